Context: an optimization exercise on an open-source flow, tuned for small area. The choices shown serve that exercise and are no tape-out recipe.
RTL that was checked went through simulation tests only; none was proved equivalent to the original.
The runs stand in the order in which they began. Some may have run side by side, so a run need not build on the results above it, and the first need not be the original design.
The series may have gaps, and a smaller design here may also do less where the tests do not look.
Function not checked in run 3: the RTL went through the layout flow alone.
In runs 9 to 14 the design's own scripts or RTL, not TritonCTS, make the clock network.
The flow treats the clock pin as an ideal source. Dropping or thinning the clock tree relies on that and would not hold on a real chip.
No activity file was given, so power comes from the tool's default toggle rates.

--- flow/design.v ---
module pewpew (
	input clk,
	input rst,
	input RX,
	output TST1,
	output TST2,
	output TST3,
	output TST4,
	output TST5,
	output LED1,
	output LED2,
	output LED3,
	output LED4,
	output LED5
);
	parameter integer BAUD_RATE = 9600;
	parameter integer CLOCK_FREQ_HZ = 12000000;
	localparam integer PERIOD = CLOCK_FREQ_HZ / BAUD_RATE;
	wire [7:0] uart_rx_byte;
	wire uart_rx_latch;
	uart_rx #(
		.HALF_PERIOD(PERIOD / 2)
	) uart_rx1 (
		.clk(clk),
		.rst(rst),
		.RX(RX),
		.debug_led(LED5),
		.read_byte(uart_rx_byte),
		.latch(uart_rx_latch)
	);
	localparam integer N_BITS = 20;
	reg reset;   
	assign LED1 = ~reset;
	assign LED2 = ~RX;
	assign LED3 = 1'b0;
	assign LED4 = 1'b0;
	reg [N_BITS-1:0] repeat_period;   
	wire [N_BITS-1:0] pulse_length = 120;
	wire [N_BITS-1:0] warm_up_time = 1680;
	reg [N_BITS-1:0] delay;   
	wire [N_BITS-1:0] pre_exposure = 120;
	reg [N_BITS-1:0] exposure_time;  
	wire cmd_enable_match;
	cmd #(
		.KEY("E")
	) cmd_enable (
		.clk(clk),
		.rst(rst),
		.in_byte(uart_rx_byte),
		.latch(uart_rx_latch),
		.match(cmd_enable_match)
	);
	wire cmd_disable_match;
	cmd #(
		.KEY("D")
	) cmd_disable (
		.clk(clk),
		.rst(rst),
		.in_byte(uart_rx_byte),
		.latch(uart_rx_latch),
		.match(cmd_disable_match)
	);
	wire cmd_reset_match;
	cmd #(
		.KEY("R")
	) cmd_reset (
		.clk(clk),
		.rst(rst),
		.in_byte(uart_rx_byte),
		.latch(uart_rx_latch),
		.match(cmd_reset_match)
	);
	wire cmd_val_repeat_period_match;
	wire [N_BITS-1:0] cmd_val_repeat_period_value;
	cmd_val #(
		.KEY("p"),
		.VAL_BITS(N_BITS)
	) cmd_val_repeat_period (
		.clk(clk),
		.rst(rst),
		.in_byte(uart_rx_byte),
		.latch(uart_rx_latch),
		.match(cmd_val_repeat_period_match),
		.value(cmd_val_repeat_period_value)
	);
	wire cmd_val_delay_match;
	wire [N_BITS-1:0] cmd_val_delay_value;
	cmd_val #(
		.KEY("d"),
		.VAL_BITS(N_BITS)
	) cmd_val_delay (
		.clk(clk),
		.rst(rst),
		.in_byte(uart_rx_byte),
		.latch(uart_rx_latch),
		.match(cmd_val_delay_match),
		.value(cmd_val_delay_value)
	);
	wire cmd_val_exposure_match;
	wire [N_BITS-1:0] cmd_val_exposure_value;
	cmd_val #(
		.KEY("e"),
		.VAL_BITS(N_BITS)
	) cmd_val_exposure (
		.clk(clk),
		.rst(rst),
		.in_byte(uart_rx_byte),
		.latch(uart_rx_latch),
		.match(cmd_val_exposure_match),
		.value(cmd_val_exposure_value)
	);
	always @(posedge clk) begin
		if (rst) begin
			reset <= 1;
			repeat_period <= 800000;
			delay <= 1200;
			exposure_time <= 360;
		end else begin
		if (cmd_enable_match) begin
			reset <= 0;
		end else if (cmd_disable_match) begin
			reset <= 1;
		end else if (cmd_reset_match) begin
			reset <= ~reset;
		end
		if (cmd_val_repeat_period_match) repeat_period <= cmd_val_repeat_period_value;
		if (cmd_val_delay_match) delay <= cmd_val_delay_value;
		if (cmd_val_exposure_match) exposure_time <= cmd_val_exposure_value;
		end
	end
	pulser #(
		.N_BITS(N_BITS)
	) pulser_1 (
		.clk(clk),
		.reset(reset),
		.repeat_period(repeat_period),
		.pulse_length(pulse_length),
		.warm_up_time(warm_up_time),
		.delay(delay),
		.pre_exposure(pre_exposure),
		.exposure_time(exposure_time),
		.warm_up_a(TST1),
		.warm_up_b(TST2),
		.trigger_a(TST3),
		.trigger_b(TST4),
		.camera(TST5)
	);
endmodule
module pulser #(
	parameter N_BITS = 20
) (
	input clk,
	input reset,
	input [N_BITS-1:0] repeat_period,
	input [N_BITS-1:0] pulse_length,
	input [N_BITS-1:0] warm_up_time,
	input [N_BITS-1:0] delay,
	input [N_BITS-1:0] pre_exposure,
	input [N_BITS-1:0] exposure_time,
	output warm_up_a,
	output warm_up_b,
	output trigger_a,
	output trigger_b,
	output camera
);
	reg [N_BITS-1:0] count;
	always @(posedge clk) begin
		if (reset) begin
			count <= 0;
		end else if (count >= repeat_period) begin
			count <= 0;
		end else begin
			count <= count + 1;
		end
	end
	assign warm_up_a = ~reset & (count > 0) & (count <= pulse_length);
	assign warm_up_b = ~reset & (
		(count > delay) &
		(count <= (delay + pulse_length)));
	assign trigger_a = ~reset & (
		(count > warm_up_time) &
		(count <= (warm_up_time + pulse_length)));
	assign trigger_b = ~reset & (
		(count > (warm_up_time + delay)) &
		(count <= (warm_up_time + delay + pulse_length)));
	assign camera = ~reset & (
		(
			(count > (warm_up_time - pre_exposure)) &
			(count <= (warm_up_time - pre_exposure + exposure_time))) |
		(
			(count > (warm_up_time - pre_exposure + delay)) &
			(count <= (warm_up_time - pre_exposure + delay + exposure_time))));
endmodule
module uart_rx #(
	parameter integer HALF_PERIOD = 5
) (
	input  clk,
	input  rst,
	input  RX,
	output debug_led,
	output reg [7:0] read_byte,
	output reg latch
);
	reg [7:0] buffer;
	reg [$clog2(3*HALF_PERIOD):0] cycle_cnt;
	reg [3:0] bit_cnt;
	reg recv;
	always @(posedge clk) begin
		if (rst) begin
			read_byte <= 8'hFF;
			latch <= 0;
			cycle_cnt <= 0;
			bit_cnt <= 0;
			recv <= 0;
		end else if (!recv) begin
			latch <= 0;
			if (!RX) begin
				cycle_cnt <= HALF_PERIOD;
				bit_cnt <= 0;
				recv <= 1;
			end
		end else begin
			if (cycle_cnt == 2*HALF_PERIOD) begin
				cycle_cnt <= 0;
				bit_cnt <= bit_cnt + 1;
				if (bit_cnt == 1) begin
					latch <= 0;
				end
				if (bit_cnt > 8) begin
					read_byte <= buffer;
					latch <= 1;
					recv <= 0;
				end else begin
					buffer <= {RX, buffer[7:1]};
				end
			end else begin
				cycle_cnt <= cycle_cnt + 1;
			end
		end
	end
	assign debug_led = latch;
endmodule
module cmd #(
	parameter KEY = "a"
) (
	input clk,
	input rst,
	input [7:0] in_byte,
	input latch,
	output reg match
);
	parameter STATE_WAIT = 0;   
	parameter STATE_IGNORE = 1;   
	parameter STATE_PACKET = 2;   
	reg [2:0] state;
	always @(posedge clk) begin
		if (rst) begin
			state <= STATE_WAIT;
			match <= 0;
		end else
		case (state)
			STATE_WAIT: begin
				match <= 0;
				if (latch) begin
					if (in_byte == KEY) begin
						state <= STATE_PACKET;
						match <= 1;
					end else if ((in_byte == 10) | (in_byte == 13)) begin
						state <= STATE_WAIT;
					end else begin
						state <= STATE_IGNORE;
					end
				end else begin
					state <= STATE_WAIT;
				end
			end
			STATE_IGNORE: begin
				match <= 0;
				if (latch & ((in_byte == 10) | (in_byte == 13))) begin
					state <= STATE_WAIT;
				end else begin
					state <= STATE_IGNORE;
				end
			end
			STATE_PACKET: begin
				match <= 0;
				if (latch & ((in_byte == 10) | (in_byte == 13))) begin
					state <= STATE_WAIT;
				end else begin
					state <= STATE_PACKET;
				end
			end
		endcase
	end
endmodule
module cmd_val #(
	parameter KEY = "a",
	parameter VAL_BITS = 8
) (
	input clk,
	input rst,
	input [7:0] in_byte,
	input latch,
	output reg match,
	output reg [VAL_BITS-1:0] value
);
	parameter STATE_WAIT = 0;   
	parameter STATE_IGNORE = 1;   
	parameter STATE_PACKET = 2;   
	reg [2:0] state;
	always @(posedge clk) begin
		if (rst) begin
			state <= STATE_WAIT;
			match <= 0;
		end else
		case (state)
			STATE_WAIT: begin
				match <= 0;
				if (latch) begin
					if (in_byte == KEY) begin
						state <= STATE_PACKET;
						value <= 0;
					end else if ((in_byte == 10) | (in_byte == 13)) begin
						state <= STATE_WAIT;
					end else begin
						state <= STATE_IGNORE;
					end
				end else begin
					state <= STATE_WAIT;
				end
			end
			STATE_IGNORE: begin
				match <= 0;
				if (latch & ((in_byte == 10) | (in_byte == 13))) begin
					state <= STATE_WAIT;
				end else begin
					state <= STATE_IGNORE;
				end
			end
			STATE_PACKET: begin
				if (latch) begin
					case (in_byte)
						10, 13: begin
							state <= STATE_WAIT;
							match <= 1;
						end
						"0","1","2","3","4",   
						"5","6","7","8","9": begin
							state <= STATE_PACKET;
							value <= (
								(value << 3) + (value << 1) +
								(in_byte - 48)
							);
						end
						default: state <= STATE_PACKET;
					endcase
				end else begin
					state <= STATE_PACKET;
				end
			end
		endcase
	end
endmodule
--- flow/run.sh ---
#!/bin/bash
# synth_recipe.tcl (not shown) runs the flow's synth.tcl, then flattens the netlist and writes it again
# the make line also repeats each setting of config.mk as NAME=value (left out here)
make -C /OpenROAD-flow-scripts/flow DESIGN_CONFIG=/design/flow/config.mk WORK_HOME=/design/flow/orfs CLKGATE_MAP_FILE= SYNTH_SCRIPT=/design/flow/synth_recipe.tcl finish
--- flow/config.mk ---
export PLATFORM = sky130hd
export DESIGN_NAME = pewpew
export DESIGN_NICKNAME = pewpew
export VERILOG_FILES = /design/flow/design.v
export SDC_FILE = /design/flow/constraint.sdc
export NUM_CORES = 4
export LEC_CHECK = 0
export CAP_MARGIN = 20
export CORE_MARGIN = 2
export CORE_UTILIZATION = 40
export SLEW_MARGIN = 20
--- flow/constraint.sdc ---
create_clock -name core_clock -period 10.0 [get_ports {clk}]
set_input_delay 2.0000 -clock core_clock [delete_from_list [all_inputs] [get_ports {clk}]]
set_output_delay 2.0000 -clock core_clock [all_outputs]
set_load 0.01 [all_outputs]
==> flow_metrics.tcl, run 1 <==
set metrics [dict create \
    status "no timing/DRC/antenna violations" \
    arrival_ns 5.94 \
    dpl_cell_area_mm2 0.0176 \
    clk_latency_ns 0.46 \
    cp_slowest_cell "clkdlybuf4s50_1" \
    hold_class "reg2reg" \
    synthCells 1878 \
    slowest_delay_ns 0.63 \
    drt-total-wl_mm 41.2 \
    seq_area_frac_synth 0.268 \
    ctsResizeCount 0 \
    die_x_um 210 \
    crit_chain "inv_1 -> ha_1 -> nand3b_1 -> xnor2_1 -> ha_1 -> o21a_1 -> o21ai_0 -> a221oi_1 -> a2bb2oi_1 -> a31oi_1 -> o21ai_0 -> a21oi_1 -> xor2_1 -> ha_1 -> nand4_1 -> nor4_1 -> a2bb2oi_1 -> o41ai_1 -> clkdlybuf4s50_1" \
    max_clock_freq_ghz 0.126 \
    antenna_found_initial 0 \
    drtIter0Drc 786 \
    drive_gt1_frac 0.0335 \
    instances_no_fill 2420 \
    hold_depth 1 \
    rsz0062_at_grt "no" \
    max_cap_violations 0 \
    std_cell_rows 75 \
    die_area_mm2 0.0440 \
    use_met3 0.0251 \
    nNetsFinal 2181 \
    busiest_layer "met2" \
    cts_tree "done" \
    place_hpwl_mm 31.7 \
    clk_pin_slew_ns 0.07 \
    cts-root-buf "clkbuf_16" \
    syn2layout_area_growth_pct 7.31 \
    drv_slew 0 \
    crit_fanout 8 \
    reg2reg_from "uart_rx1.read_byte[4]" \
    use_met2 0.335 \
    ys_seq_elements 193 \
    core_mm2 0.0419 \
    fp.dieH_um 210 \
    track_usage 0.194 \
    worst_slew_pin_slew_ns 0.996 \
    synth_cell_types 68 \
    holdCritStartpoint "cmd_enable.match" \
    min_period_ns 7.94 \
    crit_top_cell "ha_1" \
    finalSetupTns_ns 0 \
    critPathRequiredTime_ns 8.00 \
    start_kind "flop" \
    grt_pass1_vias 13300 \
    io_buffer_count 10 \
    ys.flop_type "dfxtp_1" \
    async_flop_share 0 \
    htree_levels 4 \
    grt_max_degree 69 \
    via_per_inst 5.48 \
    clock_sinks 193 \
    place_congestion 0.881 \
    drc 0 \
    io_pins 13 \
    end_kind "output port" \
    ys_warn_count 9 \
    numCtsBuffers 17 \
    post_cts_buffers 0 \
    slew_headroom 0.331 \
    layout_common_cells "258 x ha_1, 179 x nor2_1, 140 x inv_1" \
    hold-path-endpoint "reset" \
    postCtsHoldBufs 0 \
    postRouteAntennaNets 0 \
    fin_worst_skew_ns 0.0154 \
    hold_violations 0 \
    start_util 0.405 \
    first_pass_iters 5 \
    wl_per_cell_um 17.0 \
    met1_usage 0.260 \
    setup_viol 0 \
    overflow 0 \
    finalInstanceArea_mm2 0.0182 \
    syn_area_per_cell_um2 9.02 \
    critical_path_class "reg2out" \
    syn_area_mm2 0.0169 \
    clockBufferDepth 2 \
    place_inst 2388 \
    synth_edf_count 68 \
    num_vias 13300 \
    ff2ff_setup_slack_ns 5.43 \
    grt_pass1_wl_mm 69.2 \
    fin_crit_sh 0.794 \
    antenna_cells 0 \
    layout_commonest_cell "ha_1" \
    r2r-end "cmd_val_delay.value[18]" \
    reg2reg_depth 11 \
]
-- area by class of cell --
class / count / area, um^2
Clock inverter: 15 / 145
Sequential cell: 193 / 4540
Inverter: 147 / 552
Timing Repair Buffer: 21 / 178
Clock buffer: 17 / 425
Multi-Input combinational cell: 1488 / 11700
Fill cell: 4053 / 23700
Tap cell: 539 / 674
-- synthesized netlist by cell type (11+ instances only) --
master / n / area (um^2)
nand2_1: 93 / 349
nand4_1: 50 / 313
fa_1: 52 / 1040
mux2i_1: 57 / 571
a311oi_1: 16 / 140
clkbuf_1: 34 / 128
xnor2_1: 106 / 928
xor2_1: 49 / 429
o21a_1: 11 / 82.6
nor3_1: 27 / 135
nor2b_1: 18 / 113
a31oi_1: 12 / 75.1
nor4_1: 13 / 81.3
nand2b_1: 18 / 113
nor2_1: 179 / 672
a21o_1: 74 / 556
a21oi_1: 120 / 601
o21ai_0: 73 / 365
o211ai_1: 22 / 165
ha_1: 258 / 3230
dfxtp_1: 125 / 2500
edfxtp_1: 68 / 2040
inv_1: 140 / 526
and3_1: 27 / 169
nand3_1: 33 / 165
a211oi_1: 22 / 165
and2_1: 53 / 332
-- cell families (layout without fill, tap and decap cells) --
kind of cell,count (synthesis),after routing,share of synthesized area
compound gates,405,405,0.155
xor+xnor,155,155,0.0802
fa+ha+maj,310,310,0.252
buf+inv,198,200,0.0451
flops,193,193,0.268
mux,57,57,0.0337
other cells,1,2,0.000221
simple gates,559,559,0.166
-- sequential cells by signal (all words and copies together) (netlist names), 2 cells and up --
register                     count
repeat_period                   20
cmd_enable.state                 2
uart_rx1.cycle_cnt              12
cmd_val_exposure.value          20
cmd_disable.state                2
uart_rx1.bit_cnt                 4
cmd_val_repeat_period.value     20
cmd_val_delay.value             20
cmd_val_repeat_period.state      2
uart_rx1.read_byte               8
uart_rx1.buffer                  8
cmd_val_delay.state              2
delay                           20
exposure_time                   20
cmd_val_exposure.state           2
cmd_reset.state                  2
pulser_1.count                  20
-- metal layers --
metal / share of wire / vias up
li1: - / 6707
met1: 0.49 / 6338
met2: 0.48 / 193
met3: 0.027 / 35
met4: 0.011 / 0
met5: 0 / -
-- metrics by stage --
step	hold WS, ns	util	setup slack (ns)
3_3_place_gp	0.441	0.421	2.82
4_1_cts	0.448	0.434	2.10
3_5_place_dp	0.438	0.421	2.64
6_report	0.444	0.434	2.06
2_1_floorplan	0.423	-	3.16
5_1_grt	0.485	0.434	1.63
-- worst max path at each step --
stage                     startpoint                         endpoint  slack (ns)  depth (start not counted)
6_report                    delay[4]                             TST5        2.06                         19
2_1_floorplan  uart_rx1.read_byte[4]  cmd_val_repeat_period.value[18]        3.16                         11
4_1_cts                     delay[4]                             TST5        2.10                         19
5_1_grt                     delay[4]                             TST5        1.63                         19
3_3_place_gp                delay[4]                             TST5        2.82                         22
3_5_place_dp                delay[4]                             TST5        2.64                         22
-- worst max-delay path: cells and delay by family (launching register included) --
family	cells	cell delay (ns)
XOR/XNOR	2	0.35
AO/OA/AOI/OAI	9	2.08
AND/OR/NAND/NOR	3	0.82
buffers and inverters	2	0.80
flip-flops	1	0.47
adder cells (fa/ha/maj)	3	0.96
Power of run 1 is not shown: the default activity estimate is doubtful for this run.
==> run 2, diff against run 1 <==
==> flow/design.v (replaced) <==
module pewpew (
	input clk,
	input rst,
	input RX,
	output TST1,
	output TST2,
	output TST3,
	output TST4,
	output TST5,
	output LED1,
	output LED2,
	output LED3,
	output LED4,
	output LED5
);
	wire [7:0] rx_byte;
	wire rx_latch;
	uart_rx uart_rx1 (
		.clk(clk),
		.rst(rst),
		.RX(RX),
		.read_byte(rx_byte),
		.latch(rx_latch)
	);
	reg reset;   
	assign LED1 = ~reset;
	assign LED2 = ~RX;
	assign LED3 = 1'b0;
	assign LED4 = 1'b0;
	assign LED5 = rx_latch;
	wire inl, digit, do_ctrl, do_write;
	wire [2:0] typ;
	cmd cmd1 (
		.clk(clk),
		.rst(rst),
		.in_byte(rx_byte),
		.latch(rx_latch),
		.inl(inl),
		.typ(typ),
		.digit(digit),
		.do_ctrl(do_ctrl),
		.do_write(do_write)
	);
	wire [19:0] value;
	cmd_val cmd_val1 (
		.clk(clk),
		.in_byte(rx_byte),
		.latch(rx_latch),
		.inl(inl),
		.digit(digit),
		.value(value)
	);
	reg [19:0] repeat_period;   
	reg [19:0] delay;           
	reg [19:0] ex;              
	always @(posedge clk) begin
		if (rst) begin
			reset <= 1;
			repeat_period <= 800000;
			delay <= 1200;
			ex <= 1560 + 360;
		end else begin
			if (do_ctrl) begin
				if (typ[1:0] == 2'd1) reset <= 0;
				else if (typ[1:0] == 2'd2) reset <= 1;
				else reset <= ~reset;
			end
			if (do_write & (typ[1:0] == 2'd1)) repeat_period <= value;
			if (do_write & (typ[1:0] == 2'd2)) delay <= value;
			if (do_write & (typ[1:0] == 2'd3)) ex <= value + 20'd1560;
		end
	end
	pulser pulser_1 (
		.clk(clk),
		.reset(reset),
		.repeat_period(repeat_period),
		.delay(delay),
		.ex(ex),
		.warm_up_a(TST1),
		.warm_up_b(TST2),
		.trigger_a(TST3),
		.trigger_b(TST4),
		.camera(TST5)
	);
endmodule
module pulser (
	input clk,
	input reset,
	input [19:0] repeat_period,
	input [19:0] delay,
	input [19:0] ex,
	output warm_up_a,
	output warm_up_b,
	output trigger_a,
	output trigger_b,
	output camera
);
	reg [19:0] count;
	always @(posedge clk) begin
		if (reset | (count >= repeat_period)) count <= 0;
		else count <= count + 1;
	end
	wire [19:0] d = delay;
	wire [19:0] u = count - d;
	wire en = ~reset;
	wire d_hi1 = (d >= 20'hFFF88);                           
	wire d_hi2 = (d >= 20'hFF8F8) & (d <= 20'hFF96F);        
	wire ex_wrap = (ex < 20'd1560);                           
	wire d_wrap = (d >= 20'd1047016);                         
	wire le = (ex <= ~d);                                     
	wire nowrap2 = (ex_wrap == d_wrap) ? le : d_wrap;
	wire u_gt = (u > 20'd1560);
	wire u_le = (u <= ex);
	assign warm_up_a = en & (count != 0) & (count <= 20'd120);
	assign trigger_a = en & (count > 20'd1680) & (count <= 20'd1800);
	assign warm_up_b = en & (u != 0) & (u <= 20'd120) & ~d_hi1;
	assign trigger_b = en & (u > 20'd1680) & (u <= 20'd1800) & ~d_hi2;
	wire cam1 = (count > 20'd1560) & (count <= ex);
	wire cam2 = nowrap2 & (ex_wrap ? (u_gt | u_le) : (u_gt & u_le));
	assign camera = en & (cam1 | cam2);
endmodule
module uart_rx (
	input clk,
	input rst,
	input RX,
	output [7:0] read_byte,
	output latch
);
	localparam [10:0] LA = 11'd735;
	localparam [10:0] LB = 11'd309;
	localparam [10:0] TERM = 11'h7ff;
	reg recv;
	reg [10:0] cnt;
	reg [8:0] sh;
	wire term = (cnt == TERM);
	always @(posedge clk) begin
		if (!recv) cnt <= LA;
		else if (term) cnt <= LB;
		else cnt <= {cnt[9:0], cnt[10] ^ cnt[8]};
		if (rst | !recv) sh <= 9'b1_0000_0000;
		else if (term & !sh[0]) sh <= {RX, sh[8:1]};
		if (rst) recv <= 0;
		else if (!recv) recv <= !RX;
		else if (term & sh[0]) recv <= 0;
	end
	assign latch = !recv & sh[0];
	assign read_byte = sh[8:1];
endmodule
module cmd (
	input clk,
	input rst,
	input [7:0] in_byte,
	input latch,
	output reg inl,
	output reg [2:0] typ,
	output digit,
	output do_ctrl,
	output do_write
);
	wire eol = (in_byte == 8'd10) | (in_byte == 8'd13);
	assign digit = (in_byte[7:4] == 4'h3) & (in_byte[3:0] <= 4'd9);
	assign do_ctrl = typ[2];
	assign do_write = !inl & (typ[1] | typ[0]);
	reg [2:0] code;
	always @(*) begin
		case (in_byte)
			"p": code = 3'd1;
			"d": code = 3'd2;
			"e": code = 3'd3;
			"E": code = 3'd5;
			"D": code = 3'd6;
			"R": code = 3'd7;
			default: code = 3'd0;
		endcase
	end
	always @(posedge clk) begin
		if (rst) begin
			inl <= 0;
			typ <= 0;
		end else if (latch) begin
			if (!inl) begin
				if (!eol) begin
					inl <= 1;
					typ <= code;
				end
			end else if (eol) begin
				inl <= 0;
			end
		end else if (do_ctrl | do_write) begin
			typ <= 0;
		end
	end
endmodule
module cmd_val (
	input clk,
	input [7:0] in_byte,
	input latch,
	input inl,
	input digit,
	output reg [19:0] value
);
	always @(posedge clk) begin
		if (latch) begin
			if (!inl) value <= 0;
			else if (digit) value <= (value << 3) + (value << 1) + in_byte[3:0];
		end
	end
endmodule
==> run 2 against run 1 <==
Net effect:
- still clean on timing, DRC and antenna
- critical path depth increased by 1
- worst setup slack better by 0.46 ns
- non-clock buffer count is 7 lower
- synthesized cell count fell by 39%
- routed wire length is 42% lower
- via count is 40% lower
- worst hold slack better by 0.0022 ns
- clock skew decreased by 0.0066 ns
- global-route usage rose by 0.95 points
- fmax grew 6.1%
- critical path type unchanged
- critical endpoint unchanged
==> flow_metrics.tcl, run 2 <==
set metrics [dict create \
    antenna_found_initial 0 \
    first_pass_iters 5 \
    cts-root-buf "clkbuf_16" \
    fp.dieH_um 156 \
    overflow 0 \
    drive_gt1_frac 0.0443 \
    cts_tree "done" \
    finalSetupTns_ns 0 \
    critical_path_class "reg2out" \
    hold_class "reg2reg" \
    drt-total-wl_mm 23.8 \
    ys.flop_type "dfxtp_1" \
    ff2ff_setup_slack_ns 5.88 \
    layout_commonest_cell "nand2_1" \
    arrival_ns 5.48 \
    ys_seq_elements 126 \
    worst_slew_pin_slew_ns 1.01 \
    nNetsFinal 1279 \
    synthCells 1141 \
    synth_cell_types 72 \
    num_vias 7948 \
    r2r-end "cmd_val1.value[19]" \
    synth_top_area_cell "dfxtp_1" \
    syn_area_mm2 0.00925 \
    fin_crit_sh 0.748 \
    die_x_um 156 \
    numCtsBuffers 17 \
    antenna_cells 0 \
    grt_pass1_vias 7664 \
    die_area_mm2 0.0244 \
    synth_edf_count 20 \
    start_util 0.407 \
    wl_per_cell_um 16.6 \
    min_period_ns 7.48 \
    grt_max_degree 53 \
    postLayoutCoreUtil 0.449 \
    synth_commonest_cells "141 x nand2_1, 136 x ha_1, 106 x dfxtp_1, 102 x nor2_1, 100 x a21oi_1" \
    drc 0 \
    io_pins 13 \
    max_cap_violations 0 \
    clk_latency_ns 0.41 \
    drv_slew 0 \
    postCtsHoldBufs 0 \
    track_usage 0.204 \
    pre_cts_slack_ns 2.97 \
    reg2reg_from "cmd_val1.value[0]" \
    crit_path_end "TST5" \
    slew_headroom 0.329 \
    max_clock_freq_ghz 0.134 \
    critPathRequiredTime_ns 8.00 \
    place_congestion 0.878 \
    syn_area_per_cell_um2 8.11 \
    status "no timing/DRC/antenna violations" \
    cp-startpoint "delay[6]" \
    post_cts_buffers 0 \
    core_mm2 0.0227 \
    seq_area_frac_synth 0.294 \
    via_per_inst 5.54 \
    synth_top_area_frac 0.229 \
    synth_area_leaders "dfxtp_1 23%, ha_1 18%, edfxtp_1 6.5%, nand2_1 5.7%, a21oi_1 5.4%" \
    io_buffer_count 10 \
    layout_common_cells "141 x nand2_1, 136 x ha_1, 106 x dfxtp_1" \
    setup_viol 0 \
    rsz0062_at_grt "no" \
    end_kind "output port" \
    ctsResizeCount 0 \
    fin_worst_skew_ns 0.00879 \
    postRouteAntennaNets 0 \
    syn2layout_area_growth_pct 10.2 \
    crit_fanout 5 \
    ys_warn_count 5 \
    holdCritStartpoint "uart_rx1.cnt[1]" \
    drtIter0Drc 562 \
    clockBufferDepth 2 \
    clk_pin_slew_ns 0.06 \
    grt_pass1_wl_mm 39.5 \
    place_hpwl_mm 18.6 \
    fill_cells 2296 \
    start_kind "flop" \
    async_flop_share 0 \
    reg2reg_depth 11 \
    setup_ws_ns 2.52 \
    htree_levels 4 \
    hold_violations 0 \
    std_cell_rows 55 \
    clock_sinks 126 \
    post-synth-top-count-cell "nand2_1" \
]
-- run 2: cell types whose count changed after synthesis, sizes merged, moves of 41 or more --
cell / delta
and2: -41
fa: -49
nand2: +48
nor2: -77
edfxtp: -48
ha: -122
mux2i: -55
inv: -55
a21o: -44
xnor2: -73
-- run 2: cell families (layout without fill, tap and decap cells) --
logic type | Yosys count | count (layout) | synth area share
and+or+nand+nor | 401 | 401 | 0.202
muxes | 2 | 2 | 0.00216
xor gates and xnor gates | 60 | 60 | 0.0568
other | 1 | 2 | 0.000405
buffers and inverters | 128 | 136 | 0.0527
AOI/OAI and AO/OA | 284 | 284 | 0.201
adders and majority gates | 139 | 139 | 0.190
DFF | 126 | 126 | 0.294
-- run 2: area by class of cell --
class                   instances  area [um^2]  share of cell area
multi-input cells             888         6060               0.594
flip-flops and latches        126         2720               0.267
clock buffers                  20          437              0.0428
well taps                     285          357              0.0350
inverters                      90          338              0.0331
clock inverters                12          159              0.0156
repair buffers                 14          125              0.0123
-- run 2: metal layers --
layer  routed length, um  GRT usage  vias to the layer above
met3                 746     0.0275                       40
met5                   0          0                        -
li1                    -          -                     4079
met1               11800      0.281                     3695
met4                 721     0.0817                        0
met2               10600      0.321                      134
-- run 2: worst min path at each step --
stage,end,depth (start not counted)
floorplan,uart_rx1.cnt[4],1
global placement,uart_rx1.cnt[1],2
detailed placement,uart_rx1.cnt[4],1
CTS,uart_rx1.cnt[1],2
global route,uart_rx1.cnt[1],2
finish,uart_rx1.cnt[2],1
-- run 2: critical path: stages (launching register included) --
cell and delay [ns]:
dfxtp_1 0.41, inv_1 0.09, ha_1 0.36, a211o_1 0.31
a2111o_1 0.36, o211ai_2 0.22, o31ai_2 0.13, a221o_1 0.31
a21oi_1 0.17, xnor2_1 0.20, inv_1 0.08, ha_1 0.28
and3_1 0.17, nand4_1 0.16, nor3_1 0.08, a2111oi_0 0.42
a21oi_1 0.16, or3_1 0.33, a21oi_1 0.15, a22o_1 0.15
clkdlybuf4s50_1 0.53
-- run 2: through the flow --
step                instances  area, um^2  hold slack, ns
floorplan                1142        9260           0.411
global placement         1403        9600           0.430
detailed placement       1403        9600           0.423
CTS                      1435       10200           0.446
global route             1435       10200           0.450
finish                   1435       10200           0.446
Power of run 2 is not shown: the default activity estimate is doubtful for this run.
==> run 3, diff against run 2 <==
--- a/flow/design.v
+++ b/flow/design.v
@@ -97,5 +97,23 @@
 );
+	function automatic le20(input [19:0] a, input [19:0] b);  
+		integer i; reg c;
+		begin
+			c = 1'b1;
+			for (i = 0; i < 20; i = i + 1) c = (~a[i] & b[i]) | ((~a[i] | b[i]) & c);
+			le20 = c;
+		end
+	endfunction
+	function automatic [19:0] sub20(input [19:0] a, input [19:0] b);  
+		integer i; reg c;
+		begin
+			c = 1'b1;
+			for (i = 0; i < 20; i = i + 1) begin
+				sub20[i] = a[i] ^ ~b[i] ^ c;
+				c = (a[i] & ~b[i]) | (a[i] & c) | (~b[i] & c);
+			end
+		end
+	endfunction
 	reg [19:0] count;
 	always @(posedge clk) begin
-		if (reset | (count >= repeat_period)) count <= 0;
+		if (reset | le20(repeat_period, count)) count <= 0;
 		else count <= count + 1;
@@ -103,3 +121,3 @@
 	wire [19:0] d = delay;
-	wire [19:0] u = count - d;
+	wire [19:0] u = sub20(count, d);
 	wire en = ~reset;
@@ -109,6 +127,6 @@
 	wire d_wrap = (d >= 20'd1047016);                         
-	wire le = (ex <= ~d);                                     
+	wire le = le20(ex, ~d);                                     
 	wire nowrap2 = (ex_wrap == d_wrap) ? le : d_wrap;
 	wire u_gt = (u > 20'd1560);
-	wire u_le = (u <= ex);
+	wire u_le = le20(u, ex);
 	assign warm_up_a = en & (count != 0) & (count <= 20'd120);
@@ -117,3 +135,3 @@
 	assign trigger_b = en & (u > 20'd1680) & (u <= 20'd1800) & ~d_hi2;
-	wire cam1 = (count > 20'd1560) & (count <= ex);
+	wire cam1 = (count > 20'd1560) & le20(count, ex);
 	wire cam2 = nowrap2 & (ex_wrap ? (u_gt | u_le) : (u_gt & u_le));
@@ -201,2 +219,16 @@
 );
+	wire [3:0] d = in_byte[3:0];
+	wire [2:0] lo = {value[1:0], d[0]} + {d[2:1], 1'b0};
+	wire k = (value[1] & d[2]) | ((value[1] | d[2]) & value[0] & d[1]);
+	reg [16:0] hi;
+	integer i;
+	reg c;
+	always @(*) begin
+		c = k | d[3];
+		for (i = 0; i < 17; i = i + 1) begin
+			hi[i] = value[i] ^ value[i + 2] ^ c;
+			c = (value[i] & value[i + 2]) | ((value[i] | value[i + 2]) & c);
+		end
+	end
+	wire [19:0] next = {hi, lo};
 	always @(posedge clk) begin
@@ -204,5 +236,5 @@
 			if (!inl) value <= 0;
-			else if (digit) value <= (value << 3) + (value << 1) + in_byte[3:0];
-		end
-	end
-endmodule
+			else if (digit) value <= next;
+		end
+	end
+endmodule
==> flow/flow/run.sh (new file) <==
#!/bin/bash
# Standard synthesis, then the combinational logic is re-mapped by ABC for
# area (registers, their names and cell types are kept as the standard
# synthesis made them), then the standard flow from floorplan to finish.
set -euo pipefail
R=orfs/results/$FLOW_PLATFORM/pewpew/base
bash standard.sh synth > std_synth.log 2>&1
cp $R/1_2_yosys.v $R/1_2_yosys_std.v
bash flow/resyn.sh $R/1_2_yosys_std.v $R/1_2_yosys.v resyn.log
bash standard.sh finish > std_finish.log 2>&1
==> flow/flow/resyn.sh (new file) <==
#!/bin/bash
# usage: resyn.sh IN.v OUT.v LOG
# Re-maps the combinational cells of a synthesized netlist with ABC for area.
# Flip-flops, tie cells and full adders stay as they are.
set -euo pipefail
IN=$1; OUT=$2; LOG=$3
LIB=$FLOW_HOME/platforms/sky130hd/lib/sky130_fd_sc_hd__tt_025C_1v80.lib
TOP=${FLOW_TOP:-pewpew}
SCRIPT="+strash;dch;map -a;strash;dch;map -a"
DU=""
for c in $(grep -o "sky130_fd_sc_hd__probe[a-z_0-9]*\|sky130_fd_sc_hd__lpflow[a-z_0-9]*" $LIB | sort -u); do DU="$DU -dont_use $c"; done
KEEP=$(grep -o "cell *( *\"\?sky130_fd_sc_hd__[a-z0-9_]*" $LIB | sed 's/.*\(sky130_fd_sc_hd__\)/\1/' | grep -E "__(fa|df|edf|sdf|sedf|dl|conb|einv|ebuf|lpflow|probe|tap|fill|decap|diode)" | sort -u)
YS=resyn.ys
{
	echo "read_liberty -ignore_miss_func $LIB"
	echo "read_verilog $IN"
	echo "hierarchy -top $TOP"
	for k in $KEEP; do echo "setattr -mod -set keep_hierarchy 1 $k"; done
	echo "flatten"
	echo "opt_clean"
	echo "abc -liberty $LIB $DU -script \"$SCRIPT\""
	echo "opt_clean -purge"
	echo "hilomap -singleton -hicell sky130_fd_sc_hd__conb_1 HI -locell sky130_fd_sc_hd__conb_1 LO"
	echo "insbuf -buf sky130_fd_sc_hd__buf_1 A X"
	echo "opt_clean -purge"
	for k in $KEEP; do echo "blackbox $k"; done
	echo "stat -liberty $LIB $TOP"
	echo "select $TOP"
	echo "write_verilog -noattr -noexpr -nohex -nodec -selected $OUT"
} > $YS
yosys -s $YS > $LOG 2>&1
==> flow/standard.sh (new file) <==
#!/bin/bash
# synth_recipe.tcl (not shown) runs the flow's synth.tcl, then flattens the netlist and writes it again
# the make line also repeats each setting of config.mk as NAME=value (left out here)
make -C /OpenROAD-flow-scripts/flow DESIGN_CONFIG=/design/flow/config.mk WORK_HOME=/design/flow/orfs CLKGATE_MAP_FILE= SYNTH_SCRIPT=/design/flow/synth_recipe.tcl "${@:-finish}"
removed: flow/run.sh
==> run 3 against run 2 <==
Net effect:
- the layout now fails its checks (negative setup slack)
- die area shrank 25%
- final cell count is 20% lower
- clock skew is essentially flat
- critical path type unchanged
- critical endpoint unchanged
- largest cell class unchanged
==> flow_metrics.tcl, run 3 <==
set metrics [dict create \
    overflow 0 \
    finalInstanceArea_mm2 0.00811 \
    cts_tree "done" \
    place_inst 1120 \
    met2_length_mm 7.62 \
    grt_pass1_wl_mm 29.9 \
    drt-total-wl_mm 17.7 \
    wl_met1_mm 8.90 \
    wl_per_cell_um 15.3 \
    nNetsFinal 957 \
    std_cell_rows 47 \
    drive_gt1_frac 0.108 \
    status "failed layout checks" \
    crit_family "adder cells" \
    violations "negative setup slack" \
    hold_class "reg2reg" \
    clock_sinks 126 \
    layout_commonest_cell "clkinv_1" \
    antenna_found_initial 0 \
    htree_levels 4 \
    routed.top_layer "met4" \
    syn2layout_area_growth_pct 18.5 \
    ff2ff_setup_slack_ns 1.16 \
    fin_crit_sh 1.10 \
    reg2reg_from "cmd_val1.value[1]" \
    holdCritStartpoint "uart_rx1.cnt[4]" \
    track_usage 0.210 \
    crit_top_cell "fa_2" \
    dr_wl_met3_um 810 \
    min_period_ns 11.03 \
    io_buffer_count 10 \
    crit_fanout 3 \
    worst_slew_pin_slew_ns 0.984 \
    cts-root-buf "clkbuf_16" \
    clk_latency_ns 0.43 \
    max_clock_freq_ghz 0.0907 \
    cp-startpoint "delay[1]" \
    via_per_inst 5.33 \
    drtIter0Drc 468 \
    place_congestion 0.903 \
    grt_pass1_vias 5811 \
    postRouteAntennaNets 0 \
    critPathBufInv 3 \
    layout_common_cells "163 x clkinv_1, 110 x nor2_1, 103 x dfxtp_1" \
    syn_area_mm2 0.00684 \
    numCtsBuffers 17 \
    num_vias 6150 \
    end_kind "output port" \
    fp.dieH_um 135 \
    start_kind "flop" \
    slowest_delay_ns 0.39 \
    synthCells 867 \
    crit_path_end "TST5" \
    setup_ws_ns -1.03 \
    critical_path_cell_count 31 \
    die_area_mm2 0.0182 \
    drv_slew 0 \
    reg2reg_depth 23 \
    first_pass_iters 5 \
    critical_path_class "reg2out" \
    core_mm2 0.0166 \
    clockBufferDepth 2 \
    arrival_ns 9.03 \
    grt_max_degree 39 \
    cp_slowest_cell "fa_2" \
    start_util 0.411 \
    dpl_cell_area_mm2 0.00748 \
    critPathRequiredTime_ns 8.00 \
    ys_warn_count 5 \
    antenna_cells 0 \
    syn_area_per_cell_um2 7.89 \
    slew_headroom 0.340 \
    setup_viol 3 \
    clk_pin_slew_ns 0.06 \
    hold_violations 0 \
    instances_no_fill 1153 \
    drc 0 \
    r2r-end "cmd_val1.value[19]" \
    place_hpwl_mm 13.5 \
    fin_worst_skew_ns 0.00854 \
    io_pins 13 \
    max_cap_violations 0 \
    finalSetupTns_ns -2.55 \
    rsz0062_at_grt "yes" \
    die_x_um 135 \
]
==> run 3: what timing repair did <==
| item | in CTS | in global routing |
|---|---|---|
| setup endpoints to repair | 3 | 3 |
| setup buffers | 1 | 0 |
| hold buffers | 0 | 0 |
| pin swaps | 6 | 1 |
| resized for setup | 18 | 3 |
| hold endpoints to repair | 0 | 0 |
==> run 3: how the worst min path moves through the flow <==
stage / end / slack (ns) / cells past startpoint
detailed placement: uart_rx1.cnt[5] / 0.41 / 2
CTS: uart_rx1.cnt[5] / 0.43 / 2
finish: uart_rx1.cnt[5] / 0.43 / 2
floorplan: uart_rx1.cnt[8] / 0.40 / 2
global placement: uart_rx1.cnt[5] / 0.42 / 2
global route: uart_rx1.cnt[5] / 0.46 / 2
==> run 3: area by class of cell <==
class	instances	area, um^2
Tap cell	220	275
Inverter	167	632
Timing Repair Buffer	34	265
Sequential cell	126	2730
Clock inverter	14	141
Fill cell	1626	8540
Multi-Input combinational cell	574	3630
Clock buffer	18	439
==> run 3: through the flow <==
step                      hold WS (ns)   util  setup WS [ns]
after floorplan                  0.398      -         -0.372
after global placement           0.420  0.449          -1.02
after detailed placement         0.413  0.449          -1.15
after CTS                        0.427  0.486          -1.08
after global routing             0.456  0.487          -1.36
final                            0.430  0.487          -1.03
==> run 3: worst register-to-register path: cells and delay by family, from the launching register on <==
family / cells / cell delay (ns)
xor gates and xnor gates: 1 / 0.18
and+or+nand+nor: 2 / 0.16
AOI/OAI and AO/OA: 3 / 0.31
buffers and inverters: 1 / 0.15
DFF: 1 / 0.45
adders and majority gates: 16 / 7.36
==> run 3: routing by layer <==
layer  up-vias  global-route usage
li1       3144                   -
met1      2857               0.303
met2       127               0.317
met4         0              0.0661
met5         -                   0
met3        22              0.0435
Power of run 3 is not shown: the default activity estimate is doubtful for this run.
==> run 4, diff against run 3 <==
--- a/flow/design.v
+++ b/flow/design.v
@@ -233,8 +233,5 @@
 	wire [19:0] next = {hi, lo};
-	always @(posedge clk) begin
-		if (latch) begin
-			if (!inl) value <= 0;
-			else if (digit) value <= next;
-		end
-	end
-endmodule
+	wire clr = latch & !inl;
+	wire ld = latch & inl & digit;
+	always @(posedge clk) value <= value ^ (({20{ld}} & (next ^ value)) | ({20{clr}} & value));
+endmodule
--- a/flow/flow/run.sh
+++ b/flow/flow/run.sh
@@ -4,2 +4,4 @@
 # synthesis made them), then the standard flow from floorplan to finish.
+# If the re-mapped netlist misses timing before layout (ideal clock), the
+# standard netlist is kept.
 set -euo pipefail
@@ -8,3 +10,21 @@
 cp $R/1_2_yosys.v $R/1_2_yosys_std.v
-bash flow/resyn.sh $R/1_2_yosys_std.v $R/1_2_yosys.v resyn.log
+bash flow/resyn.sh $R/1_2_yosys_std.v resyn.v resyn.log
+LIB=$FLOW_HOME/platforms/sky130hd/lib/sky130_fd_sc_hd__tt_025C_1v80.lib
+cat > sta_resyn.tcl <<EOT
+read_liberty $LIB
+read_verilog resyn.v
+link_design $FLOW_TOP
+read_sdc $FLOW_SDC
+report_checks -path_delay max
+report_worst_slack -max
+EOT
+sta -no_init -exit sta_resyn.tcl > sta_resyn.log 2>&1 || true
+SLACK=$(grep -o "worst slack max [-0-9.]*" sta_resyn.log | awk '{print $4}')
+echo "resyn slack: ${SLACK:-none}" > choice.log
+if [[ -n "$SLACK" ]] && awk -v s="$SLACK" 'BEGIN{exit !(s >= 1.0)}'; then
+	cp resyn.v $R/1_2_yosys.v
+	echo "using resyn.v" >> choice.log
+else
+	echo "using the standard netlist" >> choice.log
+fi
 bash standard.sh finish > std_finish.log 2>&1
--- a/flow/flow/resyn.sh
+++ b/flow/flow/resyn.sh
@@ -3,3 +3,3 @@
 # Re-maps the combinational cells of a synthesized netlist with ABC for area.
-# Flip-flops, tie cells and full adders stay as they are.
+# Flip-flops and tie cells stay as they are.
 set -euo pipefail
@@ -8,6 +8,6 @@
 TOP=${FLOW_TOP:-pewpew}
-SCRIPT="+strash;dch;map -a;strash;dch;map -a"
+SCRIPT=${RESYN_SCRIPT:-"+strash;&get -n;&deepsyn -T 60;&put;dch;amap"}
 DU=""
 for c in $(grep -o "sky130_fd_sc_hd__probe[a-z_0-9]*\|sky130_fd_sc_hd__lpflow[a-z_0-9]*" $LIB | sort -u); do DU="$DU -dont_use $c"; done
-KEEP=$(grep -o "cell *( *\"\?sky130_fd_sc_hd__[a-z0-9_]*" $LIB | sed 's/.*\(sky130_fd_sc_hd__\)/\1/' | grep -E "__(fa|df|edf|sdf|sedf|dl|conb|einv|ebuf|lpflow|probe|tap|fill|decap|diode)" | sort -u)
+KEEP=$(grep -o "cell *( *\"\?sky130_fd_sc_hd__[a-z0-9_]*" $LIB | sed 's/.*\(sky130_fd_sc_hd__\)/\1/' | grep -E "__(df|edf|sdf|sedf|dl|conb|einv|ebuf|lpflow|probe|tap|fill|decap|diode)" | sort -u)
 YS=resyn.ys
--- a/flow/config.mk
+++ b/flow/config.mk
@@ -9,3 +9,3 @@
 export CORE_MARGIN = 2
-export CORE_UTILIZATION = 40
+export CORE_UTILIZATION = 60
 export SLEW_MARGIN = 20
==> run 4 against run 3 <==
Net effect:
- now clean on timing, DRC and antenna
- count of clock-buffer cells in the layout grew 4
- first-iteration DRC count grew 38%
- critical path depth is 15 higher
==> flow_metrics.tcl, run 4 <==
set metrics [dict create \
    crit_fanout 7 \
    switching_share 0.244 \
    hold_depth 1 \
    io_buffer_count 10 \
    antenna_cells 0 \
    hold_class "reg2reg" \
    htree_levels 4 \
    pre_cts_slack_ns 1.97 \
    layout_common_cells "135 x clkinv_1, 126 x dfxtp_1, 101 x o21ai_0" \
    arrival_ns 6.94 \
    via_per_inst 6.46 \
    ff2ff_setup_slack_ns 4.79 \
    drt-total-wl_mm 18.4 \
    std_cell_rows 37 \
    reg2reg_depth 37 \
    grt_pass1_vias 6309 \
    clkPwrFrac 0.492 \
    holdCritStartpoint "uart_rx1.cnt[3]" \
    p_leak_nw 2.41 \
    syn_area_per_cell_um2 7.46 \
    clk_latency_ns 0.54 \
    postLayoutCoreUtil 0.698 \
    syn2layout_area_growth_pct 13.2 \
    finalInstanceArea_mm2 0.00720 \
    fill_cells 880 \
    start_kind "flop" \
    drv_slew 0 \
    grt_pass1_wl_mm 30.2 \
    fin_worst_skew_ns 0.00627 \
    ctsResizeCount 0 \
    finalSetupTns_ns 0 \
    setup_ws_ns 1.06 \
    slowest_delay_ns 0.49 \
    timing.hold.ws_ns 0.450 \
    status "no timing/DRC/antenna violations" \
    crit_top_cell "nand2_1" \
    reg2reg_from "cmd_val1.value[1]" \
    ys_warn_count 5 \
    max_clock_freq_ghz 0.112 \
    first_pass_iters 5 \
    r2r-end "cmd_val1.value[19]" \
    critPathRequiredTime_ns 8.00 \
    wl_per_cell_um 17.8 \
    syn_area_mm2 0.00636 \
    hold-path-endpoint "uart_rx1.cnt[4]" \
    die_x_um 107 \
    worst_slew_pin_slew_ns 1.12 \
    overflow 0 \
    drc 0 \
    cp_slowest_cell "clkdlybuf4s50_1" \
    min_period_ns 8.94 \
    layout_commonest_cell "clkinv_1" \
    track_usage 0.334 \
    antenna_found_initial 0 \
    nNetsFinal 888 \
    numCtsBuffers 17 \
    cts_tree "done" \
    start_util 0.617 \
    rsz0062_at_grt "no" \
    internal_power_w 0.000873 \
    postRouteAntennaNets 0 \
    fin_crit_sh 0.894 \
    slew_headroom 0.250 \
    core_mm2 0.0103 \
    fp.dieH_um 107 \
    end_kind "output port" \
    max_cap_violations 0 \
    drtIter0Drc 646 \
    grt_max_degree 22 \
    clk_pin_slew_ns 0.06 \
    peakVddDrop_mv 0.132 \
    hold_violations 0 \
    setup_viol 0 \
    clockBufferDepth 2 \
    clock_sinks 126 \
    seq_power_share 0.452 \
    drive_gt1_frac 0.0356 \
    critical_path_class "reg2out" \
    place_hpwl_mm 12.8 \
    post_cts_buffers 0 \
    comb_power_share 0.056 \
    dpl_cell_area_mm2 0.00665 \
    cts-root-buf "clkbuf_8" \
    io_pins 13 \
    p_sw_w 0.000282 \
    die_area_mm2 0.0114 \
    num_vias 6676 \
    synthCells 853 \
    postCtsHoldBufs 0 \
    place_congestion 0.934 \
    p_per_area_mw_per_mm2 160 \
]
[run 4: cell types whose count changed in the layout (fill, tap and decap cells not counted), moves of 24 or more]
cell	before	now
o21a_1	1	25
clkinv_1	163	135
a21oi_1	86	43
o21ai_0	72	101
nor3_1	41	10
o22ai_1	33	62
[run 4: area by class of cell]
class / count / area, um^2 / area share
multi-input cells: 592 / 3340 / 0.463
flip-flops and latches: 126 / 2520 / 0.350
repair buffers: 13 / 126 / 0.0175
clock inverters: 10 / 90.1 / 0.0125
clock buffers: 22 / 453 / 0.0629
inverters: 135 / 507 / 0.0703
well taps: 136 / 170 / 0.0236
[run 4: metal layers]
| layer | global-route usage | wire length [um] | vias to the layer above |
|---|---|---|---|
| met3 | 0.0644 | 1240 | 49 |
| li1 | - | - | 3224 |
| met4 | 0.137 | 557 | 0 |
| met5 | 0 | 0 | - |
| met2 | 0.535 | 8500 | 267 |
| met1 | 0.441 | 8110 | 3136 |
[run 4: power by group through the flow]
stage	Sequential, W	Clock [W]	Combinational, W
after floorplan	0.000529	0	0.0000481
after global placement	0.000532	0	0.0000597
after detailed placement	0.000532	0	0.0000618
after CTS	0.000522	0.000567	0.0000630
after global routing	0.000523	0.000595	0.0000723
final	0.000522	0.000568	0.0000652
[run 4: how the worst max path moves through the flow]
stage,end,start,slack (ns),cells past startpoint
final,TST5,pulser_1.count[1],1.06,46
after CTS,TST5,pulser_1.count[1],1.27,47
after global placement,TST5,pulser_1.count[1],2.19,47
after detailed placement,TST5,pulser_1.count[1],1.97,47
after floorplan,TST5,pulser_1.count[1],3.27,47
after global routing,TST5,pulser_1.count[1],0.16,48
[run 4: through the flow]
step / total power, W / instances
2_1_floorplan: 0.000577 / 854
3_3_place_gp: 0.000592 / 1001
3_5_place_dp: 0.000594 / 1001
4_1_cts: 0.00115 / 1033
5_1_grt: 0.00119 / 1034
6_report: 0.00116 / 1034
[run 4: critical path, delay by kind of cell, from the launching register on]
kind            cells  cell delay [ns]
compound gates     22             2.94
buf+inv             2             0.64
flops               1             0.44
simple gates       22             2.38
==> run 5, diff against run 4 <==
--- a/flow/config.mk
+++ b/flow/config.mk
@@ -9,3 +9,6 @@
 export CORE_MARGIN = 2
-export CORE_UTILIZATION = 60
+export CORE_UTILIZATION = 70
+export CTS_BUF_LIST = sky130_fd_sc_hd__clkbuf_8
+export CTS_CLUSTER_DIAMETER = 100
+export CTS_CLUSTER_SIZE = 30
 export SLEW_MARGIN = 20
==> run 5 against run 4 <==
Net effect:
- sequential share of layout area is 1.1 points higher
- routed wire length is 3.2% lower
- largest cell class unchanged
- critical endpoint unchanged
- synthesized cell count stayed put
- worst hold slack worse by 0.0034 ns
- critical path depth is 1 higher
==> flow_metrics.tcl, run 5 <==
set metrics [dict create \
    status "no timing/DRC/antenna violations" \
    hold_violations 0 \
    crit_top_cell "nand2_1" \
    clockBufferDepth 2 \
    pre_cts_slack_ns 1.86 \
    layout_common_cells "135 x clkinv_1, 126 x dfxtp_1, 101 x o21ai_0" \
    critPathRequiredTime_ns 8.00 \
    cp_slowest_cell "clkdlybuf4s50_1" \
    syn_area_mm2 0.00636 \
    drtIter0Drc 802 \
    post_cts_buffers 0 \
    postCtsHoldBufs 0 \
    io_pins 13 \
    drive_gt1_frac 0.0379 \
    place_hpwl_mm 12.6 \
    slew_headroom 0.266 \
    start_util 0.726 \
    antenna_cells 0 \
    critical_path_class "reg2out" \
    crit_family "compound AO/OA/AOI/OAI gates" \
    rsz0062_at_grt "no" \
    num_vias 6823 \
    slowest_delay_ns 0.54 \
    hold-path-endpoint "uart_rx1.cnt[3]" \
    postLayoutCoreUtil 0.797 \
    setup_viol 0 \
    ctsResizeCount 0 \
    critPathBufInv 2 \
    std_cell_rows 34 \
    nNetsFinal 887 \
    end_kind "output port" \
    place_congestion 0.959 \
    peakVddDrop_mv 0.123 \
    hold_depth 2 \
    antenna_found_initial 0 \
    start_kind "flop" \
    overflow 0 \
    min_period_ns 8.99 \
    drt-total-wl_mm 17.8 \
    io_buffer_count 10 \
    met1_usage 0.488 \
    holdCritStartpoint "uart_rx1.cnt[2]" \
    timing.hold.ws_ns 0.446 \
    syn2layout_area_growth_pct 9.71 \
    p_leak_nw 2.33 \
    max_cap_violations 0 \
    setup_ws_ns 1.01 \
    crit_fanout 7 \
    hold_class "reg2reg" \
    clk_latency_ns 0.45 \
    wl_per_cell_um 17.7 \
    r2r-end "cmd_val1.value[19]" \
    max_clock_freq_ghz 0.111 \
    clock_sinks 126 \
    via_per_inst 6.79 \
    reg2reg_depth 37 \
    die_area_mm2 0.00987 \
    arrival_ns 6.99 \
    finalInstanceArea_mm2 0.00698 \
    dpl_cell_area_mm2 0.00662 \
    postRouteAntennaNets 0 \
    cts_tree "done" \
    core_mm2 0.00876 \
    cts-root-buf "clkbuf_8" \
    synthCells 853 \
    track_usage 0.377 \
    finalSetupTns_ns 0 \
    worst_slew_pin_slew_ns 1.10 \
    busiest_layer "met2" \
    ff2ff_setup_slack_ns 4.56 \
    grt_pass1_wl_mm 30.2 \
    fin_crit_sh 0.899 \
    fin_worst_skew_ns 0.0147 \
    reg2reg_from "cmd_val1.value[1]" \
    use_met3 0.113 \
    drc 0 \
    die_x_um 99.4 \
    clk_pin_slew_ns 0.08 \
    htree_levels 4 \
    layout_commonest_cell "clkinv_1" \
    numCtsBuffers 17 \
    grt_pass1_vias 6496 \
    drv_slew 0 \
    fp.dieH_um 99.4 \
    use_met2 0.585 \
    syn_area_per_cell_um2 7.46 \
    p_per_area_mw_per_mm2 144 \
    grt_max_degree 22 \
    ys_warn_count 5 \
    first_pass_iters 6 \
]
## run 5: tightest hold or removal path, cell delays in order, from the launching register on
cell,delay (ns)
dfxtp_1,0.32
nand2_1,0.05
nand2_1,0.04
## run 5: through the flow
stage | cells | total power [W]
after floorplan | 854 | 0.000577
after global placement | 973 | 0.000591
after detailed placement | 973 | 0.000594
after CTS | 1005 | 0.00100
after global routing | 1005 | 0.00104
final | 1005 | 0.00101
## run 5: where the power goes
group,total [W],internal [W],switching [W]
Sequential,0.000521,0.000510,0.0000109
Clock,0.000419,0.000200,0.000219
Combinational,0.0000659,0.0000206,0.0000454
Total,0.00101,0.000731,0.000276
## run 5: cell type report
type / count / area, um^2
multi-input cells: 592 / 3340
repair buffers: 12 / 115
inverters: 135 / 507
flip-flops and latches: 126 / 2520
clock buffers: 17 / 234
well taps: 108 / 135
clock inverters: 15 / 134
fillers: 628 / 1780
## run 5: worst max path at each step
| stage | start | to | slack [ns] | cells past startpoint |
|---|---|---|---|---|
| finish | pulser_1.count[1] | TST5 | 1.01 | 47 |
| global route | pulser_1.count[1] | TST5 | 0.08 | 47 |
| CTS | pulser_1.count[1] | TST5 | 1.24 | 47 |
| detailed placement | pulser_1.count[1] | TST5 | 1.86 | 47 |
| global placement | pulser_1.count[1] | TST5 | 2.22 | 47 |
| floorplan | pulser_1.count[1] | TST5 | 3.27 | 47 |
## run 5: routing by layer
metal  routed length (um)  share of wire  up-vias
li1                     -              -     3234
met1                 7420           0.42     3111
met2                 7860           0.44      397
met3                 1730          0.097       81
met4                  784          0.044        0
met5                    0              0        -
==> run 6, diff against run 5 <==
--- a/flow/config.mk
+++ b/flow/config.mk
@@ -11,4 +11,4 @@
 export CTS_BUF_LIST = sky130_fd_sc_hd__clkbuf_8
-export CTS_CLUSTER_DIAMETER = 100
-export CTS_CLUSTER_SIZE = 30
+export CTS_CLUSTER_DIAMETER = 300
+export CTS_CLUSTER_SIZE = 60
 export SLEW_MARGIN = 20
==> run 6 against run 5 <==
Net effect:
- combinational power about the same
- non-clock buffer count unchanged
- final cell count unchanged
- count of clock-buffer cells in the layout unchanged
- clock skew unchanged
- clock power about the same
- critical path depth unchanged
- via count unchanged
- critical endpoint unchanged
- largest cell class unchanged
==> flow_metrics.tcl, run 6 <==
set metrics [dict create \
    first_pass_iters 6 \
    ys_warn_count 5 \
    syn_area_mm2 0.00636 \
    crit_top_cell "nand2_1" \
    cp_slowest_cell "clkdlybuf4s50_1" \
    status "no timing/DRC/antenna violations" \
    hold_class "reg2reg" \
    cts-root-buf "clkbuf_8" \
    crit_fanout 7 \
    use_met2 0.585 \
    rsz0062_at_grt "no" \
    antenna_found_initial 0 \
    crit_path_end "TST5" \
    critical_path_class "reg2out" \
    cts_tree "done" \
    grt_pass1_vias 6496 \
    die_x_um 99.4 \
    slowest_delay_ns 0.54 \
    drtIter0Drc 802 \
    std_cell_rows 34 \
    hold_violations 0 \
    overflow 0 \
    fin_crit_sh 0.899 \
    grt_max_degree 22 \
    r2r-end "cmd_val1.value[19]" \
    fp.dieH_um 99.4 \
    met1_usage 0.488 \
    place_congestion 0.959 \
    postRouteAntennaNets 0 \
    layout_common_cells "135 x clkinv_1, 126 x dfxtp_1, 101 x o21ai_0" \
    drt-total-wl_mm 17.8 \
    clockBufferDepth 2 \
    timing.hold.ws_ns 0.446 \
    critPathBufInv 2 \
    busiest_layer "met2" \
    min_period_ns 8.99 \
    drive_gt1_frac 0.0379 \
    start_util 0.726 \
    grt_pass1_wl_mm 30.2 \
    antenna_cells 0 \
    drv_slew 0 \
    numCtsBuffers 17 \
    critical_path_cell_count 47 \
    worst_slew_pin_slew_ns 1.10 \
    ctsResizeCount 0 \
    postCtsHoldBufs 0 \
    clock_sinks 126 \
    place_hpwl_mm 12.6 \
    end_kind "output port" \
    p_leak_nw 2.33 \
    wl_per_cell_um 17.7 \
    arrival_ns 6.99 \
    num_vias 6823 \
    track_usage 0.377 \
    via_per_inst 6.79 \
    crit_family "compound AO/OA/AOI/OAI gates" \
    use_met3 0.113 \
    start_kind "flop" \
    multi_input_area_mm2 0.00334 \
    ff2ff_setup_slack_ns 4.56 \
    critPathRequiredTime_ns 8.00 \
    reg2reg_depth 37 \
    peakVddDrop_mv 0.123 \
    clk_latency_ns 0.45 \
    syn_area_per_cell_um2 7.46 \
    setup_viol 0 \
    finalSetupTns_ns 0 \
    syn2layout_area_growth_pct 9.71 \
    drc 0 \
    reg2reg_from "cmd_val1.value[1]" \
    max_clock_freq_ghz 0.111 \
    core_mm2 0.00876 \
    post_cts_buffers 0 \
    synthCells 853 \
    htree_levels 4 \
    io_buffer_count 10 \
    slew_headroom 0.266 \
    layout_commonest_cell "clkinv_1" \
    max_cap_violations 0 \
    cp-startpoint "pulser_1.count[1]" \
    nNetsFinal 887 \
    io_pins 13 \
    clk_pin_slew_ns 0.08 \
    die_area_mm2 0.00987 \
    seq_area_mm2 0.00252 \
    fin_worst_skew_ns 0.0147 \
    p_per_area_mw_per_mm2 144 \
    fill_cells 628 \
]
-- run 6: cell counts in the layout (fill, tap and decap cells not counted) --
Identical to the previous run, type by type.
-- run 6: metrics by stage --
step | instances | utilization | instance area (um^2) | power [W] | setup WS, ns
4_1_cts | 1005 | 0.797 | 6980 | 0.00100 | 1.24
3_5_place_dp | 973 | 0.755 | 6620 | 0.000594 | 1.86
5_1_grt | 1005 | 0.797 | 6980 | 0.00104 | 0.0844
3_3_place_gp | 973 | 0.755 | 6620 | 0.000591 | 2.22
6_report | 1005 | 0.797 | 6980 | 0.00101 | 1.01
2_1_floorplan | 854 | - | 6370 | 0.000577 | 3.27
-- run 6: layer usage --
layer / wire (um) / up-vias
met5: 0 / -
met4: 784 / 0
met3: 1730 / 81
met2: 7860 / 397
met1: 7420 / 3111
li1: - / 3234
-- run 6: tightest hold or removal path, stage by stage (launching register included) --
cell,delay [ns]
dfxtp_1,0.32
nand2_1,0.05
nand2_1,0.04
-- run 6: layout make-up --
| cell class | count | area share |
|---|---|---|
| multi-input combinational | 592 | 0.478 |
| sequential | 126 | 0.361 |
| inverter | 135 | 0.0726 |
| clock buffer | 17 | 0.0335 |
| tap | 108 | 0.0194 |
| clock inverter | 15 | 0.0192 |
| timing repair buffer | 12 | 0.0165 |
-- run 6: where the power goes --
group          total (W)  switching [W]  internal (W)
logic          0.0000659      0.0000454     0.0000206
registers       0.000521      0.0000109      0.000510
clock network   0.000419       0.000219      0.000200
-- run 6: how the worst min path moves through the flow --
stage,startpoint,endpoint,cells past startpoint
4_1_cts,uart_rx1.cnt[2],uart_rx1.cnt[3],2
3_5_place_dp,uart_rx1.cnt[3],uart_rx1.cnt[4],1
5_1_grt,uart_rx1.cnt[3],uart_rx1.cnt[4],1
6_report,uart_rx1.cnt[2],uart_rx1.cnt[3],2
3_3_place_gp,uart_rx1.cnt[2],uart_rx1.cnt[3],2
2_1_floorplan,uart_rx1.cnt[3],uart_rx1.cnt[4],1
==> run 7, diff against run 6 <==
--- a/flow/config.mk
+++ b/flow/config.mk
@@ -10,5 +10,5 @@
 export CORE_UTILIZATION = 70
-export CTS_BUF_LIST = sky130_fd_sc_hd__clkbuf_8
-export CTS_CLUSTER_DIAMETER = 300
-export CTS_CLUSTER_SIZE = 60
+export CTS_BUF_LIST = sky130_fd_sc_hd__clkbuf_4 sky130_fd_sc_hd__clkbuf_8
+export CTS_CLUSTER_DIAMETER = 100
+export CTS_CLUSTER_SIZE = 30
 export SLEW_MARGIN = 20
==> run 7 against run 6 <==
Net effect:
- largest cell class unchanged
- still clean on timing, DRC and antenna
- die area unchanged
- cell area unchanged
- fmax unchanged
- sequential cell count unchanged
- clock skew unchanged
- largest power group unchanged
- count of clock-buffer cells in the layout unchanged
==> flow_metrics.tcl, run 7 <==
set metrics [dict create \
    status "no timing/DRC/antenna violations" \
    max_cap_violations 0 \
    drc 0 \
    clk_pin_slew_ns 0.08 \
    p_leak_nw 2.33 \
    seq_area_mm2 0.00252 \
    syn2layout_area_growth_pct 9.71 \
    min_period_ns 8.99 \
    critical_path_class "reg2out" \
    hold_class "reg2reg" \
    drt-total-wl_mm 17.8 \
    start_kind "flop" \
    worst_slew_pin_slew_ns 1.10 \
    clk_latency_ns 0.45 \
    fill_cells 628 \
    place_congestion 0.959 \
    layout_commonest_cell "clkinv_1" \
    drv_slew 0 \
    p_per_area_mw_per_mm2 144 \
    layout_common_cells "135 x clkinv_1, 126 x dfxtp_1, 101 x o21ai_0" \
    drive_gt1_frac 0.0379 \
    fin_worst_skew_ns 0.0147 \
    finalSetupTns_ns 0 \
    wl_per_cell_um 17.7 \
    crit_fanout 7 \
    start_util 0.726 \
    cts-root-buf "clkbuf_8" \
    die_area_mm2 0.00987 \
    grt_pass1_wl_mm 30.2 \
    nNetsFinal 887 \
    setup_ws_ns 1.01 \
    clock_sinks 126 \
    std_cell_rows 34 \
    htree_levels 4 \
    place_hpwl_mm 12.6 \
    clockBufferDepth 2 \
    arrival_ns 6.99 \
    overflow 0 \
    first_pass_iters 6 \
    syn_area_per_cell_um2 7.46 \
    grt_pass1_vias 6496 \
    numCtsBuffers 17 \
    crit_top_cell "nand2_1" \
    max_clock_freq_ghz 0.111 \
    cts_tree "done" \
    io_pins 13 \
    rsz0062_at_grt "no" \
    num_vias 6823 \
    slew_headroom 0.266 \
    fp.dieH_um 99.4 \
    die_x_um 99.4 \
    hold_violations 0 \
    setup_viol 0 \
    io_buffer_count 10 \
    ys_warn_count 5 \
    postCtsHoldBufs 0 \
    multi_input_area_mm2 0.00334 \
    power_w 0.00101 \
    synthCells 853 \
    antenna_found_initial 0 \
    post_cts_buffers 0 \
    ctsResizeCount 0 \
    drtIter0Drc 802 \
    postRouteAntennaNets 0 \
    critPathRequiredTime_ns 8.00 \
    syn_area_mm2 0.00636 \
    via_per_inst 6.79 \
    cp_slowest_cell "clkdlybuf4s50_1" \
    slowest_delay_ns 0.54 \
    timing.hold.ws_ns 0.446 \
    end_kind "output port" \
    postLayoutCoreUtil 0.797 \
    fin_crit_sh 0.899 \
    peakVddDrop_mv 0.123 \
    pre_cts_slack_ns 1.86 \
    core_mm2 0.00876 \
    antenna_cells 0 \
    track_usage 0.377 \
    grt_max_degree 22 \
]
==> run 7: critical path: cells and delay by family, from the launching register on <==
kind                   cells  cell delay (ns)
flip-flops                 1             0.44
AND/OR/NAND/NOR           23             2.33
AO/OA/AOI/OAI             22             3.09
buffers and inverters      2             0.69
==> run 7: cell type report <==
class / instances / area share
Clock buffer: 17 / 0.0335
Clock inverter: 15 / 0.0192
Inverter: 135 / 0.0726
Multi-Input combinational cell: 592 / 0.478
Sequential cell: 126 / 0.361
Tap cell: 108 / 0.0194
Timing Repair Buffer: 12 / 0.0165
==> run 7: layer usage <==
metal / part of all wire / global-route usage / vias up
li1: - / - / 3234
met1: 0.42 / 0.488 / 3111
met2: 0.44 / 0.585 / 397
met3: 0.097 / 0.113 / 81
met4: 0.044 / 0.165 / 0
met5: 0 / 0 / -
==> run 7: through the flow <==
step | instance area [um^2] | cells
CTS | 6980 | 1005
finish | 6980 | 1005
detailed placement | 6620 | 973
floorplan | 6370 | 854
global route | 6980 | 1005
global placement | 6620 | 973
==> run 7: power by group <==
group | switching, W | total (W) | internal [W]
registers | 0.0000109 | 0.000521 | 0.000510
logic | 0.0000454 | 0.0000659 | 0.0000206
clock network | 0.000219 | 0.000419 | 0.000200
total | 0.000276 | 0.00101 | 0.000731
==> run 7: path summary, 6_finish.rpt <==
kind                startpoint            endpoint  slack, ns  cells past startpoint
max          pulser_1.count[1]                TST5       1.01                     47
min            uart_rx1.cnt[2]     uart_rx1.cnt[3]       0.45                      2
max reg2reg  cmd_val1.value[1]  cmd_val1.value[19]       4.56                     37
min reg2reg    uart_rx1.cnt[2]     uart_rx1.cnt[3]       0.45                      2
==> run 8, diff against run 7 <==
--- a/flow/flow/run.sh
+++ b/flow/flow/run.sh
@@ -1,7 +1,8 @@
 #!/bin/bash
-# Standard synthesis, then the combinational logic is re-mapped by ABC for
+# Standard synthesis; then the combinational logic is re-mapped by ABC for
 # area (registers, their names and cell types are kept as the standard
-# synthesis made them), then the standard flow from floorplan to finish.
+# synthesis made them); then the standard flow from floorplan to finish,
+# with 1x port buffers and a clock tree of clkbuf_8 without dummy loads.
 # If the re-mapped netlist misses timing before layout (ideal clock), the
-# standard netlist is kept.
+# standard netlist is kept. Each tool's output goes to its own log here.
 set -euo pipefail
@@ -10,3 +11,4 @@
 cp $R/1_2_yosys.v $R/1_2_yosys_std.v
-bash flow/resyn.sh $R/1_2_yosys_std.v resyn.v resyn.log
+python3 flow/softfa.py $R/1_2_yosys_std.v soft.v > softfa.log 2>&1
+bash flow/resyn.sh soft.v resyn.v resyn.log
 LIB=$FLOW_HOME/platforms/sky130hd/lib/sky130_fd_sc_hd__tt_025C_1v80.lib
@@ -29,2 +31,5 @@
 fi
-bash standard.sh finish > std_finish.log 2>&1
+bash standard.sh \
+	"BUFFER_PORTS_ARGS=-inputs -outputs -buffer_cell sky130_fd_sc_hd__buf_1" \
+	"CTS_ARGS=-sink_clustering_enable -repair_clock_nets -dont_use_dummy_load -buf_list sky130_fd_sc_hd__clkbuf_8" \
+	finish > std_finish.log 2>&1
--- a/flow/flow/resyn.sh
+++ b/flow/flow/resyn.sh
@@ -3,3 +3,3 @@
 # Re-maps the combinational cells of a synthesized netlist with ABC for area.
-# Flip-flops and tie cells stay as they are.
+# Flip-flops, tie cells and full adders (but fa_soft, see softfa.py) stay as they are.
 set -euo pipefail
@@ -8,6 +8,6 @@
 TOP=${FLOW_TOP:-pewpew}
-SCRIPT=${RESYN_SCRIPT:-"+strash;&get -n;&deepsyn -T 60;&put;dch;amap"}
+SCRIPT=${RESYN_SCRIPT:-"+strash;&get -n;&deepsyn -T 120;&put;dch;amap"}
 DU=""
 for c in $(grep -o "sky130_fd_sc_hd__probe[a-z_0-9]*\|sky130_fd_sc_hd__lpflow[a-z_0-9]*" $LIB | sort -u); do DU="$DU -dont_use $c"; done
-KEEP=$(grep -o "cell *( *\"\?sky130_fd_sc_hd__[a-z0-9_]*" $LIB | sed 's/.*\(sky130_fd_sc_hd__\)/\1/' | grep -E "__(df|edf|sdf|sedf|dl|conb|einv|ebuf|lpflow|probe|tap|fill|decap|diode)" | sort -u)
+KEEP=$(grep -o "cell *( *\"\?sky130_fd_sc_hd__[a-z0-9_]*" $LIB | sed 's/.*\(sky130_fd_sc_hd__\)/\1/' | grep -E "__(fa|df|edf|sdf|sedf|dl|conb|einv|ebuf|lpflow|probe|tap|fill|decap|diode)" | sort -u)
 YS=resyn.ys
@@ -18,3 +18,3 @@
 	for k in $KEEP; do echo "setattr -mod -set keep_hierarchy 1 $k"; done
-	echo "flatten"
+	echo "flatten"; echo "techmap"; echo "opt -fast"
 	echo "opt_clean"
==> flow/flow/softfa.py (new file) <==
#!/usr/bin/env python3
"""softfa.py IN.v OUT.v: in a flat gate-level netlist, retype the full-adder
cells (sky130_fd_sc_hd__fa_*) from which a top-level output port is reached
through combinational cells only to fa_soft, a module of plain logic that
the re-mapping then flattens, so ABC may restructure those (timing-critical)
carry chains. Full adders that only feed registers stay as cells."""
import re, sys
src = open(sys.argv[1]).read()
OUTPINS = {"X", "Y", "Q", "Q_N", "COUT", "SUM", "HI", "LO", "GCLK"}
inst_re = re.compile(r"^\s*(sky130_fd_sc_hd__\w+)\s+(\\\S+|\S+)\s*\((.*?)\);", re.S | re.M)
pin_re = re.compile(r"\.(\w+)\s*\(\s*(.*?)\s*\)\s*(?:,|$)", re.S)
insts = []
for m in inst_re.finditer(src):
    typ, name, body = m.group(1), m.group(2), m.group(3)
    pins = {p: n.strip() for p, n in pin_re.findall(body)}
    insts.append((typ, name, pins, m.start(1)))
loads = {}
for i, (typ, name, pins, _) in enumerate(insts):
    for p, n in pins.items():
        if p not in OUTPINS:
            loads.setdefault(n, []).append(i)
alias = {}
for a, b in re.findall(r"assign\s+(\\\S+\s|\S+)\s*=\s*(\\\S+\s|[^;]+?)\s*;", src):
    alias.setdefault(b.strip(), []).append(a.strip())
outs = set()
for decl in re.findall(r"^\s*output\s+(?:\[[^\]]*\]\s*)?([^;]+);", src, re.M):
    for n in decl.split(","):
        outs.add(n.strip())
def seq(typ):
    return re.search(r"__(df|edf|sdf|sedf|dl)", typ) is not None
memo = {}
def reaches_out(i):
    if i in memo:
        return memo[i]
    memo[i] = False
    typ, name, pins, _ = insts[i]
    res = False
    stack = [n for p, n in pins.items() if p in OUTPINS]
    seen = set()
    while stack and not res:
        n = stack.pop()
        if n in seen:
            continue
        seen.add(n)
        base = re.sub(r"\s*\[\d+\]$", "", n)
        if n in outs or base in outs:
            res = True
            break
        for a in alias.get(n, []):
            stack.append(a)
        for j in loads.get(n, []):
            if seq(insts[j][0]):
                continue
            if reaches_out(j):
                res = True
                break
    memo[i] = res
    return res
soft = [i for i, (typ, _, _, _) in enumerate(insts) if re.match(r"sky130_fd_sc_hd__fa_\d+$", typ) and reaches_out(i)]
out = list(src)
for i in sorted(soft, key=lambda i: -insts[i][3]):
    pos = insts[i][3]
    typ = insts[i][0]
    src = src[:pos] + "fa_soft" + src[pos + len(typ):]
src += """
module fa_soft (A, B, CIN, COUT, SUM);
  input A, B, CIN;
  output COUT, SUM;
  assign SUM = A ^ B ^ CIN;
  assign COUT = (A & B) | (CIN & (A | B));
endmodule
"""
open(sys.argv[2], "w").write(src)
print("fa cells: %d, softened: %d" % (sum(1 for t in insts if t[0].startswith("sky130_fd_sc_hd__fa_")), len(soft)))
--- a/flow/config.mk
+++ b/flow/config.mk
@@ -10,5 +10,2 @@
 export CORE_UTILIZATION = 70
-export CTS_BUF_LIST = sky130_fd_sc_hd__clkbuf_4 sky130_fd_sc_hd__clkbuf_8
-export CTS_CLUSTER_DIAMETER = 100
-export CTS_CLUSTER_SIZE = 30
 export SLEW_MARGIN = 20
==> run 8 against run 7 <==
Net effect:
- utilization decreased by 2.8 points
- final cell count decreased by 6.7%
- global-route usage decreased by 2.9 points
- non-clock buffer count unchanged
- area after synthesis decreased by 1.4%
- critical path depth unchanged
- cell area decreased by 4.0%
- register-to-register slack got worse by 2.1 ns
- worst setup slack improved by 0.37 ns
- critical path type unchanged
- largest power group unchanged
==> flow_metrics.tcl, run 8 <==
set metrics [dict create \
    status "no timing/DRC/antenna violations" \
    p_leak_nw 2.27 \
    place_congestion 0.961 \
    max_cap_violations 0 \
    clk_pin_slew_ns 0.08 \
    std_cell_rows 34 \
    grt_pass1_wl_mm 27.4 \
    antenna_found_initial 0 \
    core_mm2 0.00872 \
    layout_commonest_cell "clkinv_1" \
    cts_tree "done" \
    drt-total-wl_mm 16.4 \
    cts-root-buf "clkbuf_8" \
    end_kind "output port" \
    crit_family "compound AO/OA/AOI/OAI gates" \
    syn_area_mm2 0.00628 \
    postCtsHoldBufs 0 \
    die_area_mm2 0.00974 \
    crit_fanout 7 \
    critPathRequiredTime_ns 8.00 \
    ys_warn_count 5 \
    io_pins 13 \
    fp.dieH_um 98.7 \
    clock_sinks 126 \
    cp_slowest_cell "dfxtp_1" \
    clockBufferDepth 2 \
    io_buffer_count 10 \
    p_per_area_mw_per_mm2 133 \
    drive_gt1_frac 0.0229 \
    critical_path_class "reg2out" \
    start_util 0.720 \
    start_kind "flop" \
    finalSetupTns_ns 0 \
    setup_ws_ns 1.39 \
    track_usage 0.347 \
    num_vias 6198 \
    drv_slew 0 \
    antenna_cells 0 \
    ctsResizeCount 0 \
    critPathBufInv 2 \
    nNetsFinal 851 \
    layout_common_cells "138 x clkinv_1, 126 x dfxtp_1, 105 x o21ai_0" \
    hold_violations 0 \
    pre_cts_slack_ns 2.21 \
    arrival_ns 6.61 \
    rsz0062_at_grt "no" \
    min_period_ns 8.61 \
    postRouteAntennaNets 0 \
    overflow 0 \
    slowest_delay_ns 0.44 \
    via_per_inst 6.61 \
    fin_worst_skew_ns 0.0301 \
    max_clock_freq_ghz 0.116 \
    hold_class "reg2reg" \
    drtIter0Drc 550 \
    wl_per_cell_um 17.5 \
    post_cts_buffers 0 \
    worst_slew_pin_slew_ns 1.13 \
    syn_area_per_cell_um2 7.84 \
    fill_cells 682 \
    fin_crit_sh 0.861 \
    crit_top_cell "nand2_1" \
    grt_max_degree 22 \
    synthCells 801 \
    slew_headroom 0.243 \
    peakVddDrop_mv 0.103 \
    place_hpwl_mm 11.6 \
    numCtsBuffers 17 \
    setup_viol 0 \
    grt_pass1_vias 5816 \
    first_pass_iters 5 \
    drc 0 \
    syn2layout_area_growth_pct 6.84 \
    power_w 0.000893 \
    htree_levels 4 \
    clk_latency_ns 0.45 \
    die_x_um 98.7 \
]
## run 8: cell count changes in the layout (fill, tap and decap cells not counted), sizes merged, moves of 5 or more
cell	before	now
a21oi	43	35
o21a	25	13
a22oi	29	18
nand2	82	70
o221ai	15	10
nor2	96	71
clkdlybuf4s50	10	0
o211ai	14	4
buf	2	12
o22ai	62	76
fa	0	16
inv	7	0
o32ai	14	9
## run 8: cell type report
cell class                 instances  area [um^2]  share of cell area
timing repair buffer              12         60.1             0.00896
clock buffer                      17          234              0.0349
multi-input combinational        537         3240               0.483
inverter                         138          518              0.0773
tap                              108          135              0.0202
sequential                       126         2520               0.376
## run 8: path summary, 6_finish.rpt
kind                                        start                  to  slack (ns)  cells past startpoint
worst max-delay path            pulser_1.count[1]                TST5        1.39                     47
worst min-delay path              uart_rx1.cnt[0]     uart_rx1.cnt[1]        0.45                      2
worst max register to register     uart_rx1.sh[3]  cmd_val1.value[19]        2.41                     22
worst min register to register    uart_rx1.cnt[0]     uart_rx1.cnt[1]        0.45                      2
## run 8: per-layer routing
layer  track usage  wire length [um]
met5             0                 0
met4         0.158               712
met1         0.451              6820
met3        0.0716              1300
met2         0.561              7610
## run 8: per-stage QoR
stage / instance area (um^2) / utilization / hold WS (ns) / cells
after floorplan: 6280 / - / 0.415 / 802
after global placement: 6460 / 0.740 / 0.431 / 920
after detailed placement: 6460 / 0.740 / 0.444 / 920
after CTS: 6690 / 0.767 / 0.451 / 937
after global routing: 6710 / 0.769 / 0.473 / 938
final: 6710 / 0.769 / 0.448 / 938
## run 8: worst register-to-register path: stages (launching register included)
cell and delay (ns):
dfxtp_1 0.36, nor2_1 0.16, a21oi_1 0.07, nand2_1 0.10, a21oi_1 0.08, fa_1 0.39, fa_1 0.39, fa_1 0.41
fa_1 0.41, fa_1 0.41, fa_1 0.41, fa_1 0.40, fa_1 0.40, fa_1 0.40, fa_1 0.41, fa_1 0.40
fa_1 0.39, fa_1 0.40, fa_1 0.39, fa_1 0.38, fa_1 0.38, xor2_1 0.19, o22ai_1 0.09
## run 8: where the power goes
group          switching (W)  leakage (nW)  internal, W   total, W
combinational      0.0000383          1.13    0.0000180  0.0000563
sequential        0.00000729          1.02     0.000511   0.000518
clock               0.000170         0.122     0.000149   0.000319
total               0.000215          2.27     0.000678   0.000893
==> run 9, diff against run 8 <==
--- a/flow/flow/run.sh
+++ b/flow/flow/run.sh
@@ -3,8 +3,11 @@
 # area (registers, their names and cell types are kept as the standard
-# synthesis made them); then the standard flow from floorplan to finish,
-# with 1x port buffers and a clock tree of clkbuf_8 without dummy loads.
+# synthesis made them); then the standard flow to placement with 1x port
+# buffers; then a small balanced clock tree (flow/mcts.tcl) in place of the
+# standard CTS step; then the standard flow from global routing to finish.
 # If the re-mapped netlist misses timing before layout (ideal clock), the
-# standard netlist is kept. Each tool's output goes to its own log here.
+# standard netlist is kept; if no clock tree meets the slew limit, the
+# standard CTS step runs. Each tool's output goes to its own log here.
 set -euo pipefail
 R=orfs/results/$FLOW_PLATFORM/pewpew/base
+LIB=$FLOW_HOME/platforms/sky130hd/lib/sky130_fd_sc_hd__tt_025C_1v80.lib
 bash standard.sh synth > std_synth.log 2>&1
@@ -13,3 +16,2 @@
 bash flow/resyn.sh soft.v resyn.v resyn.log
-LIB=$FLOW_HOME/platforms/sky130hd/lib/sky130_fd_sc_hd__tt_025C_1v80.lib
 cat > sta_resyn.tcl <<EOT
@@ -31,5 +33,31 @@
 fi
-bash standard.sh \
-	"BUFFER_PORTS_ARGS=-inputs -outputs -buffer_cell sky130_fd_sc_hd__buf_1" \
-	"CTS_ARGS=-sink_clustering_enable -repair_clock_nets -dont_use_dummy_load -buf_list sky130_fd_sc_hd__clkbuf_8" \
-	finish > std_finish.log 2>&1
+PB="BUFFER_PORTS_ARGS=-inputs -outputs -buffer_cell sky130_fd_sc_hd__buf_1"
+bash standard.sh "$PB" place > std_place.log 2>&1
+BEST=""; BESTA=1e9
+for K in 5 8 12; do
+	if MCTS_LIB=$LIB MCTS_IN=$R/3_place.odb MCTS_SDC=$R/3_place.sdc MCTS_OUT_ODB=mcts_$K.odb MCTS_OUT_SDC=mcts_$K.sdc \
+		MCTS_K=$K MCTS_LEAF=sky130_fd_sc_hd__clkbuf_16 MCTS_ROOT=sky130_fd_sc_hd__clkbuf_8 MCTS_SLEW=0.105 \
+		openroad -no_init -exit flow/mcts.tcl > mcts_$K.log 2>&1; then
+		L=$(grep "mcts: K=" mcts_$K.log | tail -1)
+		A=$(echo "$L" | sed 's/.*area=\([0-9.]*\).*/\1/')
+		S=$(echo "$L" | sed 's/.*maxslew=\([0-9.]*\).*/\1/')
+		H=$(grep -o "worst slack min [-0-9.]*" mcts_$K.log | awk '{print $4}')
+		echo "K=$K area=$A slew=$S hold=$H" >> choice.log
+		if awk -v a="$A" -v b="$BESTA" -v s="$S" -v h="$H" 'BEGIN{exit !(a < b && s <= 0.115 && h >= 0.05)}'; then
+			BEST=$K; BESTA=$A
+		fi
+	fi
+done
+if [[ -n "$BEST" ]]; then
+	echo "clock tree: K=$BEST" >> choice.log
+	cp mcts_$BEST.odb $R/4_1_cts.odb
+	cp mcts_$BEST.odb $R/4_cts.odb
+	cp mcts_$BEST.sdc $R/4_cts.sdc
+	touch $R/4_cts.sdc
+else
+	echo "clock tree: standard CTS" >> choice.log
+	bash standard.sh "$PB" \
+		"CTS_ARGS=-sink_clustering_enable -repair_clock_nets -dont_use_dummy_load -buf_list sky130_fd_sc_hd__clkbuf_8" \
+		cts > std_cts.log 2>&1
+fi
+bash standard.sh "$PB" finish > std_finish.log 2>&1
==> flow/flow/mcts.tcl (new file) <==
# Clock tree: the clock port drives one root buffer, which drives K leaf
# buffers; the registers are split into K groups by k-means on their placed
# positions and each group hangs on the leaf buffer at its centre. Each leaf
# (then the root) is sized down to the smallest clock buffer that keeps the
# slew at its registers within MCTS_SLEW (or what clkbuf_16 gives, if more).
# Env: MCTS_LIB MCTS_IN MCTS_SDC MCTS_OUT_ODB MCTS_OUT_SDC MCTS_K MCTS_LEAF MCTS_ROOT MCTS_SLEW
# Env: MCTS_IN, MCTS_SDC, MCTS_OUT_ODB, MCTS_OUT_SDC, MCTS_K, MCTS_LEAF, MCTS_ROOT
read_liberty $::env(MCTS_LIB)
read_db $::env(MCTS_IN)
read_sdc $::env(MCTS_SDC)
source $::env(FLOW_HOME)/platforms/sky130hd/setRC.tcl
set block [ord::get_db_block]
set db [ord::get_db]
set clk [$block findNet clk]
set K $::env(MCTS_K)
set sinks {}
foreach it [$clk getITerms] {
  lappend sinks $it
}
puts "mcts: [llength $sinks] sinks"
# positions
set xs {}; set ys {}
foreach it $sinks {
  set inst [$it getInst]
  set bb [$inst getBBox]
  lappend xs [expr {([$bb xMin] + [$bb xMax]) / 2.0}]
  lappend ys [expr {([$bb yMin] + [$bb yMax]) / 2.0}]
}
set n [llength $sinks]
# k-means, initial centres spread along x
set idx [lsort -real -indices $xs]
set cx {}; set cy {}
for {set k 0} {$k < $K} {incr k} {
  set j [lindex $idx [expr {int(($k + 0.5) * $n / $K)}]]
  lappend cx [lindex $xs $j]; lappend cy [lindex $ys $j]
}
for {set iter 0} {$iter < 50} {incr iter} {
  set asg {}
  for {set i 0} {$i < $n} {incr i} {
    set best 0; set bd 1e30
    for {set k 0} {$k < $K} {incr k} {
      set d [expr {abs([lindex $xs $i] - [lindex $cx $k]) + abs([lindex $ys $i] - [lindex $cy $k])}]
      if {$d < $bd} { set bd $d; set best $k }
    }
    lappend asg $best
  }
  # balance: not needed for small K, keep plain k-means
  set ncx {}; set ncy {}
  for {set k 0} {$k < $K} {incr k} {
    set sx 0.0; set sy 0.0; set c 0
    for {set i 0} {$i < $n} {incr i} {
      if {[lindex $asg $i] == $k} { set sx [expr {$sx + [lindex $xs $i]}]; set sy [expr {$sy + [lindex $ys $i]}]; incr c }
    }
    if {$c > 0} { lappend ncx [expr {$sx / $c}]; lappend ncy [expr {$sy / $c}] } else { lappend ncx [lindex $cx $k]; lappend ncy [lindex $cy $k] }
  }
  set cx $ncx; set cy $ncy
}
set leafm [$db findMaster $::env(MCTS_LEAF)]
set rootm [$db findMaster $::env(MCTS_ROOT)]
# root buffer at the centre of the leaf centres
set rx 0.0; set ry 0.0
for {set k 0} {$k < $K} {incr k} { set rx [expr {$rx + [lindex $cx $k]}]; set ry [expr {$ry + [lindex $cy $k]}] }
set rx [expr {int($rx / $K)}]; set ry [expr {int($ry / $K)}]
set root [odb::dbInst_create $block $rootm "clkbuf_root"]
set rootnet [odb::dbNet_create $block "clknet_root"]
$rootnet setSigType CLOCK
[$root findITerm A] connect $clk
[$root findITerm X] connect $rootnet
$root setLocation $rx $ry
$root setPlacementStatus PLACED
for {set k 0} {$k < $K} {incr k} {
  set b [odb::dbInst_create $block $leafm "clkbuf_leaf_$k"]
  set net [odb::dbNet_create $block "clknet_leaf_$k"]
  $net setSigType CLOCK
  [$b findITerm A] connect $rootnet
  [$b findITerm X] connect $net
  $b setLocation [expr {int([lindex $cx $k])}] [expr {int([lindex $cy $k])}]
  $b setPlacementStatus PLACED
  set c 0
  for {set i 0} {$i < $n} {incr i} {
    if {[lindex $asg $i] == $k} {
      set it [lindex $sinks $i]
      $it disconnect
      $it connect $net
      incr c
    }
  }
  puts "mcts: leaf $k at ([lindex $cx $k], [lindex $cy $k]) drives $c sinks"
}
detailed_placement
check_placement -verbose
set_propagated_clock [all_clocks]
estimate_parasitics -placement
# size each leaf (and then the root) down to the smallest buffer whose sinks
# stay at or under the slew target
set target $::env(MCTS_SLEW)
proc maxslew {net} {
  set ms 0
  foreach it [$net getITerms] {
    if {[$it isInputSignal] || [[$it getMTerm] getName] == "CLK"} {
      set inst [$it getInst]
      set pin [get_pins "[$inst getName]/[[$it getMTerm] getName]"]
      set s [get_property $pin slew_max]
      if {$s > $ms} {set ms $s}
    }
  }
  return $ms
}
proc allmax {} {
  set ms 0
  foreach pin [get_pins -hierarchical */CLK] {
    set s [get_property $pin slew_max]
    if {$s > $ms} {set ms $s}
  }
  return $ms
}
set sizes {sky130_fd_sc_hd__clkbuf_2 sky130_fd_sc_hd__clkbuf_4 sky130_fd_sc_hd__clkbuf_8 sky130_fd_sc_hd__clkbuf_16}
set bufs {}
for {set k 0} {$k < $K} {incr k} { lappend bufs [$block findInst "clkbuf_leaf_$k"] }
lappend bufs $root
foreach b $bufs {
  set orig [[$b getMaster] getName]
  set net [[$b findITerm X] getNet]
  if {$b == $root} { set lim [expr {max($target, [allmax])}] } else { set lim [expr {max($target, [maxslew $net])}] }
  foreach m $sizes {
    replace_cell [$b getName] $m
    estimate_parasitics -placement
    if {$b == $root} { set cur [allmax] } else { set cur [maxslew $net] }
    if {$cur <= $lim} { break }
  }
}
detailed_placement
check_placement -verbose
estimate_parasitics -placement
set area 0.0
foreach b $bufs { set m [$b getMaster]; set area [expr {$area + [$m getWidth] * [$m getHeight] / 1e6}] ; puts "mcts: [$b getName] [$m getName]" }
report_clock_skew
puts "mcts: K=$K area=$area maxslew=[allmax]"
report_worst_slack -max
report_worst_slack -min
write_db $::env(MCTS_OUT_ODB)
write_sdc -no_timestamp $::env(MCTS_OUT_SDC)
==> run 9 against run 8 <==
Net effect:
- critical path depth is the same
- routed wire length grew 0.60%
- largest cell class unchanged
- still clean on timing, DRC and antenna
- combinational power is essentially flat
- sequential power is essentially flat
- worst setup slack lost 0.10 ns
- final cell count shrank 0.43%
==> flow_metrics.tcl, run 9 <==
set metrics [dict create \
    status "no timing/DRC/antenna violations" \
    syn_area_per_cell_um2 7.84 \
    start_util 0.720 \
    postRouteAntennaNets 0 \
    critical_path_class "reg2out" \
    max_clock_freq_ghz 0.115 \
    clk_latency_ns 0.55 \
    ys_warn_count 5 \
    track_usage 0.338 \
    p_leak_nw 2.23 \
    place_hpwl_mm 11.6 \
    slowest_delay_ns 0.45 \
    io_buffer_count 10 \
    layout_commonest_cell "clkinv_1" \
    start_kind "flop" \
    crit_fanout 7 \
    place_congestion 0.961 \
    syn2layout_area_growth_pct 5.32 \
    io_pins 13 \
    fin_crit_sh 0.872 \
    hold_violations 0 \
    p_per_area_mw_per_mm2 123 \
    die_x_um 98.7 \
    antenna_cells 0 \
    die_area_mm2 0.00974 \
    peakVddDrop_mv 0.103 \
    drc 0 \
    fin_worst_skew_ns 0.0425 \
    num_vias 6180 \
    place_inst 920 \
    finalSetupTns_ns 0 \
    drive_gt1_frac 0.0182 \
    end_kind "output port" \
    crit_family "compound AO/OA/AOI/OAI gates" \
    critPathRequiredTime_ns 8.00 \
    grt_pass1_wl_mm 27.6 \
    min_period_ns 8.72 \
    arrival_ns 6.72 \
    grt_max_degree 22 \
    max_cap_violations 0 \
    grt_pass1_vias 5862 \
    drv_slew 0 \
    cp_slowest_cell "dfxtp_1" \
    setup_viol 0 \
    drt-total-wl_mm 16.5 \
    overflow 0 \
    hold_class "reg2reg" \
    syn_area_mm2 0.00628 \
    antenna_found_initial 0 \
    std_cell_rows 34 \
    fp.dieH_um 98.7 \
    wl_per_cell_um 17.7 \
    nNetsFinal 847 \
    clk_pin_slew_ns 0.10 \
    instances_no_fill 934 \
    postLayoutCoreUtil 0.758 \
    layout_common_cells "138 x clkinv_1, 126 x dfxtp_1, 105 x o21ai_0" \
    first_pass_iters 5 \
    synthCells 801 \
    via_per_inst 6.62 \
    drtIter0Drc 573 \
    slew_headroom 0.263 \
    rsz0062_at_grt "no" \
    core_mm2 0.00872 \
    critPathBufInv 2 \
    crit_top_cell "nand2_1" \
    worst_slew_pin_slew_ns 1.10 \
]
## run 9: area by class of cell
type	instances	area (um^2)
timing repair buffer	12	60.1
buffer	13	139
tap	108	135
inverter	138	518
multi-input combinational	537	3240
sequential	126	2520
fill	666	2110
## run 9: metal layers
metal  vias to the layer above  GRT usage  wire length, um
met4                         0      0.126              681
met3                        47     0.0326             1230
met2                       277      0.580             7780
li1                       2986          -                -
met1                      2870      0.445             6840
met5                         -          0                0
## run 9: final timing paths
kind,depth (start not counted),start,slack [ns],end
max,47,pulser_1.count[1],1.28,TST5
min,2,uart_rx1.cnt[6],0.45,uart_rx1.cnt[7]
max reg2reg,22,uart_rx1.sh[3],2.42,cmd_val1.value[19]
min reg2reg,2,uart_rx1.cnt[6],0.45,uart_rx1.cnt[7]
## run 9: tightest hold or removal path, cell delays in order, from the launching register on
cell and delay (ns):
dfxtp_1 0.33, nand2_1 0.06, nand2_1 0.05
## run 9: report_power, final
part,switching (W),internal (W)
registers,0.00000739,0.000510
logic,0.0000386,0.0000180
clock network,0.000155,0.0000868
total,0.000201,0.000615
## run 9: stage by stage
stage | power (W) | setup slack [ns] | cell area [um^2] | hold slack, ns
after floorplan | 0.000569 | 2.86 | 6280 | 0.415
after global placement | 0.000580 | 2.63 | 6460 | 0.431
after detailed placement | 0.000584 | 2.21 | 6460 | 0.444
after global routing | 0.000842 | 0.402 | 6610 | 0.473
final | 0.000816 | 1.28 | 6610 | 0.446
==> run 10, diff against run 9 <==
--- a/flow/flow/run.sh
+++ b/flow/flow/run.sh
@@ -38,3 +38,3 @@
 	if MCTS_LIB=$LIB MCTS_IN=$R/3_place.odb MCTS_SDC=$R/3_place.sdc MCTS_OUT_ODB=mcts_$K.odb MCTS_OUT_SDC=mcts_$K.sdc \
-		MCTS_K=$K MCTS_LEAF=sky130_fd_sc_hd__clkbuf_16 MCTS_ROOT=sky130_fd_sc_hd__clkbuf_8 MCTS_SLEW=0.105 \
+		MCTS_K=$K MCTS_LEAF=sky130_fd_sc_hd__clkbuf_16 MCTS_ROOT=sky130_fd_sc_hd__clkbuf_8 MCTS_SLEW=0.100 \
 		openroad -no_init -exit flow/mcts.tcl > mcts_$K.log 2>&1; then
@@ -45,3 +45,3 @@
 		echo "K=$K area=$A slew=$S hold=$H" >> choice.log
-		if awk -v a="$A" -v b="$BESTA" -v s="$S" -v h="$H" 'BEGIN{exit !(a < b && s <= 0.115 && h >= 0.05)}'; then
+		if awk -v a="$A" -v b="$BESTA" -v s="$S" -v h="$H" 'BEGIN{exit !(a < b && s <= 0.108 && h >= 0.05)}'; then
 			BEST=$K; BESTA=$A
--- a/flow/flow/mcts.tcl
+++ b/flow/flow/mcts.tcl
@@ -6,3 +6,2 @@
 # Env: MCTS_LIB MCTS_IN MCTS_SDC MCTS_OUT_ODB MCTS_OUT_SDC MCTS_K MCTS_LEAF MCTS_ROOT MCTS_SLEW
-# Env: MCTS_IN, MCTS_SDC, MCTS_OUT_ODB, MCTS_OUT_SDC, MCTS_K, MCTS_LEAF, MCTS_ROOT
 read_liberty $::env(MCTS_LIB)
==> run 10 against run 9 <==
Net effect:
- critical path depth unchanged
- sequential power about the same
- clock power up 2%
- fmax up 2.8%
- clock skew down 0.017 ns
- utilization unchanged
- via count down 1.9%
- highest routed layer unchanged
==> flow_metrics.tcl, run 10 <==
set metrics [dict create \
    syn_area_per_cell_um2 7.84 \
    layout_commonest_cell "clkinv_1" \
    cp_slowest_cell "dfxtp_1" \
    crit_fanout 7 \
    syn2layout_area_growth_pct 5.32 \
    postLayoutCoreUtil 0.758 \
    crit_top_cell "nand2_1" \
    reg2reg_depth 22 \
    io_pins 13 \
    crit_family "compound AO/OA/AOI/OAI gates" \
    arrival_ns 6.48 \
    p_leak_nw 2.22 \
    crit_path_end "TST5" \
    start_kind "flop" \
    peakVddDrop_mv 0.142 \
    grt_pass1_wl_mm 26.6 \
    track_usage 0.324 \
    reg2reg_from "uart_rx1.sh[3]" \
    start_util 0.720 \
    critical_path_cell_count 47 \
    num_vias 6062 \
    critical_path_class "reg2out" \
    core_mm2 0.00872 \
    status "no timing/DRC/antenna violations" \
    place_hpwl_mm 11.6 \
    place_inst 920 \
    synthCells 801 \
    die_area_mm2 0.00974 \
    std_cell_rows 34 \
    comb_power_share 0.068 \
    critPathRequiredTime_ns 8.00 \
    slew_headroom 0.262 \
    slowest_delay_ns 0.45 \
    grt_max_degree 30 \
    grt_pass1_vias 5656 \
    fin_crit_sh 0.848 \
    worst_slew_pin_slew_ns 1.10 \
    drtIter0Drc 509 \
    max_clock_freq_ghz 0.118 \
    fin_worst_skew_ns 0.0251 \
    end_kind "output port" \
    drv_slew 0 \
    internal_power_w 0.000628 \
    max_cap_violations 0 \
    io_buffer_count 10 \
    overflow 0 \
    drc 0 \
    clk_latency_ns 0.40 \
    clk_pin_slew_ns 0.10 \
    critPathBufInv 2 \
    fp.dieH_um 98.7 \
    drt-total-wl_mm 15.9 \
    switching_share 0.235 \
    r2r-end "cmd_val1.value[19]" \
    p_per_area_mw_per_mm2 124 \
    antenna_cells 0 \
    syn_area_mm2 0.00628 \
    place_congestion 0.961 \
    min_period_ns 8.48 \
    antenna_found_initial 0 \
    hold_class "reg2reg" \
    drive_gt1_frac 0.00977 \
    cp-startpoint "pulser_1.count[1]" \
    seq_power_share 0.631 \
    ys_warn_count 5 \
    finalSetupTns_ns 0 \
    rsz0062_at_grt "no" \
    instances_no_fill 927 \
    layout_common_cells "138 x clkinv_1, 126 x dfxtp_1, 105 x o21ai_0" \
    via_per_inst 6.54 \
    ff2ff_setup_slack_ns 2.42 \
    p_sw_w 0.000192 \
    first_pass_iters 5 \
    clkPwrFrac 0.301 \
    wl_per_cell_um 17.1 \
    postRouteAntennaNets 0 \
    die_x_um 98.7 \
    setup_viol 0 \
    hold_violations 0 \
    nNetsFinal 840 \
]
[run 10: power by group through the flow]
stage / logic, W / clock network (W) / registers [W]
3_3_place_gp: 0.0000516 / 0 / 0.000529
5_1_grt: 0.0000637 / 0.000264 / 0.000519
6_report: 0.0000556 / 0.000247 / 0.000518
2_1_floorplan: 0.0000416 / 0 / 0.000527
3_5_place_dp: 0.0000545 / 0 / 0.000529
[run 10: tightest hold or removal path, stage by stage (launching register included)]
cell,delay (ns)
dfxtp_1,0.32
nand2_1,0.06
nand2_1,0.05
[run 10: metrics by stage]
step	total power [W]	hold slack (ns)	area [um^2]	setup WS [ns]
floorplan	0.000569	0.415	6280	2.86
finish	0.000820	0.460	6610	1.52
global route	0.000847	0.491	6610	0.629
global placement	0.000580	0.431	6460	2.63
detailed placement	0.000584	0.444	6460	2.21
[run 10: worst min path at each step]
stage / from / end / slack (ns) / depth (start not counted)
5_1_grt: uart_rx1.cnt[2] / uart_rx1.cnt[3] / 0.49 / 2
2_1_floorplan: uart_rx1.cnt[3] / uart_rx1.cnt[4] / 0.41 / 1
3_5_place_dp: uart_rx1.cnt[3] / uart_rx1.cnt[4] / 0.44 / 1
6_report: uart_rx1.cnt[2] / uart_rx1.cnt[3] / 0.46 / 2
3_3_place_gp: uart_rx1.cnt[6] / uart_rx1.cnt[7] / 0.43 / 2
[run 10: routing by layer]
layer  vias up  global-route usage  wire, um
met3        40              0.0191      1090
met2       265               0.545      7380
met4         0               0.114       621
met1      2790               0.449      6770
li1       2967                   -         -
met5         -                   0         0
[run 10: layout make-up]
type,count,area (um^2)
Buffer,6,139
Fill cell,695,2110
Inverter,138,518
Tap cell,108,135
Timing Repair Buffer,12,60.1
Multi-Input combinational cell,537,3240
Sequential cell,126,2520
==> run 11, diff against run 10 <==
--- a/flow/design.v
+++ b/flow/design.v
@@ -146,5 +146,5 @@
 );
-	localparam [10:0] LA = 11'd735;
-	localparam [10:0] LB = 11'd309;
-	localparam [10:0] TERM = 11'h7ff;
+	localparam [10:0] LA = 11'd1993;
+	localparam [10:0] LB = 11'd1992;
+	localparam [10:0] TERM = 11'd322;
 	reg recv;
--- a/flow/config.mk
+++ b/flow/config.mk
@@ -9,3 +9,4 @@
 export CORE_MARGIN = 2
-export CORE_UTILIZATION = 70
+export CORE_UTILIZATION = 80
+export PLACE_DENSITY = 0.85
 export SLEW_MARGIN = 20
==> run 11 against run 10 <==
Net effect:
- still clean
- area after synthesis is essentially flat
- utilization increased by 10 points
- fmax decreased by 4.5%
- synthesized cell count decreased by 0.50%
- die area decreased by 12%
- final cell count down 0.86%
- critical path depth decreased by 3
- worst setup slack worse by 0.40 ns
- register-to-register slack worse by 0.10 ns
- sequential share of layout area is 0.087 points higher
- sequential cell count did not move
- combinational power grew 9.7%
- critical path type unchanged
- critical endpoint is now TST2
==> flow_metrics.tcl, run 11 <==
set metrics [dict create \
    grt_pass1_vias 6095 \
    drc 0 \
    start_util 0.821 \
    clk_pin_slew_ns 0.09 \
    reg2reg_from "uart_rx1.sh[3]" \
    min_period_ns 8.88 \
    via_per_inst 7.04 \
    critPathRequiredTime_ns 8.00 \
    p_per_area_mw_per_mm2 126 \
    layout_commonest_cell "clkinv_1" \
    num_vias 6471 \
    crit_fanout 7 \
    critical_path_cell_count 44 \
    die_area_mm2 0.00858 \
    crit_family "compound AO/OA/AOI/OAI gates" \
    place_congestion 1.02 \
    slowest_delay_ns 0.57 \
    nNetsFinal 838 \
    start_kind "flop" \
    power_w 0.000829 \
    ys_warn_count 5 \
    place_hpwl_mm 12.6 \
    slew_headroom 0.234 \
    setup_viol 0 \
    r2r-end "cmd_val1.value[19]" \
    worst_slew_pin_slew_ns 1.15 \
    grt_pass1_wl_mm 29.3 \
    cp-startpoint "pulser_1.count[1]" \
    drt-total-wl_mm 17.8 \
    reg2reg_depth 22 \
    core_mm2 0.00765 \
    antenna_found_initial 0 \
    synthCells 797 \
    seq_area_mm2 0.00252 \
    finalSetupTns_ns 0 \
    multi_input_area_mm2 0.00326 \
    max_clock_freq_ghz 0.113 \
    crit_top_cell "nand2_1" \
    clk_latency_ns 0.54 \
    die_x_um 92.6 \
    arrival_ns 6.88 \
    drtIter0Drc 931 \
    rsz0062_at_grt "no" \
    drive_gt1_frac 0.0122 \
    first_pass_iters 6 \
    overflow 0 \
    io_buffer_count 10 \
    critical_path_class "reg2out" \
    drv_slew 0 \
    std_cell_rows 32 \
    fin_worst_skew_ns 0.0294 \
    status "no timing/DRC/antenna violations" \
    hold_class "reg2reg" \
    timing.hold.ws_ns 0.430 \
    postRouteAntennaNets 0 \
    ff2ff_setup_slack_ns 2.32 \
    p_leak_nw 2.21 \
    max_cap_violations 0 \
    fp.dieH_um 92.6 \
    hold_violations 0 \
    track_usage 0.417 \
    peakVddDrop_mv 0.173 \
    syn_area_per_cell_um2 7.88 \
    layout_common_cells "132 x clkinv_1, 126 x dfxtp_1, 93 x nor2_1" \
    antenna_cells 0 \
    syn_area_mm2 0.00628 \
    grt_max_degree 27 \
    wl_per_cell_um 19.4 \
    end_kind "output port" \
    critPathBufInv 2 \
    io_pins 13 \
    crit_path_end "TST2" \
    fin_crit_sh 0.888 \
    syn2layout_area_growth_pct 4.98 \
    fill_cells 437 \
    cp_slowest_cell "a2111oi_0" \
]
run 11: final cells by class:
class | instances | area share
Multi-Input combinational cell | 539 | 0.495
Timing Repair Buffer | 11 | 0.00683
Inverter | 132 | 0.0751
Tap cell | 102 | 0.0194
Sequential cell | 126 | 0.382
Buffer | 9 | 0.0212
run 11: worst register-to-register path, stage by stage, from the launching register on:
cell	delay (ns)
dfxtp_1	0.36
nor2_1	0.19
a21oi_1	0.08
nand2_1	0.11
a21oi_1	0.09
fa_1	0.39
fa_1	0.40
fa_1	0.40
fa_1	0.41
fa_1	0.42
fa_1	0.41
fa_1	0.41
fa_1	0.40
fa_1	0.39
fa_1	0.39
fa_1	0.42
fa_1	0.41
fa_1	0.40
fa_1	0.40
fa_1	0.39
fa_1	0.39
xor2_1	0.16
o22ai_1	0.08
run 11: metal layers:
metal / vias to the layer above / part of all wire / track usage
met2: 487 / 0.46 / 0.676
met1: 2944 / 0.38 / 0.568
met5: - / 0 / 0
met4: 0 / 0.048 / 0.176
met3: 99 / 0.11 / 0.0553
li1: 2941 / - / -
run 11: stage by stage:
step / util / instances / instance area (um^2) / setup slack (ns)
6_report: 0.862 / 919 / 6600 / 1.12
3_5_place_dp: 0.844 / 910 / 6450 / 2.08
2_1_floorplan: - / 798 / 6290 / 2.87
5_1_grt: 0.862 / 919 / 6600 / 0.553
3_3_place_gp: 0.844 / 910 / 6450 / 2.64
run 11: worst min path at each step:
stage                         start         endpoint  slack, ns  cells past startpoint
finish              uart_rx1.cnt[4]  uart_rx1.cnt[5]       0.43                      2
detailed placement  uart_rx1.cnt[5]  uart_rx1.cnt[6]       0.42                      1
global placement    uart_rx1.cnt[7]  uart_rx1.cnt[8]       0.41                      1
global route        uart_rx1.cnt[4]  uart_rx1.cnt[5]       0.45                      2
floorplan           uart_rx1.cnt[1]  uart_rx1.cnt[2]       0.40                      2
run 11: power by group:
part | internal [W] | leakage [nW] | switching (W)
Sequential | 0.000510 | 1.02 | 0.00000625
Combinational | 0.0000187 | 1.11 | 0.0000423
Clock | 0.0000927 | 0.0724 | 0.000159
Total | 0.000621 | 2.21 | 0.000207
==> run 12, diff against run 11 <==
--- a/flow/flow/run.sh
+++ b/flow/flow/run.sh
@@ -14,7 +14,16 @@
 cp $R/1_2_yosys.v $R/1_2_yosys_std.v
+: > choice.log
 python3 flow/softfa.py $R/1_2_yosys_std.v soft.v > softfa.log 2>&1
-bash flow/resyn.sh soft.v resyn.v resyn.log
-cat > sta_resyn.tcl <<EOT
+for S in 1 2 3 4; do
+	mkdir -p resyn_$S
+	(cd resyn_$S && RESYN_SCRIPT="+strash;&get -n;&deepsyn -T 120 -S $S;&put;dch;amap" \
+		bash ../flow/resyn.sh ../soft.v resyn.v resyn.log) &
+done
+wait
+BESTV=""; BESTA=1e9
+for S in 1 2 3 4; do
+	[[ -s resyn_$S/resyn.v ]] || continue
+	cat > resyn_$S/sta.tcl <<EOT
 read_liberty $LIB
-read_verilog resyn.v
+read_verilog resyn_$S/resyn.v
 link_design $FLOW_TOP
@@ -24,8 +33,13 @@
 EOT
-sta -no_init -exit sta_resyn.tcl > sta_resyn.log 2>&1 || true
-SLACK=$(grep -o "worst slack max [-0-9.]*" sta_resyn.log | awk '{print $4}')
-echo "resyn slack: ${SLACK:-none}" > choice.log
-if [[ -n "$SLACK" ]] && awk -v s="$SLACK" 'BEGIN{exit !(s >= 1.0)}'; then
-	cp resyn.v $R/1_2_yosys.v
-	echo "using resyn.v" >> choice.log
+	sta -no_init -exit resyn_$S/sta.tcl > resyn_$S/sta.log 2>&1 || true
+	SLACK=$(grep -o "worst slack max [-0-9.]*" resyn_$S/sta.log | awk '{print $4}')
+	A=$(grep "Chip area" resyn_$S/resyn.log | tail -1 | awk '{print $NF}')
+	echo "resyn seed $S: area ${A:-none} slack ${SLACK:-none}" >> choice.log
+	if [[ -n "$SLACK" && -n "$A" ]] && awk -v s="$SLACK" -v a="$A" -v b="$BESTA" 'BEGIN{exit !(s >= 1.0 && a < b)}'; then
+		BESTV=resyn_$S/resyn.v; BESTA=$A
+	fi
+done
+if [[ -n "$BESTV" ]]; then
+	cp $BESTV $R/1_2_yosys.v
+	echo "using $BESTV" >> choice.log
 else
==> run 12 against run 11 <==
Net effect:
- register-to-register slack worse by 0.28 ns
- worst hold slack gained 0.0033 ns
- first-iteration DRC count grew 6.6%
- via count grew 0.54%
- largest power group unchanged
- critical path depth stayed put
- global-route usage up 0.14 points
- total power shrank 1.5%
- sequential share of layout area up 0.051 points
==> flow_metrics.tcl, run 12 <==
set metrics [dict create \
    track_usage 0.419 \
    peakVddDrop_mv 0.148 \
    grt_max_degree 22 \
    holdCritStartpoint "uart_rx1.cnt[4]" \
    synthCells 794 \
    drt-total-wl_mm 17.7 \
    reg2reg_depth 23 \
    power_w 0.000816 \
    num_vias 6506 \
    p_leak_nw 2.19 \
    io_pins 13 \
    hold_class "reg2reg" \
    grt_pass1_wl_mm 29.3 \
    drive_gt1_frac 0.0135 \
    slew_headroom 0.285 \
    p_per_area_mw_per_mm2 124 \
    layout_commonest_cell "clkinv_1" \
    hold_depth 2 \
    die_x_um 92.5 \
    syn_area_per_cell_um2 7.89 \
    drv_slew 0 \
    syn2layout_area_growth_pct 5.07 \
    slowest_delay_ns 0.46 \
    cp_slowest_cell "dfxtp_1" \
    reg2reg_from "cmd_val1.value[1]" \
    place_hpwl_mm 12.3 \
    worst_slew_pin_slew_ns 1.07 \
    std_cell_rows 32 \
    postRouteAntennaNets 0 \
    drc 0 \
    nNetsFinal 836 \
    critPathRequiredTime_ns 8.00 \
    end_kind "output port" \
    drtIter0Drc 992 \
    overflow 0 \
    first_pass_iters 6 \
    fin_worst_skew_ns 0.0164 \
    fp.dieH_um 92.5 \
    ff2ff_setup_slack_ns 2.04 \
    status "no timing/DRC/antenna violations" \
    antenna_cells 0 \
    io_buffer_count 10 \
    wl_per_cell_um 19.3 \
    fin_crit_sh 0.864 \
    min_period_ns 8.64 \
    max_clock_freq_ghz 0.116 \
    postLayoutCoreUtil 0.861 \
    layout_common_cells "136 x clkinv_1, 126 x dfxtp_1, 94 x nor2_1" \
    arrival_ns 6.64 \
    ys_warn_count 5 \
    start_util 0.820 \
    setup_viol 0 \
    pre_cts_slack_ns 2.34 \
    place_congestion 1.03 \
    critical_path_class "reg2out" \
    setup_ws_ns 1.36 \
    crit_fanout 7 \
    antenna_found_initial 0 \
    via_per_inst 7.09 \
    grt_pass1_vias 6127 \
    rsz0062_at_grt "no" \
    finalSetupTns_ns 0 \
    r2r-end "cmd_val1.value[19]" \
    syn_area_mm2 0.00627 \
    hold_violations 0 \
    clk_latency_ns 0.65 \
    max_cap_violations 0 \
    crit_top_cell "nand2_1" \
    clk_pin_slew_ns 0.09 \
    die_area_mm2 0.00856 \
    start_kind "flop" \
    core_mm2 0.00765 \
    hold-path-endpoint "uart_rx1.cnt[5]" \
]
run 12: changes by cell type in the layout (fill, tap and decap cells not counted), sizes merged, moves of 3 or more:
cell / previous run / this run
o21ai: 65 / 78
or4: 4 / 1
nor4: 5 / 2
nor3: 15 / 26
clkinv: 132 / 136
o21bai: 8 / 4
o221ai: 10 / 16
o22ai: 72 / 69
a221oi: 13 / 9
nand2: 71 / 53
nand3: 9 / 12
run 12: metrics by stage:
step           std cells  hold slack (ns)  cell area [um^2]
2_1_floorplan        795            0.397              6270
3_3_place_gp         908            0.411              6450
3_5_place_dp         908            0.419              6450
5_1_grt              917            0.452              6590
6_report             917            0.433              6590
run 12: final cells by class:
cell class / count / area, um^2
Fill cell: 434 / 1060
Buffer: 9 / 138
Multi-Input combinational cell: 532 / 3240
Inverter: 136 / 510
Timing Repair Buffer: 12 / 52.6
Tap cell: 102 / 128
Sequential cell: 126 / 2520
run 12: how the worst max path moves through the flow:
stage | from | end | slack [ns] | cells past startpoint
after floorplan | uart_rx1.sh[2] | cmd_val1.value[19] | 2.72 | 23
final | pulser_1.count[3] | TST5 | 1.36 | 44
after global placement | cmd_val1.value[1] | cmd_val1.value[19] | 2.54 | 23
after detailed placement | uart_rx1.sh[2] | cmd_val1.value[19] | 2.34 | 23
after global routing | pulser_1.count[3] | TST5 | 0.59 | 44
run 12: report_power, final:
group          internal, W  switching, W
registers         0.000510    0.00000617
clock network    0.0000901      0.000151
logic            0.0000177     0.0000415
run 12: critical path: cells and delay by family (launching register included):
family	cells	cell delay [ns]
compound gates	20	2.91
buf+inv	3	0.45
flops	1	0.46
simple gates	21	2.18
run 12: metal layers:
layer  track usage  routed length [um]  up-vias
li1              -                   -     2944
met1         0.543                6570     2941
met2         0.701                8260      525
met3        0.0675                2110       96
met4         0.170                 801        0
met5             0                   0        -
==> run 13, diff against run 12 <==
--- a/flow/flow/run.sh
+++ b/flow/flow/run.sh
@@ -16,10 +16,12 @@
 python3 flow/softfa.py $R/1_2_yosys_std.v soft.v > softfa.log 2>&1
-for S in 1 2 3 4; do
-	mkdir -p resyn_$S
-	(cd resyn_$S && RESYN_SCRIPT="+strash;&get -n;&deepsyn -T 120 -S $S;&put;dch;amap" \
-		bash ../flow/resyn.sh ../soft.v resyn.v resyn.log) &
+for G in "1 2 3 4" "5 6 7 8"; do
+	for S in $G; do
+		mkdir -p resyn_$S
+		(cd resyn_$S && RESYN_SCRIPT="+strash;&get -n;&deepsyn -T 120 -S $S;&put;dch;amap" \
+			bash ../flow/resyn.sh ../soft.v resyn.v resyn.log) &
+	done
+	wait
 done
-wait
 BESTV=""; BESTA=1e9
-for S in 1 2 3 4; do
+for S in 1 2 3 4 5 6 7 8; do
 	[[ -s resyn_$S/resyn.v ]] || continue
@@ -50,3 +52,3 @@
 BEST=""; BESTA=1e9
-for K in 5 8 12; do
+for K in 4 5 6 8 10 12 16; do
 	if MCTS_LIB=$LIB MCTS_IN=$R/3_place.odb MCTS_SDC=$R/3_place.sdc MCTS_OUT_ODB=mcts_$K.odb MCTS_OUT_SDC=mcts_$K.sdc \
==> run 13 against run 12 <==
Net effect:
- sequential power barely moved
- clock power barely moved
- critical path type unchanged
- via count rose by 2.3%
- critical endpoint unchanged
- combinational power rose by 2%
- worst setup slack improved by 0.12 ns
- routed wire length rose by 4.7%
==> flow_metrics.tcl, run 13 <==
set metrics [dict create \
    drv_slew 0 \
    finalSetupTns_ns 0 \
    grt_pass1_wl_mm 29.9 \
    grt_max_degree 22 \
    syn2layout_area_growth_pct 4.99 \
    use_met3 0.0635 \
    p_leak_nw 2.19 \
    met1_usage 0.534 \
    comb_power_share 0.074 \
    slew_headroom 0.311 \
    via_per_inst 7.24 \
    rsz0062_at_grt "no" \
    grt_pass1_vias 6274 \
    worst_slew_pin_slew_ns 1.03 \
    cp_slowest_cell "dfxtp_1" \
    clk_pin_slew_ns 0.08 \
    nNetsFinal 838 \
    clkPwrFrac 0.296 \
    place_hpwl_mm 12.3 \
    busiest_layer "met2" \
    antenna_cells 0 \
    num_vias 6657 \
    syn_area_per_cell_um2 7.89 \
    critical_path_class "reg2out" \
    slowest_delay_ns 0.44 \
    use_met2 0.727 \
    fin_worst_skew_ns 0.0319 \
    postRouteAntennaNets 0 \
    hold_violations 0 \
    std_cell_rows 32 \
    fp.dieH_um 92.5 \
    core_mm2 0.00765 \
    drt-total-wl_mm 18.6 \
    first_pass_iters 9 \
    seq_power_share 0.631 \
    io_buffer_count 10 \
    seq_area_mm2 0.00252 \
    synthCells 794 \
    max_cap_violations 0 \
    internal_power_w 0.000612 \
    peakVddDrop_mv 0.127 \
    syn_area_mm2 0.00627 \
    drive_gt1_frac 0.0159 \
    io_pins 13 \
    fill_cells 433 \
    pre_cts_slack_ns 2.34 \
    hold_class "reg2reg" \
    start_kind "flop" \
    track_usage 0.430 \
    ys_warn_count 5 \
    die_x_um 92.5 \
    start_util 0.820 \
    status "no timing/DRC/antenna violations" \
    layout_common_cells "136 x clkinv_1, 126 x dfxtp_1, 94 x nor2_1" \
    drtIter0Drc 1100 \
    setup_viol 0 \
    multi_input_area_mm2 0.00324 \
    clk_latency_ns 0.54 \
    critPathRequiredTime_ns 8.00 \
    crit_fanout 7 \
    die_area_mm2 0.00856 \
    overflow 0 \
    antenna_found_initial 0 \
    fin_crit_sh 0.852 \
    end_kind "output port" \
    min_period_ns 8.52 \
    switching_share 0.252 \
    arrival_ns 6.52 \
    layout_commonest_cell "clkinv_1" \
    place_congestion 1.03 \
    setup_ws_ns 1.48 \
    drc 0 \
    crit_top_cell "o21ai_0" \
    max_clock_freq_ghz 0.117 \
    p_sw_w 0.000206 \
    p_per_area_mw_per_mm2 124 \
    wl_per_cell_um 20.2 \
]
## run 13: changes by cell type in the layout (fill, tap and decap cells not counted)
cell       change
clkbuf_16      -2
clkbuf_4       +3
clkbuf_2       -1
clkbuf_8       +2
## run 13: cell type report
cell class	count	area share
plain buffers	11	0.0202
inverters	136	0.0776
multi-input cells	532	0.492
flip-flops and latches	126	0.383
well taps	102	0.0194
repair buffers	12	0.00798
## run 13: power groups by stage
stage          Combinational [W]  Sequential [W]  Clock (W)
2_1_floorplan          0.0000407        0.000526          0
3_3_place_gp           0.0000503        0.000527          0
5_1_grt                0.0000662        0.000517   0.000253
6_report               0.0000602        0.000516   0.000242
3_5_place_dp           0.0000544        0.000528          0
## run 13: through the flow
stage	util	std cells	power [W]	instance area [um^2]	hold WS (ns)
final	0.861	919	0.000819	6580	0.431
after global routing	0.861	919	0.000836	6580	0.452
after floorplan	-	795	0.000566	6270	0.397
after global placement	0.843	908	0.000577	6450	0.411
after detailed placement	0.843	908	0.000582	6450	0.419
## run 13: worst max-delay path, delay by kind of cell, from the launching register on
family          cells  cell delay, ns
compound gates     27            3.72
buf+inv             4            0.54
flops               1            0.44
simple gates       15            1.31
## run 13: worst paths after layout
check,cells past startpoint,to,from,slack (ns)
worst min register to register,2,uart_rx1.cnt[2],uart_rx1.cnt[1],0.43
worst max register to register,23,cmd_val1.value[19],uart_rx1.sh[2],2.11
worst min-delay path,2,uart_rx1.cnt[2],uart_rx1.cnt[1],0.43
worst max-delay path,46,TST5,pulser_1.count[2],1.48
## run 13: per-layer routing
metal | vias to the layer above | share of wire
met1 | 2975 | 0.36
li1 | 2947 | -
met4 | 0 | 0.068
met3 | 153 | 0.11
met5 | - | 0
met2 | 582 | 0.46
==> run 14, diff against run 13 <==
--- a/flow/flow/run.sh
+++ b/flow/flow/run.sh
@@ -16,12 +16,10 @@
 python3 flow/softfa.py $R/1_2_yosys_std.v soft.v > softfa.log 2>&1
-for G in "1 2 3 4" "5 6 7 8"; do
-	for S in $G; do
-		mkdir -p resyn_$S
-		(cd resyn_$S && RESYN_SCRIPT="+strash;&get -n;&deepsyn -T 120 -S $S;&put;dch;amap" \
-			bash ../flow/resyn.sh ../soft.v resyn.v resyn.log) &
-	done
-	wait
+for S in 1 2 3 4; do
+	mkdir -p resyn_$S
+	(cd resyn_$S && RESYN_SCRIPT="+strash;&get -n;&deepsyn -T 120 -S $S;&put;amap;strash;amap" \
+		bash ../flow/resyn.sh ../soft.v resyn.v resyn.log) &
 done
+wait
 BESTV=""; BESTA=1e9
-for S in 1 2 3 4 5 6 7 8; do
+for S in 1 2 3 4; do
 	[[ -s resyn_$S/resyn.v ]] || continue
--- a/flow/flow/resyn.sh
+++ b/flow/flow/resyn.sh
@@ -8,3 +8,3 @@
 TOP=${FLOW_TOP:-pewpew}
-SCRIPT=${RESYN_SCRIPT:-"+strash;&get -n;&deepsyn -T 120;&put;dch;amap"}
+SCRIPT=${RESYN_SCRIPT:-"+strash;&get -n;&deepsyn -T 120;&put;amap;strash;amap"}
 DU=""
==> run 14 against run 13 <==
Net effect:
- largest cell class unchanged
- via count is 0.71% lower
- global-route usage increased by 0.19 points
- still clean
- worst setup slack got worse by 0.76 ns
- sequential cell count stayed put
- highest routed layer unchanged
==> flow_metrics.tcl, run 14 <==
set metrics [dict create \
    status "no timing/DRC/antenna violations" \
    finalSetupTns_ns 0 \
    crit_fanout 5 \
    reg2reg_depth 21 \
    cp_slowest_cell "dfxtp_1" \
    drv_slew 0 \
    layout_commonest_cell "clkinv_1" \
    clk_pin_slew_ns 0.10 \
    peakVddDrop_mv 0.130 \
    p_leak_nw 2.19 \
    overflow 0 \
    grt_max_degree 22 \
    critical_path_class "reg2out" \
    core_mm2 0.00761 \
    postRouteAntennaNets 0 \
    via_per_inst 7.34 \
    syn2layout_area_growth_pct 5.39 \
    syn_area_per_cell_um2 8.04 \
    crit_top_cell "o21ai_0" \
    worst_slew_pin_slew_ns 1.06 \
    reg2reg_from "uart_rx1.sh[3]" \
    layout_common_cells "134 x clkinv_1, 126 x dfxtp_1, 97 x o21ai_0" \
    antenna_cells 0 \
    start_kind "flop" \
    rsz0062_at_grt "no" \
    fp.dieH_um 92.0 \
    hold_class "reg2reg" \
    syn_area_mm2 0.00620 \
    start_util 0.815 \
    fin_crit_sh 0.927 \
    synthCells 771 \
    num_vias 6610 \
    busiest_layer "met2" \
    place_congestion 1.01 \
    end_kind "output port" \
    switching_share 0.248 \
    track_usage 0.432 \
    grt_pass1_wl_mm 30.0 \
    p_per_area_mw_per_mm2 125 \
    slowest_delay_ns 0.40 \
    met1_usage 0.558 \
    drive_gt1_frac 0.0213 \
    seq_power_share 0.629 \
    min_period_ns 9.27 \
    slew_headroom 0.289 \
    r2r-end "cmd_val1.value[19]" \
    drt-total-wl_mm 18.4 \
    internal_power_w 0.000616 \
    die_area_mm2 0.00847 \
    std_cell_rows 32 \
    arrival_ns 7.27 \
    grt_pass1_vias 6336 \
    holdCritStartpoint "uart_rx1.cnt[1]" \
    ys_warn_count 5 \
    clk_latency_ns 0.73 \
    critPathRequiredTime_ns 8.00 \
    use_met2 0.718 \
    use_met3 0.0468 \
    max_clock_freq_ghz 0.108 \
    hold_violations 0 \
    nNetsFinal 819 \
    antenna_found_initial 0 \
    io_buffer_count 10 \
    drtIter0Drc 859 \
    ff2ff_setup_slack_ns 2.01 \
    clkPwrFrac 0.298 \
    place_hpwl_mm 12.2 \
    drc 0 \
    die_x_um 92.0 \
    wl_per_cell_um 20.4 \
    io_pins 13 \
    comb_power_share 0.074 \
    fill_cells 418 \
    hold_depth 2 \
    setup_viol 0 \
    hold-path-endpoint "uart_rx1.cnt[2]" \
    postLayoutCoreUtil 0.859 \
    first_pass_iters 12 \
    fin_worst_skew_ns 0.0316 \
    max_cap_violations 0 \
    p_sw_w 0.000204 \
]
==> run 14: changes by cell type in the layout (fill, tap and decap cells not counted), moves of 12 or more <==
cell,change
nor3_1,-12
o21a_1,-13
o21ai_0,+21
o221ai_1,+15
o22ai_1,+18
nor2_1,-28
a21oi_1,-22
==> run 14: worst max-delay path by stage <==
stage,cells after the start,slack (ns),end,from
after global placement,41,2.46,TST5,delay[1]
final,45,0.73,TST5,delay[1]
after floorplan,21,2.75,cmd_val1.value[19],cmd_val1.value[1]
after detailed placement,41,2.10,TST5,delay[1]
after global routing,45,0.23,TST5,delay[1]
==> run 14: metrics by stage <==
stage	cell area [um^2]	total power (W)	hold slack (ns)	setup WS (ns)	instances
after floorplan	6200	0.000567	0.397	2.75	772
after global placement	6390	0.000578	0.411	2.46	887
after detailed placement	6390	0.000582	0.420	2.10	887
after global routing	6530	0.000837	0.460	0.234	900
final	6530	0.000820	0.442	0.728	900
==> run 14: cell type report <==
class	count	area, um^2	area share
Inverter	134	503	0.0770
Sequential cell	126	2520	0.386
Tap cell	102	128	0.0195
Timing Repair Buffer	14	67.6	0.0103
Buffer	13	139	0.0213
Multi-Input combinational cell	511	3170	0.486
==> run 14: power groups by stage <==
stage | Sequential (W) | Combinational, W | Clock (W)
finish | 0.000515 | 0.0000605 | 0.000244
global placement | 0.000526 | 0.0000518 | 0
global route | 0.000516 | 0.0000671 | 0.000254
detailed placement | 0.000527 | 0.0000556 | 0
floorplan | 0.000525 | 0.0000418 | 0
==> run 14: critical path: cells and delay by family (launching register included) <==
| kind | cells | cell delay [ns] |
|---|---|---|
| AO/OA/AOI/OAI | 25 | 3.86 |
| flip-flops | 1 | 0.40 |
| buffers and inverters | 2 | 0.30 |
| AND/OR/NAND/NOR | 18 | 1.99 |
==> run 14: routing by layer <==
metal,vias to the layer above,wire [um]
li1,2916,-
met1,2982,6910
met2,564,8270
met3,148,1960
met4,0,1240
met5,-,0

## separate check: timing with driven ports
Ports are ideal in the flow. The routed layouts listed here were re-timed in OpenROAD. Step 1 (the two cells are an assumption about what drives the block):
set clk [get_ports {clk}]
set_driving_cell -lib_cell sky130_fd_sc_hd__clkbuf_16 $clk
set_driving_cell -lib_cell sky130_fd_sc_hd__buf_2 [delete_from_list [all_inputs] $clk]
Step 2 times the ports against the registers' clock, not the clock port: input delays grow and output delays shrink by t, the midpoint of the rising clock arrivals with the driver on. Slacks: no drivers / after step 1 / after step 2; pairs: no drivers / after step 1.
run | t (ns) | slack for setup (ns) | worst setup path after step 2 | cell pins on the clock port's net
run 1 | 0.506 | 2.062 / 2.012 / 2.519 | register to output | 1
run 2 | 0.454 | 2.520 / 2.476 / 2.929 | register to output | 1
run 3 | 0.468 | -1.028 / -1.075 / -0.607 | register to output | 1
run 4 | 0.578 | 1.059 / 1.022 / 1.600 | register to output | 1
run 5 | 0.474 | 1.014 / 0.979 / 1.452 | register to output | 1
run 6 | 0.474 | 1.014 / 0.979 / 1.452 | register to output | 1
run 7 | 0.474 | 1.014 / 0.979 / 1.452 | register to output | 1
run 8 | 0.467 | 1.388 / 1.355 / 1.822 | register to output | 1
run 9 | 0.565 | 1.284 / 1.255 / 1.819 | register to output | 1
run 10 | 0.414 | 1.520 / 1.490 / 1.905 | register to output | 1
run 11 | 0.558 | 1.118 / 1.084 / 1.642 | register to output | 1
run 12 | 0.679 | 1.363 / 1.330 / 2.009 | register to output | 1
run 13 | 0.560 | 1.484 / 1.448 / 2.009 | register to output | 1
run 14 | 0.746 | 0.728 / 0.699 / 1.445 | register to output | 1
